From an optimization exercise on the open Yosys and OpenROAD flow, aimed at small area and a short achievable clock period; shortcuts taken in it are not production practice. Only simulation tests tie the RTL to the original design; equivalence was not proved. Runs are listed by start time; runs that overlapped did not see each other's results, and the first one shown may already differ from the original design. Not every run is shown, and edits may drop behaviour that the tests do not exercise. Power and IR drop assume default switching activity.

### design/flow/design.v
module csa(a,b,cin,s,cout);
   parameter N = 64;
   input [N-1:0] a;
   input [N-1:0] b;
   input [N-1:0] cin;
   output [N-1:0] s;
   output [N-1:0] cout;
   wire [N-1:0]   w_xor_ab = a^b;
   assign s = w_xor_ab ^ cin;
   assign cout = a&b | (cin & w_xor_ab);
endmodule  
module ff(q,d,clk);
   parameter N = 1;
   input logic [N-1:0] d;
   input logic 	       clk;
   output logic [N-1:0] q;
   always_ff@(posedge clk)
     begin
	q <= d;
     end  
endmodule  
module mul(clk,
	   reset,
	   is_signed,
	   is_high,
	   go,
	   src_A,
	   src_B,
	   rob_ptr_in,
	   prf_ptr_in,
	   y,
	   complete,
	   rob_ptr_out,
	   prf_ptr_val_out,
	   prf_ptr_out);
   input logic clk;
   input logic reset;
   input logic is_signed;
   input logic is_high;
   input logic go;
   input logic [31:0] src_A;
   input logic [31:0] src_B;
   input logic [5-1:0] rob_ptr_in;
   input logic [6-1:0] prf_ptr_in;
   output logic [63:0] 			  y;
   output logic 			  complete;
   output logic [5-1:0] 	  rob_ptr_out;
   output logic 			  prf_ptr_val_out;
   output logic [6-1:0] prf_ptr_out;
   logic [3:0] 		      r_is_high;
   logic [3:0] 		      r_complete;
   logic [3:0] 			   r_gpr_val;
   logic [6-1:0] 		   r_gpr_ptr[3:0];
   logic [5-1:0] 		   r_rob_ptr[3:0];
   assign complete = r_complete[3];
   assign rob_ptr_out = r_rob_ptr[3];
   assign prf_ptr_val_out = r_gpr_val[3];
   assign prf_ptr_out = r_gpr_ptr[3];
   logic 			   r_signed;
   wire [63:0] 			   r_mul31;   
   always_comb
     begin
	y = r_is_high[3] ? {32'd0, r_mul31[63:32]} : r_mul31;
     end  
   wire [63:0] w_pp_us[31:0];
   wire [63:0] w_pp[31:0];
   logic [31:0][63:0] r_pp0, r_pp1;
   logic [31:0] rA,rB;
   always_ff@(posedge clk)
     begin
	rA <= src_A;
	rB <= src_B;
	r_signed <= is_signed;
     end
   assign w_pp_us[0] = {32'd0, (rA & {32{rB[0]}})};
   assign w_pp_us[31] = {1'b0, (rA & {32{rB[31]}}), 31'd0};
   generate
      for(genvar i = 1; i < 31; i=i+1)
	begin
	   assign w_pp_us[i] = { {(32-i){1'b0}}, (rA & {32{rB[i]}} ), {i{1'b0}} };
	end
      for(genvar i = 1; i < 31; i=i+1)
	begin
	   assign w_pp[i] = {w_pp_us[i][63:(32+i)], (r_signed ? ~w_pp_us[i][31+i] : w_pp_us[i][31+i]), w_pp_us[i][(30+i):0]};
	end
   endgenerate
   assign w_pp[0] = {w_pp_us[0][63:33], (r_signed ? {1'b1, ~w_pp_us[0][31]} : {1'b0, w_pp_us[0][31]} ), w_pp_us[0][30:0]};
   assign w_pp[31] = r_signed ? {1'b1, w_pp_us[31][62], ~w_pp_us[31][61:31], 31'd0} : w_pp_us[31];
   always_ff@(posedge clk)
     begin
	for(integer j = 0; j < 32; j=j+1)
	  begin
	     r_pp0[j] <= w_pp[j];
	     r_pp1[j] <= r_pp0[j];
	  end
     end
   wire [63:0] w_c0, w_s0;
   csa #(.N(64)) c0 (.a(w_pp[0]), .b(w_pp[1]), .cin(w_pp[2]), .s(w_s0), .cout(w_c0));
   wire [63:0] w_c1, w_s1;
   csa #(.N(64)) c1 (.a(w_s0), .b({w_c0[62:0], 1'b0}), .cin(w_pp[3]), .s(w_s1), .cout(w_c1));
   wire [63:0] w_c2, w_s2;
   csa #(.N(64)) c2 (.a(w_s1), .b({w_c1[62:0], 1'b0}), .cin(w_pp[4]), .s(w_s2), .cout(w_c2));
   wire [63:0] w_c3, w_s3;
   csa #(.N(64)) c3 (.a(w_s2), .b({w_c2[62:0], 1'b0}), .cin(w_pp[5]), .s(w_s3), .cout(w_c3));
   wire [63:0] w_c4, w_s4;
   csa #(.N(64)) c4 (.a(w_s3), .b({w_c3[62:0], 1'b0}), .cin(w_pp[6]), .s(w_s4), .cout(w_c4));
   wire [63:0] w_c5, w_s5;
   csa #(.N(64)) c5 (.a(w_s4), .b({w_c4[62:0], 1'b0}), .cin(w_pp[7]), .s(w_s5), .cout(w_c5));
   wire [63:0] w_c6, w_s6;
   csa #(.N(64)) c6 (.a(w_s5), .b({w_c5[62:0], 1'b0}), .cin(w_pp[8]), .s(w_s6), .cout(w_c6));
   wire [63:0] w_c7, w_s7;
   csa #(.N(64)) c7 (.a(w_s6), .b({w_c6[62:0], 1'b0}), .cin(w_pp[9]), .s(w_s7), .cout(w_c7));
   wire [63:0] w_c8, w_s8;
   csa #(.N(64)) c8 (.a(w_s7), .b({w_c7[62:0], 1'b0}), .cin(w_pp[10]), .s(w_s8), .cout(w_c8));
   wire [63:0] w_c9, w_s9;
   csa #(.N(64)) c9 (.a(w_s8), .b({w_c8[62:0], 1'b0}), .cin(w_pp[11]), .s(w_s9), .cout(w_c9));
   wire [63:0] w_c10, w_s10;
   csa #(.N(64)) c10 (.a(w_s9), .b({w_c9[62:0], 1'b0}), .cin(w_pp[12]), .s(w_s10), .cout(w_c10));
   wire [63:0] w_c11, w_s11;
   csa #(.N(64)) c11 (.a(w_s10), .b({w_c10[62:0], 1'b0}), .cin(w_pp[13]), .s(w_s11), .cout(w_c11));
   wire [63:0] r_s11, r_c11;
   ff #(.N(64)) ff_s0 (.clk(clk), .d(w_s11), .q(r_s11));
   ff #(.N(64)) ff_c0 (.clk(clk), .d(w_c11), .q(r_c11));
   wire [63:0] w_c12, w_s12;
   csa #(.N(64)) c12 (.a(r_s11), .b({r_c11[62:0], 1'b0}), .cin(r_pp0[14]), .s(w_s12), .cout(w_c12));
   wire [63:0] w_c13, w_s13;
   csa #(.N(64)) c13 (.a(w_s12), .b({w_c12[62:0], 1'b0}), .cin(r_pp0[15]), .s(w_s13), .cout(w_c13));
   wire [63:0] w_c14, w_s14;
   csa #(.N(64)) c14 (.a(w_s13), .b({w_c13[62:0], 1'b0}), .cin(r_pp0[16]), .s(w_s14), .cout(w_c14));
   wire [63:0] w_c15, w_s15;
   csa #(.N(64)) c15 (.a(w_s14), .b({w_c14[62:0], 1'b0}), .cin(r_pp0[17]), .s(w_s15), .cout(w_c15));
   wire [63:0] w_c16, w_s16;
   csa #(.N(64)) c16 (.a(w_s15), .b({w_c15[62:0], 1'b0}), .cin(r_pp0[18]), .s(w_s16), .cout(w_c16));
   wire [63:0] w_c17, w_s17;
   csa #(.N(64)) c17 (.a(w_s16), .b({w_c16[62:0], 1'b0}), .cin(r_pp0[19]), .s(w_s17), .cout(w_c17));
   wire [63:0] w_c18, w_s18;
   csa #(.N(64)) c18 (.a(w_s17), .b({w_c17[62:0], 1'b0}), .cin(r_pp0[20]), .s(w_s18), .cout(w_c18));
   wire [63:0] w_c19, w_s19;
   csa #(.N(64)) c19 (.a(w_s18), .b({w_c18[62:0], 1'b0}), .cin(r_pp0[21]), .s(w_s19), .cout(w_c19));
   wire [63:0] w_c20, w_s20;
   csa #(.N(64)) c20 (.a(w_s19), .b({w_c19[62:0], 1'b0}), .cin(r_pp0[22]), .s(w_s20), .cout(w_c20));
   wire [63:0] w_c21, w_s21;
   csa #(.N(64)) c21 (.a(w_s20), .b({w_c20[62:0], 1'b0}), .cin(r_pp0[23]), .s(w_s21), .cout(w_c21));
   wire [63:0] w_c22, w_s22;
   csa #(.N(64)) c22 (.a(w_s21), .b({w_c21[62:0], 1'b0}), .cin(r_pp0[24]), .s(w_s22), .cout(w_c22));
   wire [63:0] r_s22, r_c22;
   ff #(.N(64)) ff_s1 (.clk(clk), .d(w_s22), .q(r_s22));
   ff #(.N(64)) ff_c1 (.clk(clk), .d(w_c22), .q(r_c22));
   wire [63:0] w_c23, w_s23;
   csa #(.N(64)) c23 (.a(r_s22), .b({r_c22[62:0], 1'b0}), .cin(r_pp1[25]), .s(w_s23), .cout(w_c23));
   wire [63:0] w_c24, w_s24;
   csa #(.N(64)) c24 (.a(w_s23), .b({w_c23[62:0], 1'b0}), .cin(r_pp1[26]), .s(w_s24), .cout(w_c24));
   wire [63:0] w_c25, w_s25;
   csa #(.N(64)) c25 (.a(w_s24), .b({w_c24[62:0], 1'b0}), .cin(r_pp1[27]), .s(w_s25), .cout(w_c25));
   wire [63:0] w_c26, w_s26;
   csa #(.N(64)) c26 (.a(w_s25), .b({w_c25[62:0], 1'b0}), .cin(r_pp1[28]), .s(w_s26), .cout(w_c26));
   wire [63:0] w_c27, w_s27;
   csa #(.N(64)) c27 (.a(w_s26), .b({w_c26[62:0], 1'b0}), .cin(r_pp1[29]), .s(w_s27), .cout(w_c27));
   wire [63:0] w_c28, w_s28;
   csa #(.N(64)) c28 (.a(w_s27), .b({w_c27[62:0], 1'b0}), .cin(r_pp1[30]), .s(w_s28), .cout(w_c28));
   wire [63:0] w_c29, w_s29;
   csa #(.N(64)) c29 (.a(w_s28), .b({w_c28[62:0], 1'b0}), .cin(r_pp1[31]), .s(w_s29), .cout(w_c29));
   wire [63:0] w_mul31 = w_s29 + {w_c29[62:0], 1'b0};
   ff #(.N(64)) s0 (.clk(clk), .d(w_mul31), .q(r_mul31));
   always_ff@(posedge clk)
     begin
	if(reset)
	  begin
	     for(integer i = 0; i <= 3; i=i+1)
	       begin
		  r_rob_ptr[i] <= 'd0;
		  r_gpr_ptr[i] <= 'd0;
	       end
	     r_complete <= 'd0;
	     r_gpr_val <= 'd0;
	     r_is_high <= 'd0;
	  end
	else
	  begin
	     for(integer i = 0; i <= 3; i=i+1)
	       begin
		  if(i == 0)
		    begin
		       r_complete[0] <= go;
		       r_is_high[0] <= is_high;
		       r_rob_ptr[0] <= rob_ptr_in;
		       r_gpr_val[0] <= go;
		       r_gpr_ptr[0] <= prf_ptr_in;
		    end
		  else
		    begin
		       r_complete[i] <= r_complete[i-1];
		       r_is_high[i] <= r_is_high[i-1];
		       r_rob_ptr[i] <= r_rob_ptr[i-1];
		       r_gpr_val[i] <= r_gpr_val[i-1];
		       r_gpr_ptr[i] <= r_gpr_ptr[i-1];
		    end
	       end
	  end
     end  
endmodule
### design/flow/run.sh
#!/bin/bash
# synth_recipe.tcl (not shown) runs the flow's synth.tcl, then flattens the netlist and writes it again
# the make line also repeats each setting of config.mk as NAME=value (left out here)
make -C /OpenROAD-flow-scripts/flow DESIGN_CONFIG=/design/flow/config.mk WORK_HOME=/design/flow/orfs CLKGATE_MAP_FILE= SYNTH_SCRIPT=/design/flow/synth_recipe.tcl finish
### design/flow/config.mk
export PLATFORM = sky130hd
export DESIGN_NAME = mul
export DESIGN_NICKNAME = mul
export VERILOG_FILES = /design/flow/design.v
export SDC_FILE = /design/flow/constraint.sdc
export NUM_CORES = 4
export LEC_CHECK = 0
export CAP_MARGIN = 20
export CORE_MARGIN = 2
export CORE_UTILIZATION = 40
export SLEW_MARGIN = 20
### design/flow/constraint.sdc
create_clock -name core_clock -period 8.0 [get_ports {clk}]
set_input_delay 1.6000 -clock core_clock [delete_from_list [all_inputs] [get_ports {clk}]]
set_output_delay 1.6000 -clock core_clock [all_outputs]
set_load 0.01 [all_outputs]
==> reports/metrics.yaml, run 1 <==
clock_network:
  hold_buffers: 0
  clk_path_buf_depth: 3
  clock-sinks: 1148
  clk_pin_slew_worst_paths_ns: 0.07
  tritoncts: "built"
  post_cts_buffers: 0
  cts.htree.levels: 3
  clk_latency_ns: 0.72
  cts_resized: 0
  root_buffer: "clkbuf_16"
  cts_buffers: 115
synthesis:
  synth-edff-count: 0
  synth_cells: 4197
  synth_area_leaders: "dfxtp_1 43%, fa_1 35%, and2_1 9.9%, inv_1 2.8%, clkbuf_1 1.5%"
  yosysMostFrequentCell: "dfxtp_1"
  synth_top_family_by_area: "adder cells"
  synth-simple-area-share_pct: 13.0
  synth-compound-area-share_pct: 1.43
  synth_area_mm2: 0.0536
  synthTopCellsByCount: "1148 x dfxtp_1, 930 x fa_1, 849 x and2_1, 397 x inv_1, 210 x clkbuf_1"
  synth-xor-area-share_pct: 1.45
  yosys_register_bits: 1148
  ys.flop_type: "dfxtp_1"
  synth-seq-area-share_pct: 42.9
  async_reset_ff_share_pct: 0
  synth_top_cell_by_area: "dfxtp_1"
  muxShareOfSynthArea_pct: 0.673
  syn_avg_cell_area_um2: 12.8
  synth_top_area_share_pct: 42.9
  synth-adder-area-share_pct: 36.2
  yosysWarnings: 6
  syn_nets: 5269
  synth_cell_types: 55
grt:
  grt_pass1_vias: 30800
  grt_pass1_wl_mm: 174
  grt_max_degree: 65
  gr-usage-all-layers_pct: 16.3
  antenna_found_initial: 10
  grt-ovfl-total: 0
layout:
  drive_gt1_share_pct: 6.88
  area_delta_synth_final_pct: 13.7
  fin_nets: 5379
placement:
  dpl_worst_slack_ns: 1.10
  gp_congestion: 0.816
  portBuffers: 156
  dp_hpwl_mm: 79.1
critical_path:
  worst_path_most_repeated_cell: "fa_1"
  reg2reg_slack_ns: 1.11
  crit_type: "reg2reg"
  reg2reg_depth: 17
  crit_chain: "buf_4 -> nand2_1 -> fa_1 -> fa_1 -> fa_1 -> fa_1 -> fa_1 -> fa_1 -> fa_1 -> fa_1 -> fa_1 -> inv_1 -> fa_1 -> fa_1 -> inv_1 -> fa_1 -> inv_1"
  crit_start: "rA[4]"
  crit_arrival_ns: 7.55
  r2r_start: "rA[4]"
  slowest_stage: "dfxtp_1"
  worstReg2RegEnd: "ff_s0.q[13]"
  slowest_delay_ns: 0.72
  cp-end-kind: "flop"
  cp_data_required_time_ns: 8.66
  crit_end: "ff_s0.q[13]"
  cp_max_fo: 18
  cp-start-kind: "flop"
sta:
  maxSlewHeadroom_pct: 36.8
  setup_viol: 0
  period_share_pct: 86.2
  final.setup.tns_ns: 0
  rsz0062_at_grt: "false"
  fin_crit_ns: 6.89
  timing.fmax_ghz: 0.145
  worst_pin_slew_ns: 0.947
  finalWorstSetupSlack_ns: 1.11
  hold_violations: 0
  skew_ns: 0.0237
  final_max_slew_viol_count: 0
die:
  die_y_um: 370
  die_area_mm2: 0.137
  start_util_pct: 40.2
  core_area_mm2: 0.133
  die_x_um: 370
  rows: 134
  io_pins: 157
detailed_routing:
  wirelength_mm: 107
  drc: 0
  drt_iter0_drc: 1230
  ant_nets: 0
  vias_per_cell: 4.43
  drt_first_pass_iters: 5
  wire_per_inst_um: 17.3
  vias: 27400
status:
  status: "timing/DRC/antenna clean"
worst_hold_path:
  hold_class: "reg2reg"
flow_run:
  maxCapViolCount: 0
[flip-flops by register name (all words and copies together), names as in the netlist]
name        cells
ff_s1.q        54
r_is_high       4
ff_c1.q        32
r_gpr_ptr      24
rA             32
r_rob_ptr      20
s0.q           64
r_pp1         227
r_signed        1
ff_s0.q        44
rB             32
r_pp0         578
r_complete      4
ff_c0.q        32
[stage by stage]
| step | std cells | hold WS [ns] | area (um^2) | util (%) |
|---|---|---|---|---|
| floorplan | 4197 | 0.310 | 53600 | - |
| global placement | 5958 | 0.310 | 57000 | 42.7 |
| detailed placement | 5958 | 0.312 | 57000 | 42.7 |
| CTS | 6173 | 0.314 | 60900 | 45.7 |
| global route | 6174 | 0.323 | 60900 | 45.7 |
| finish | 6174 | 0.308 | 60900 | 45.7 |
[layout by cell type, fill, tap and decap left out, types with 23 or more instances in the layout]
master and n:
inv_1 397, mux2_2 32, nand2_1 204, xnor2_1 70
ha_1 62, o21ai_0 23, clkbuf_16 116, and2_1 849
clkbuf_8 23, fa_1 930, clkdlybuf4s50_1 155, dfxtp_1 1141
buf_4 62, nor2b_1 85, clkbuf_1 26, a21oi_1 35
nor2_1 25
[routing by layer]
| metal | GRT usage [%] | up-vias | share of wire [%] |
|---|---|---|---|
| met4 | 4.89 | 2 | 2.9 |
| met5 | 0 | - | 0.013 |
| met3 | 2.79 | 165 | 3.7 |
| met1 | 21.5 | 14100 | 45 |
| li1 | - | 12700 | - |
| met2 | 27.6 | 441 | 49 |
[layout make-up]
type / count / area, um^2
fillers: 12100 / 72300
inverters: 397 / 1490
diodes: 1 / 2.50
clock buffers: 165 / 3320
flip-flops and latches: 1148 / 23000
multi-input cells: 2427 / 28200
repair buffers: 218 / 2020
clock inverters: 50 / 662
well taps: 1768 / 2210
[how the worst min path moves through the flow]
stage	slack, ns	from	cells past startpoint	end
5_1_grt	0.32	r_pp0[1851]	0	r_pp1[1851]
3_3_place_gp	0.31	r_pp0[1843]	0	r_pp1[1843]
2_1_floorplan	0.31	ff_s0.q[10]	0	ff_s1.q[10]
3_5_place_dp	0.31	ff_s0.q[4]	0	ff_s1.q[4]
6_report	0.31	r_pp0[1637]	0	r_pp1[1637]
4_1_cts	0.31	r_pp0[1637]	0	r_pp1[1637]
[kinds of logic (layout without fill, tap and decap cells)]
group,after synthesis,count (layout)
flops,1148,1148
compound gates,111,111
fa+ha+maj,992,992
other cells,0,1
xor+xnor,89,89
simple gates,1203,1203
mux,32,32
buf+inv,622,830
[critical path: cells and delay by family, from the launching register on]
kind | cells | cell delay, ns
and+or+nand+nor | 1 | 0.11
buffers and inverters | 4 | 0.59
adders and majority gates | 12 | 5.42
DFF | 1 | 0.72
Power of run 1 is not shown: default switching activity piles up to over one toggle a cycle in this logic, so the estimate is an artifact.
## Run 2: large edit since run 1, in outline
design/flow/design.v: 201 -> 3839 lines; modules unchanged: 1
  mul: edited, 180 -> 3828 lines, shown in part
  removed: ff
==> module mul, changes in run 2, first 51 of 3964 lines <==
@@ -21,160 +21,3808 @@
    input logic [31:0] src_B;
    input logic [5-1:0] rob_ptr_in;
    input logic [6-1:0] prf_ptr_in;
-   output logic [63:0] 			  y;
-   output logic 			  complete;
-   output logic [5-1:0] 	  rob_ptr_out;
-   output logic 			  prf_ptr_val_out;
+   output logic [63:0] y;
+   output logic complete;
+   output logic [5-1:0] rob_ptr_out;
+   output logic prf_ptr_val_out;
    output logic [6-1:0] prf_ptr_out;
-   logic [3:0] 		      r_is_high;
-   logic [3:0] 		      r_complete;
-   logic [3:0] 			   r_gpr_val;
-   logic [6-1:0] 		   r_gpr_ptr[3:0];
-   logic [5-1:0] 		   r_rob_ptr[3:0];
-   assign complete = r_complete[3];
-   assign rob_ptr_out = r_rob_ptr[3];
-   assign prf_ptr_val_out = r_gpr_val[3];
-   assign prf_ptr_out = r_gpr_ptr[3];
-   logic 			   r_signed;
-   wire [63:0] 			   r_mul31;   
-   always_comb
-     begin
-	y = r_is_high[3] ? {32'd0, r_mul31[63:32]} : r_mul31;
-     end  
-   wire [63:0] w_pp_us[31:0];
-   wire [63:0] w_pp[31:0];
-   logic [31:0][63:0] r_pp0, r_pp1;
-   logic [31:0] rA,rB;
-   always_ff@(posedge clk)
-     begin
-	rA <= src_A;
-	rB <= src_B;
-	r_signed <= is_signed;
-     end
-   assign w_pp_us[0] = {32'd0, (rA & {32{rB[0]}})};
-   assign w_pp_us[31] = {1'b0, (rA & {32{rB[31]}}), 31'd0};
-   generate
-      for(genvar i = 1; i < 31; i=i+1)
-	begin
-	   assign w_pp_us[i] = { {(32-i){1'b0}}, (rA & {32{rB[i]}} ), {i{1'b0}} };
-	end
-      for(genvar i = 1; i < 31; i=i+1)
-	begin
-	   assign w_pp[i] = {w_pp_us[i][63:(32+i)], (r_signed ? ~w_pp_us[i][31+i] : w_pp_us[i][31+i]), w_pp_us[i][(30+i):0]};
-	end
-   endgenerate
-   assign w_pp[0] = {w_pp_us[0][63:33], (r_signed ? {1'b1, ~w_pp_us[0][31]} : {1'b0, w_pp_us[0][31]} ), w_pp_us[0][30:0]};
--- a/design/flow/config.mk
+++ b/design/flow/config.mk
@@ -5,7 +5,9 @@
 export SDC_FILE = /design/flow/constraint.sdc
 export NUM_CORES = 4
 export LEC_CHECK = 0
+export ABC_CLOCK_PERIOD_IN_PS = 2500
 export CAP_MARGIN = 20
 export CORE_MARGIN = 2
 export CORE_UTILIZATION = 40
+export SETUP_SLACK_MARGIN = 5
 export SLEW_MARGIN = 20
==> run 2 against run 1 <==
Still clean on timing, DRC and antenna; flip-flop and latch count decreased by 634; non-clock buffer count increased by 110; design area decreased by 26%; via count increased by 1.9%; clock skew increased by 0.029 ns; first-iteration DRC count increased by 130%; global-route usage increased by 9.4 points; critical path depth decreased by 8; cell count decreased by 19%; core utilization increased by 3.6 points; largest cell class unchanged.
==> reports/metrics.yaml, run 2 <==
clock_network:
  clk_path_buf_depth: 3  # unchanged
  clock-sinks: 514  # -55%
  cts_buffers: 60  # -48%
  clk_pin_slew_worst_paths_ns: 0.06  # about the same
  root_buffer: "clkbuf_16"
  tritoncts: "built"
  cts.htree.levels: 2  # -1
  clk_latency_ns: 0.69  # -0.03 ns
  hold_buffers: 0  # unchanged
detailed_routing:
  wire_per_inst_um: 24.8  # +44%
  met2_length_mm: 55.4  # +6.9%
  drt_first_pass_iters: 7  # +2
  vias: 27900  # +1.9%
  wl_met3_mm: 13.7  # +250%
  met1_length_mm: 48.4  # +1.2%
  vias_per_cell: 5.59  # +26%
  drc: 0  # unchanged
  ant_nets: 0  # unchanged
  wirelength_mm: 124  # +16%
  top_layer: "met5"
  drt_iter0_drc: 2776  # +130%
layout:
  largest_register_ff_count: 64  # -89%
  ff_latch_area_mm2: 0.0106  # -54%
  largestRegisters: "r3_y: 64 flops, r0_A: 32 flops, r1_A: 32 flops"
  fillers: 8234  # -32%
  drive_gt1_share_pct: 20.1  # +13 points
  area_delta_synth_final_pct: 22.2
  diodes: 0  # -1
  regMostFlops: "r3_y"
  multi_input_area_mm2: 0.0254  # -10%
  final_cell_mix: "483 x inv_1, 438 x a22oi_1, 410 x dfxtp_1, 390 x fa_1, 315 x xor2_1"
  fin_nets: 4404  # -18%
  final_common_cell: "inv_1"
sta:
  period_share_pct: 39.5  # -47 points
  rsz0062_at_grt: "true"
  fin_crit_ns: 3.16  # -3.74 ns
  final.setup.tns_ns: 0  # unchanged
  setup_viol: 0  # unchanged
  hold_violations: 0  # unchanged
  timing.fmax_ghz: 0.317  # +120%
  maxSlewHeadroom_pct: 47.7  # +11 points
  final_max_slew_viol_count: 0  # unchanged
  worst_pin_slew_ns: 0.784  # -0.163 ns
  skew_ns: 0.0525  # +0.0287 ns
die:
  die_x_um: 308  # -17%
  rows: 111  # -17%
  io_pins: 157  # unchanged
  die_area_mm2: 0.0949  # -31%
  start_util_pct: 40.3  # +0.14 points
  core_area_mm2: 0.0917  # -31%
  die_y_um: 308  # -17%
critical_path:
  crit_chain: "buf_4 -> a22oi_1 -> xor2_1 -> fa_1 -> inv_1 -> fa_2 -> fa_2 -> fa_1 -> fa_2"
  critPathBufInv: 2  # -2
  r2r_start: "r1_x2_12"
  cp-start-kind: "flop"
  cp_data_required_time_ns: 8.55  # -0.11 ns
  crit_type: "reg2reg"
  crit_arrival_ns: 3.71  # -3.84 ns
  slowest_stage: "fa_1"
  cp_max_fo: 6  # -12
  worst_path_most_repeated_cell: "fa_2"
  worst_path_dominant_cell_family: "adder cells"
  worstReg2RegEnd: "r2_40_1"
  reg2reg_depth: 9  # -8
  cp-end-kind: "flop"
  slowest_delay_ns: 0.53  # -0.19 ns
  reg2reg_slack_ns: 4.84  # +3.74 ns
worst_hold_path:
  hold_start: "r0_x1_14"
  hold_class: "reg2reg"
  min_path_cells: 0  # unchanged
  hold_end: "r1_x1_14"
synthesis:
  yosysMostFrequentCell: "dfxtp_1"
  yosys_register_bits: 514  # -55%
  synth-seq-area-share_pct: 27.8  # -15 points
  synth-edff-count: 0  # unchanged
  async_reset_ff_share_pct: 0  # unchanged
  yosysWarnings: 1  # -5
  synth_cells: 3686  # -12%
  synth_top_area_share_pct: 27.8  # -15 points
  synth_area_leaders: "dfxtp_1 28%, fa_1 26%, a22oi_1 10%, xor2_1 7.9%, xnor2_1 7.4%"
  synthTopCellsByCount: "514 x dfxtp_1, 513 x a22oi_1, 509 x inv_1, 472 x fa_1, 333 x xor2_1"
  synth_top_cell_by_area: "dfxtp_1"
  syn_avg_cell_area_um2: 10.0  # -21%
  syn_nets: 4344  # -18%
  synth_cell_types: 66  # +20%
  ys.flop_type: "dfxtp_1"
  synth_area_mm2: 0.0370  # -31%
grt:
  grt_pass1_vias: 29200  # -5.2%
  antenna_found_initial: 2  # -8
  gr-usage-all-layers_pct: 25.7  # +9.4 points
  grt_pass1_wl_mm: 184  # +5.8%
  grt_max_degree: 65  # unchanged
  grt-ovfl-total: 0  # unchanged
status:
  status: "timing/DRC/antenna clean"
flow_run:
  maxCapViolCount: 0  # unchanged
placement:
  gp_congestion: 0.929  # +14%
  portBuffers: 156  # unchanged
  dp_hpwl_mm: 75.8  # -4.2%
run 2: cell types whose count changed in the layout (fill, tap and decap cells not counted), sizes merged, moves of 60 or more:
cell           before  now
buf                63  166
dfxtp            1148  514
dlygate4sd2         0   74
xnor2              70  314
nand2             204  144
xor2               19  333
fa                930  472
a22oi               2  513
inv               403  521
clkdlybuf4s50     155   79
nor2b              85   13
clkbuf            165   81
and2              850   13
nor2               25   85
run 2: area by class of cell:
class                      count  share of cell area (%)
multi-input combinational   2329                    56.2
sequential                   514                    23.4
timing repair buffer         328                    8.07
inverter                     513                    4.31
clock buffer                  77                    3.75
tap                         1186                    3.28
clock inverter                35                   0.975
run 2: kinds of logic (layout without fill, tap and decap cells):
kind of cell	Yosys count	in the layout	share of synthesized area, %
AOI/OAI and AO/OA	759	759	14.7
xor gates and xnor gates	647	647	15.3
adders and majority gates	578	578	29.1
buffers and inverters	843	953	8.64
DFF	514	514	27.8
muxes	11	11	0.311
and+or+nand+nor	334	334	4.09
run 2: timing repair:
action,in CTS,in global routing
endpoints found under the setup margin,280,107
resized for setup,461,256
pin swaps,127,155
setup buffers,86,29
cloned,9,4
run 2: how the worst max path moves through the flow:
stage,from,slack [ns],cells past startpoint,end
detailed placement,r1_ng_10,4.07,7,r2_30_1
global placement,r1_ng_10,4.17,7,r2_30_1
floorplan,r1_ng_16,4.94,8,r2_35_1
global route,r2_35_0,4.76,13,r3_y[30]
finish,r1_x2_12,4.84,9,r2_40_1
CTS,r2_10_2,4.83,11,r3_y[60]
run 2: metrics by stage:
| stage | area, um^2 | setup WS (ns) | util, % | hold slack [ns] | cells |
|---|---|---|---|---|---|
| 6_report | 45200 | 4.84 | 49.3 | 0.297 | 4982 |
| 4_1_cts | 43800 | 4.83 | 47.7 | 0.281 | 4949 |
| 5_1_grt | 45200 | 4.76 | 49.3 | 0.299 | 4982 |
| 3_5_place_dp | 39200 | 4.07 | 42.7 | 0.312 | 4742 |
| 2_1_floorplan | 37200 | 4.94 | - | 0.310 | 3686 |
| 3_3_place_gp | 39200 | 4.17 | 42.7 | 0.310 | 4742 |
run 2: metal layers:
metal	track usage [%]	vias to the layer above
met5	0.0517	-
met4	11.1	2
met3	6.91	378
met2	40.4	1712
met1	33.3	13800
li1	-	12000
Power of run 2 is not shown: the default activity estimate is doubtful for this run.
## Run 3: large edit since run 2, in outline
design/flow/design.v: 3839 -> 3663 lines; modules unchanged: 1
  fa: new, 9 lines
  mul: edited, 3828 -> 3643 lines, shown in part
==> module fa as of run 3 <==
module fa(a,b,c,s,co);
   input a;
   input b;
   input c;
   output s;
   output co;
   assign s = a ^ b ^ c;
   assign co = (a & b) | (a & c) | (b & c);
endmodule  
==> module mul as of run 3, first 75 of 3643 lines <==
module mul(clk,
	   reset,
	   is_signed,
	   is_high,
	   go,
	   src_A,
	   src_B,
	   rob_ptr_in,
	   prf_ptr_in,
	   y,
	   complete,
	   rob_ptr_out,
	   prf_ptr_val_out,
	   prf_ptr_out);
   input logic clk;
   input logic reset;
   input logic is_signed;
   input logic is_high;
   input logic go;
   input logic [31:0] src_A;
   input logic [31:0] src_B;
   input logic [5-1:0] rob_ptr_in;
   input logic [6-1:0] prf_ptr_in;
   output logic [63:0] y;
   output logic complete;
   output logic [5-1:0] rob_ptr_out;
   output logic prf_ptr_val_out;
   output logic [6-1:0] prf_ptr_out;
   logic [3:0] r_v;
   logic [5-1:0] r_rob0, r_rob1, r_rob2, r_rob3;
   logic [6-1:0] r_prf0, r_prf1, r_prf2, r_prf3;
   logic r0_hi, r1_hi, r2_hi;
   logic [31:0] r0_A, r1_A;
   logic r0_sA, r1_sA;
   logic [63:0] r3_y;
   always_ff @(posedge clk) begin
      if (reset) r_v <= 4'd0;
      else r_v <= {r_v[2:0], go};
      r_rob0 <= rob_ptr_in; r_rob1 <= r_rob0; r_rob2 <= r_rob1; r_rob3 <= r_rob2;
      r_prf0 <= prf_ptr_in; r_prf1 <= r_prf0; r_prf2 <= r_prf1; r_prf3 <= r_prf2;
      r0_hi <= is_high; r1_hi <= r0_hi; r2_hi <= r1_hi;
   end
   assign complete = r_v[3];
   assign prf_ptr_val_out = r_v[3];
   assign rob_ptr_out = r_rob3;
   assign prf_ptr_out = r_prf3;
   assign y = r3_y;
   logic r0_x1_0;
   logic r0_x2_0;
   logic r0_ng_0;
   logic r0_x1_1;
   logic r0_x2_1;
   logic r0_ng_1;
   logic r0_x1_2;
   logic r0_x2_2;
   logic r0_ng_2;
   logic r0_x1_3;
   logic r0_x2_3;
   logic r0_ng_3;
   logic r0_x1_4;
   logic r0_x2_4;
   logic r0_ng_4;
   logic r0_x1_5;
   logic r0_x2_5;
   logic r0_ng_5;
   logic r0_x1_6;
   logic r0_x2_6;
   logic r0_ng_6;
   logic r0_x1_7;
   logic r0_x2_7;
   logic r0_ng_7;
   logic r0_x1_8;
   logic r0_x2_8;
   logic r0_ng_8;
   logic r0_x1_9;
--- a/design/flow/config.mk
+++ b/design/flow/config.mk
@@ -11,3 +11,4 @@
 export CORE_UTILIZATION = 40
 export SETUP_SLACK_MARGIN = 5
 export SLEW_MARGIN = 20
+export SYNTH_HIERARCHICAL = 1
==> run 3 against run 2 <==
Flip-flop and latch count grew 15; synthesized area shrank 3.7%; first-iteration DRC count grew 6.9%; critical path depth shrank 8; global-route usage grew 1.6 points.
==> reports/metrics.yaml, run 3 <==
worst_hold_path:
  hold_class: "reg2reg"
  hold_start: "r_prf2[5]"
  hold_end: "r_prf3[5]"
  min_path_cells: 0  # unchanged
clock_network:
  cts_buffers: 59  # -1.7%
  cts.htree.levels: 2  # unchanged
  root_buffer: "clkbuf_16"
  clock-sinks: 529  # +2.9%
  clk_latency_ns: 0.66  # -0.03 ns
  tritoncts: "built"
  clk_pin_slew_worst_paths_ns: 0.06  # about the same
  clk_path_buf_depth: 3  # unchanged
synthesis:
  synth_top_area_share_pct: 29.7  # +1.9 points
  ys.flop_type: "dfxtp_1"
  syn_avg_cell_area_um2: 11.0  # +9.8%
  synth-xor-area-share_pct: 15.8  # +0.49 points
  synth_cells: 3233  # -12%
  muxShareOfSynthArea_pct: 0.151  # -0.16 points
  yosys_register_bits: 529  # +2.9%
  synth-simple-area-share_pct: 4.48  # +0.38 points
  synth_area_leaders: "dfxtp_1 30%, fa_1 27%, xnor2_1 14%, a22oi_1 11%, clkbuf_1 3.2%"
  async_reset_ff_share_pct: 0  # unchanged
  synth_top_cell_by_area: "dfxtp_1"
  yosysWarnings: 7  # +6
  synthTopCellsByCount: "566 x xnor2_1, 529 x dfxtp_1, 512 x a22oi_1, 487 x fa_1, 307 x clkbuf_1"
  synth_cell_types: 67  # +1.5%
  synth-adder-area-share_pct: 30.3  # +1.1 points
  synth_top_family_by_area: "adder cells"
  synth-edff-count: 0  # unchanged
  synth_area_mm2: 0.0356  # -3.7%
  synth-seq-area-share_pct: 29.7  # +1.9 points
  syn_nets: 3882  # -11%
  synth-compound-area-share_pct: 15.3  # +0.60 points
  yosysMostFrequentCell: "xnor2_1"
layout:
  fillers: 8254  # +0.24%
  ff_latch_area_mm2: 0.0108  # +2.1%
  fin_util_pct: 45.2  # -4.1 points
  area_delta_synth_final_pct: 12.2
  final_cell_mix: "564 x xnor2_1, 512 x a22oi_1, 487 x fa_1, 469 x dfxtp_1, 100 x nand2_1"
  largest_register_ff_count: 64  # unchanged
  final_common_cell: "xnor2_1"
  drive_gt1_share_pct: 7.51  # -13 points
  layoutNonFillerInstCount: 4350  # -13%
  largestRegisters: "r3_y: 64 flops, r0_A: 32 flops"
  fin_nets: 3784  # -14%
  multi_input_area_mm2: 0.0236  # -7.3%
  regMostFlops: "r3_y"
detailed_routing:
  drc: 0  # unchanged
  vias_per_cell: 5.99  # +7.2%
  wire_per_inst_um: 28.6  # +15%
  ant_nets: 0  # unchanged
  vias: 26100  # -6.4%
  wirelength_mm: 124  # +0.34%
  drt_first_pass_iters: 6  # -1
  drt_iter0_drc: 2967  # +6.9%
grt:
  grt-busiest-layer: "met2"
  grt-ovfl-total: 0  # unchanged
  grt_max_degree: 79  # +22%
  use_met3_pct: 8.76  # +1.9 points
  grt_pass1_vias: 27500  # -5.7%
  grt_use_met2_pct: 41.5  # +1.1 points
  antenna_found_initial: 8  # +6
  grt_pass1_wl_mm: 184  # -0.11%
  gr-usage-all-layers_pct: 27.3  # +1.6 points
  use_met1_pct: 35.0  # +1.7 points
status:
  status: "timing/DRC/antenna clean"
sta:
  final.setup.tns_ns: 0  # unchanged
  timing.fmax_ghz: 0.337  # +6.4%
  setup_viol: 0  # unchanged
  hold_violations: 0  # unchanged
  rsz0062_at_grt: "true"
  skew_ns: 0.0243  # -0.0282 ns
  period_share_pct: 37.1  # -2.4 points
  maxSlewHeadroom_pct: 36.6  # -11 points
  worst_pin_slew_ns: 0.952  # +0.168 ns
  fin_crit_ns: 2.97  # -0.189 ns
  final_max_slew_viol_count: 0  # unchanged
critical_path:
  reg2reg_depth: 5  # -4
  worstReg2RegEnd: "r1_26_3"
  crit_arrival_ns: 1.37  # -2.34 ns
  crit_type: "reg2out"
  worst_path_dominant_cell_family: "flip-flops"
  cp_max_fo: 1  # -5
  cp-end-kind: "output pin"
  cp_data_required_time_ns: 6.40  # -2.15 ns
  reg2reg_slack_ns: 5.05  # +0.21 ns
  cp-start-kind: "flop"
  critPathBufInv: 1  # -1
  slowest_delay_ns: 0.41  # -0.12 ns
  crit_chain: "clkdlybuf4s15_1"
  slowest_stage: "dfxtp_1"
  r2r_start: "r0_ng_2"
die:
  die_y_um: 302  # -1.8%
  core_area_mm2: 0.0884  # -3.6%
  die_area_mm2: 0.0914  # -3.6%
  start_util_pct: 40.3  # about the same
  die_x_um: 302  # -1.8%
  io_pins: 157  # unchanged
  rows: 109  # -1.8%
placement:
  portBuffers: 156  # unchanged
  dp_hpwl_mm: 75.8  # about the same
  dpl.cell_count: 4238  # -11%
  gp_congestion: 0.939  # +1.2%
power_and_ir_drop:
  vdd_drop_max_mv: 0.455
  p_leak_nw: 14.9
  p_per_area_mw_per_mm2: 463
flow_run:
  maxCapViolCount: 0  # unchanged
run 3: worst max path at each step:
stage | from | end | slack [ns] | depth (start not counted)
final | r3_y[10] | y[10] | 5.03 | 1
after global routing | r2_0_0 | r3_y[60] | 4.93 | 10
after CTS | r3_y[10] | y[10] | 4.95 | 1
after detailed placement | r0_x2_1 | r1_24_3 | 4.82 | 5
after global placement | r0_x2_1 | r1_24_3 | 4.84 | 5
after floorplan | r0_ng_3 | r1_25_3 | 5.15 | 6
run 3: cell type report:
type,instances,share of cell area [%]
antenna,3,0.0188
clock buffer,64,3.82
clock inverter,44,1.65
inverter,51,0.479
multi-input combinational,2296,58.9
sequential,529,27.0
tap,1165,3.65
timing repair buffer,198,4.50
run 3: per-stage QoR:
step	instance area [um^2]	power [mW]	setup WS [ns]	hold slack [ns]
finish	40000	18.5	5.03	0.326
global placement	37700	15.3	4.84	0.310
global route	40000	19.9	4.93	0.332
CTS	39900	18.3	4.95	0.326
floorplan	35600	10.4	5.15	0.310
detailed placement	37700	15.4	4.82	0.312
run 3: worst reg2reg max path, delay by kind of cell, from the launching register on:
kind / cells / cell delay [ns]
xor+xnor: 1 / 0.26
fa+ha+maj: 3 / 1.58
buf+inv: 1 / 0.68
flops: 1 / 0.31
run 3: repair_timing:
item,CTS,global route
setup buffers,1,0
hold buffers,0,0
endpoints found under the setup margin,193,30
pin swaps,1,1
resized for setup,121,17
run 3: report_power, final:
| group | switching [mW] | total [mW] | leakage (nW) | internal, mW |
|---|---|---|---|---|
| sequential | 0.873 | 4.81 | 4.48 | 3.94 |
| clock | 1.22 | 3.01 | 1.03 | 1.79 |
| combinational | 6.37 | 10.7 | 9.39 | 4.32 |
| total | 8.46 | 18.5 | 14.9 | 10.1 |
run 3: cells by family (layout without fill, tap and decap cells):
logic type,Yosys count,count (layout)
AOI/OAI and AO/OA,755,755
xor gates and xnor gates,643,643
adders and majority gates,569,569
buffers and inverters,408,357
DFF,529,529
muxes,5,5
other,0,3
and+or+nand+nor,324,324
run 3: metal layers:
layer | up-vias | wire, um
li1 | 10800 | -
met1 | 12900 | 47800
met2 | 1917 | 53600
met3 | 456 | 15800
met4 | 4 | 7040
met5 | - | 26
run 3: modules after synthesis (local to each module, per instance):
module,flip-flops and latches,area (um^2),cells inside
fa,0,20.0,1
mul,529,25900,2746
==> inputs of run 4 (changes only) <==
==> design/flow/flow/run.sh (new file) <==
#!/bin/bash
# The standard layout (standard.sh: unchanged synthesis, floorplan, power grid, tap
# cells, placement, CTS and routing), with the port buffers that placement inserts on every
# input and output made plain buf_2 cells instead of the default delay-buffer cell.
set -euo pipefail
bash standard.sh "BUFFER_PORTS_ARGS=-buffer_cell sky130_fd_sc_hd__buf_2" finish > standard.log 2>&1
==> design/flow/standard.sh (new file) <==
#!/bin/bash
# synth_recipe.tcl (not shown) runs the flow's synth.tcl, then flattens the netlist and writes it again
# the make line also repeats each setting of config.mk as NAME=value (left out here)
make -C /OpenROAD-flow-scripts/flow DESIGN_CONFIG=/design/flow/config.mk WORK_HOME=/design/flow/orfs CLKGATE_MAP_FILE= SYNTH_SCRIPT=/design/flow/synth_recipe.tcl "${@:-finish}"
==> design/flow/config.mk (replaced) <==
export PLATFORM = sky130hd
export DESIGN_NAME = mul
export DESIGN_NICKNAME = mul
export VERILOG_FILES = /design/flow/design.v
export SDC_FILE = /design/flow/constraint.sdc
export NUM_CORES = 4
export LEC_CHECK = 0
export CAP_MARGIN = 20
export CORE_MARGIN = 2
export CORE_UTILIZATION = 55
export SETUP_SLACK_MARGIN = 5
export SLEW_MARGIN = 20
export SYNTH_HIERARCHICAL = 1
removed: design/flow/run.sh
==> run 4 against run 3 <==
Non-clock buffer count shrank 7; critical path depth grew 8; total power shrank 3.3%; first-iteration DRC count grew 12%; global-route usage grew 8.7 points; hold slack lost 0.0021 ns; combinational power is essentially flat; clock power shrank 12%; via count grew 1.5%; clock skew grew 0.0049 ns; die area shrank 27%.
==> reports/metrics.yaml, run 4 <==
clock_network:
  clock-sinks: 529  # unchanged
  cts_buffers: 56  # -5.1%
  cts.htree.levels: 2  # unchanged
  clk_latency_ns: 0.64  # -0.02 ns
  clk_pin_slew_worst_paths_ns: 0.06  # about the same
  root_buffer: "clkbuf_16"
  tritoncts: "built"
  clk_path_buf_depth: 3  # unchanged
sta:
  skew_ns: 0.0292  # +0.00490 ns
  maxSlewHeadroom_pct: 36.6  # about the same
  fin_crit_ns: 2.95  # -0.0227 ns
  hold_violations: 0  # unchanged
  rsz0062_at_grt: "true"
  final.setup.tns_ns: 0  # unchanged
  timing.fmax_ghz: 0.340  # +0.77%
  period_share_pct: 36.8  # -0.28 points
  setup_viol: 0  # unchanged
  final_max_slew_viol_count: 0  # unchanged
  worst_pin_slew_ns: 0.951  # -0.000273 ns
synthesis:
  synth_top_cell_by_area: "dfxtp_1"
  synth_area_mm2: 0.0356  # unchanged
  yosys_register_bits: 529  # unchanged
  yosysWarnings: 7  # unchanged
  syn_avg_cell_area_um2: 11.0  # unchanged
  synth_cell_types: 67  # unchanged
  synth_area_leaders: "dfxtp_1 30%, fa_1 27%, xnor2_1 14%, a22oi_1 11%, clkbuf_1 3.2%"
  async_reset_ff_share_pct: 0  # unchanged
  synth_cells: 3233  # unchanged
  synth-seq-area-share_pct: 29.7  # unchanged
  synth-edff-count: 0  # unchanged
  synthTopCellsByCount: "566 x xnor2_1, 529 x dfxtp_1, 512 x a22oi_1, 487 x fa_1, 307 x clkbuf_1"
  ys.flop_type: "dfxtp_1"
  yosysMostFrequentCell: "xnor2_1"
  syn_nets: 3882  # unchanged
  synth_top_area_share_pct: 29.7  # unchanged
power_and_ir_drop:
  p_per_area_mw_per_mm2: 464  # +0.18%
  p_leak_nw: 14.6  # -1.7%
  vdd_drop_max_mv: 0.351  # -23%
grt:
  grt_pass1_wl_mm: 178  # -2.9%
  grt-ovfl-total: 0  # unchanged
  gr-usage-all-layers_pct: 36.0  # +8.7 points
  grt_max_degree: 41  # -48%
  antenna_found_initial: 9  # +1
  grt_pass1_vias: 28200  # +2.6%
critical_path:
  reg2reg_slack_ns: 5.05  # about the same
  reg2reg_depth: 9  # +4
  cp_max_fo: 7  # +6
  r2r_start: "r2_42_0"
  crit_end: "r3_y[25]"
  worstReg2RegEnd: "r3_y[25]"
  crit_start: "r2_42_0"
  crit_arrival_ns: 3.48  # +2.11 ns
  crit_type: "reg2reg"
  cp_data_required_time_ns: 8.53  # +2.13 ns
  cp-start-kind: "flop"
  cp-end-kind: "flop"
detailed_routing:
  vias: 26500  # +1.5%
  wirelength_mm: 120  # -3.3%
  drt_first_pass_iters: 7  # +1
  drt_iter0_drc: 3325  # +12%
  drc: 0  # unchanged
  vias_per_cell: 6.58  # +9.8%
  ant_nets: 0  # unchanged
  wire_per_inst_um: 29.8  # +4.5%
layout:
  largest_register_ff_count: 64  # unchanged
  finalInstanceArea_mm2: 0.0386  # -3.5%
  final_common_cell: "xnor2_1"
  largestRegisters: "r3_y: 64 flops, r0_A: 32 flops"
  area_delta_synth_final_pct: 8.29
  fin_nets: 3774  # -0.26%
  drive_gt1_share_pct: 12.1  # +4.6 points
  regMostFlops: "r3_y"
  final_cell_mix: "565 x xnor2_1, 512 x a22oi_1, 487 x fa_1, 458 x dfxtp_1, 156 x buf_2"
  fin_util_pct: 60.0  # +15 points
die:
  io_pins: 157  # unchanged
  start_util_pct: 55.5  # +15 points
  core_area_mm2: 0.0642  # -27%
  die_x_um: 258  # -15%
  die_area_mm2: 0.0668  # -27%
  die_y_um: 258  # -15%
  rows: 93  # -15%
placement:
  placed_area_mm2: 0.0365  # -3.2%
  portBuffers: 156  # unchanged
  dp_hpwl_mm: 73.6  # -2.8%
  gp_congestion: 0.962  # +2.4%
status:
  status: "timing/DRC/antenna clean"
flow_run:
  maxCapViolCount: 0  # unchanged
worst_hold_path:
  hold_class: "reg2reg"
[run 4: cell counts after synthesis]
Identical to the previous run, type by type.
[run 4: timing repair]
| action | CTS | global route |
|---|---|---|
| hold buffers | 0 | 0 |
| hold endpoints to repair | 0 | 0 |
| setup buffers | 1 | 0 |
| setup endpoints to repair | 118 | 65 |
| resized for setup | 51 | 20 |
| pin swaps | 1 | 2 |
| gates cloned | 0 | 0 |
[run 4: kinds of logic (layout without fill, tap and decap cells)]
kind of cell	after synthesis	in the layout	synth area share (%)
adders and majority gates	569	569	30.3
other	0	1	0
DFF	529	529	29.7
buffers and inverters	408	342	4.31
muxes	5	5	0.151
xor gates and xnor gates	643	643	15.8
and+or+nand+nor	324	324	4.48
AOI/OAI and AO/OA	755	755	15.3
[run 4: layer usage]
metal	GRT usage [%]	vias to the layer above	wire length, um
li1	-	10700	-
met1	46.4	13300	44900
met2	55.8	1962	53700
met3	11.2	487	15500
met4	16.3	4	6060
met5	0	-	23
[run 4: through the flow]
step	power, mW	setup slack, ns	cells	hold slack, ns
after global routing	19.1	4.92	4022	0.331
after CTS	17.7	5.00	4022	0.326
after global placement	14.8	4.86	3921	0.309
after detailed placement	15.0	4.81	3921	0.312
final	17.9	5.05	4023	0.324
after floorplan	10.4	5.15	3233	0.310
[run 4: worst min path at each step]
| stage | depth (start not counted) | startpoint | slack (ns) | end |
|---|---|---|---|---|
| 6_report | 0 | r_prf2[3] | 0.32 | r_prf3[3] |
| 5_1_grt | 0 | r1_63_0 | 0.33 | r2_63_0 |
| 4_1_cts | 0 | r_prf1[2] | 0.33 | r_prf2[2] |
| 3_5_place_dp | 0 | r_prf1[0] | 0.31 | r_prf2[0] |
| 3_3_place_gp | 0 | r_rob1[0] | 0.31 | r_rob2[0] |
| 2_1_floorplan | 0 | r0_hi | 0.31 | r1_hi |
[run 4: worst max-delay path: stages, from the launching register on]
cell      delay [ns]
dfxtp_1         0.30
ha_1            0.40
a21o_1          0.22
a21o_1          0.18
a31oi_1         0.16
o21ai_0         0.17
a221oi_1        0.58
a21oi_1         0.23
or3_1           0.40
a31oi_1         0.21
[run 4: report_power, final]
| group | leakage [nW] | switching, mW | internal, mW |
|---|---|---|---|
| logic | 9.24 | 6.22 | 4.25 |
| clock network | 0.927 | 1.10 | 1.54 |
| registers | 4.48 | 0.861 | 3.94 |
[run 4: layout make-up]
class                           instances  area (um^2)
Fill cell                            5368        25700
Multi-Input combinational cell       2296        23600
Sequential cell                       529        10800
Clock buffer                           78         1580
Tap cell                              855         1070
Timing Repair Buffer                  191         1050
Clock inverter                         22          283
Inverter                               51          191
Antenna cell                            1         2.50
[run 4: modules after synthesis (local to each module, per instance)]
module / flip-flops and latches / cells inside / copies in the design / area (um^2)
mul: 529 / 2746 / 1 / 25900
fa: 0 / 1 / 487 / 20.0
--- run 5: outline of the changes from run 4 ---
design/flow/design.v: 3663 -> 2855 lines; modules unchanged: 2
  mul: edited, 3643 -> 2835 lines, shown in part
==> module mul, changes in run 5, first 91 of 4782 lines <==
@@ -45,57 +45,62 @@
    assign rob_ptr_out = r_rob3;
    assign prf_ptr_out = r_prf3;
    assign y = r3_y;
-   logic r0_x1_0;
-   logic r0_x2_0;
+   logic [34:1] r0_T;
+   logic r0_s1_0;
+   logic r0_s2_0;
+   logic r0_s3_0;
+   logic r0_s4_0;
    logic r0_ng_0;
-   logic r0_x1_1;
-   logic r0_x2_1;
+   logic r0_s1_1;
+   logic r0_s2_1;
+   logic r0_s3_1;
+   logic r0_s4_1;
    logic r0_ng_1;
-   logic r0_x1_2;
-   logic r0_x2_2;
+   logic r0_s1_2;
+   logic r0_s2_2;
+   logic r0_s3_2;
+   logic r0_s4_2;
    logic r0_ng_2;
-   logic r0_x1_3;
-   logic r0_x2_3;
+   logic r0_s1_3;
+   logic r0_s2_3;
+   logic r0_s3_3;
+   logic r0_s4_3;
    logic r0_ng_3;
-   logic r0_x1_4;
-   logic r0_x2_4;
+   logic r0_s1_4;
+   logic r0_s2_4;
+   logic r0_s3_4;
+   logic r0_s4_4;
    logic r0_ng_4;
-   logic r0_x1_5;
-   logic r0_x2_5;
+   logic r0_s1_5;
+   logic r0_s2_5;
+   logic r0_s3_5;
+   logic r0_s4_5;
    logic r0_ng_5;
-   logic r0_x1_6;
-   logic r0_x2_6;
+   logic r0_s1_6;
+   logic r0_s2_6;
+   logic r0_s3_6;
+   logic r0_s4_6;
    logic r0_ng_6;
-   logic r0_x1_7;
-   logic r0_x2_7;
+   logic r0_s1_7;
+   logic r0_s2_7;
+   logic r0_s3_7;
+   logic r0_s4_7;
    logic r0_ng_7;
-   logic r0_x1_8;
-   logic r0_x2_8;
+   logic r0_s1_8;
+   logic r0_s2_8;
+   logic r0_s3_8;
+   logic r0_s4_8;
    logic r0_ng_8;
-   logic r0_x1_9;
-   logic r0_x2_9;
+   logic r0_s1_9;
+   logic r0_s2_9;
+   logic r0_s3_9;
+   logic r0_s4_9;
    logic r0_ng_9;
-   logic r0_x1_10;
-   logic r0_x2_10;
+   logic r0_s1_10;
+   logic r0_s2_10;
+   logic r0_s3_10;
+   logic r0_s4_10;
    logic r0_ng_10;
-   logic r0_x1_11;
-   logic r0_x2_11;
-   logic r0_ng_11;
-   logic r0_x1_12;
-   logic r0_x2_12;
-   logic r0_ng_12;
-   logic r0_x1_13;
-   logic r0_x2_13;
-   logic r0_ng_13;
==> run 5 against run 4 <==
Fmax fell by 8.6%; clock power rose by 5%; routed wire length rose by 2.6%; total power fell by 11%; synthesized area fell by 4.0%; clock-buffer cell count fell by 1.
==> reports/metrics.yaml, run 5 <==
status:
  status: "timing/DRC/antenna clean"
detailed_routing:
  drc: 0  # unchanged
  drt_first_pass_iters: 9  # +2
  vias: 28600  # +8.1%
  wire_per_inst_um: 29.9  # +0.30%
  drt_iter0_drc: 3619  # +8.8%
  vias_per_cell: 6.95  # +5.6%
  wirelength_mm: 123  # +2.6%
  ant_nets: 0  # unchanged
layout:
  largest_register_ff_count: 64  # unchanged
  drive_gt1_share_pct: 14.6  # +2.4 points
  area_delta_synth_final_pct: 11.4
  fin_nets: 3721  # -1.4%
  fin_util_pct: 61.8  # +1.8 points
  final_cell_mix: "508 x dfxtp_1, 396 x xnor2_1, 344 x a221oi_1, 341 x a22o_1, 299 x fa_1"
  regMostFlops: "r3_y"
  final_common_cell: "dfxtp_1"
  largestRegisters: "r3_y: 64 flops, r0_T: 33 flops, r0_A: 32 flops"
  fillers: 5009  # -6.7%
grt:
  grt_pass1_wl_mm: 183  # +2.8%
  grt_pass1_vias: 29000  # +2.8%
  grt-ovfl-total: 0  # unchanged
  grt-busiest-layer: "met2"
  grt_use_met2_pct: 56.2  # +0.47 points
  grt_max_degree: 48  # +17%
  antenna_found_initial: 1  # -8
  use_met3_pct: 15.0  # +3.8 points
  use_met1_pct: 48.7  # +2.3 points
  gr-usage-all-layers_pct: 38.1  # +2.1 points
die:
  io_pins: 157  # unchanged
  core_area_mm2: 0.0616  # -4.1%
  rows: 91  # -2.2%
  start_util_pct: 55.5  # about the same
  die_y_um: 253  # -2.0%
  die_area_mm2: 0.0642  # -4.0%
  die_x_um: 253  # -2.0%
synthesis:
  yosysWarnings: 7  # unchanged
  synth_area_mm2: 0.0342  # -4.0%
  ys.flop_type: "dfxtp_1"
  synthTopCellsByCount: "541 x dfxtp_1, 398 x xnor2_1, 345 x a221oi_1, 341 x a22o_1, 330 x clkbuf_1"
  async_reset_ff_share_pct: 0  # unchanged
  synth_cells: 3292  # +1.8%
  synth_area_leaders: "dfxtp_1 32%, fa_1 18%, xnor2_1 10%, a221oi_1 8.8%, a22o_1 8.7%"
  synth-seq-area-share_pct: 31.7  # +2.0 points
  syn_avg_cell_area_um2: 10.4  # -5.7%
  yosys_register_bits: 541  # +2.3%
  synth_top_cell_by_area: "dfxtp_1"
  synth_cell_types: 65  # -3.0%
  synth-edff-count: 0  # unchanged
  syn_nets: 3780  # -2.6%
  yosysMostFrequentCell: "dfxtp_1"
  synth_top_area_share_pct: 31.7  # +2.0 points
clock_network:
  root_buffer: "clkbuf_16"
  cts_buffers: 57  # +1.8%
  clock-sinks: 541  # +2.3%
  clk_path_buf_depth: 3  # unchanged
  tritoncts: "built"
  clk_pin_slew_worst_paths_ns: 0.06  # about the same
  clk_latency_ns: 0.66  # +0.02 ns
  cts.htree.levels: 2  # unchanged
sta:
  rsz0062_at_grt: "true"
  hold_violations: 0  # unchanged
  timing.fmax_ghz: 0.310  # -8.6%
  finalWorstSetupSlack_ns: 4.78  # -0.277 ns
  period_share_pct: 40.3  # +3.5 points
  maxSlewHeadroom_pct: 20.1  # -17 points
  holdWs_ns: 0.325  # +0.000781 ns
  fin_crit_ns: 3.22  # +0.277 ns
  final.setup.tns_ns: 0  # unchanged
  setup_viol: 0  # unchanged
  skew_ns: 0.0458  # +0.0166 ns
  worst_pin_slew_ns: 1.20  # +0.246 ns
  final_max_slew_viol_count: 0  # unchanged
power_and_ir_drop:
  p_leak_nw: 14.7  # +0.23%
  p_per_area_mw_per_mm2: 419  # -9.8%
  power_mw: 15.9  # -11%
  vdd_drop_max_mv: 0.227  # -35%
critical_path:
  reg2reg_depth: 6  # -3
  worst_path_dominant_cell_family: "compound AO/OA/AOI/OAI gates"
  cp-end-kind: "flop"
  cp-start-kind: "input port"
  crit_arrival_ns: 3.73  # +0.25 ns
  critPathBufInv: 1  # +1
  worst_path_most_repeated_cell: "a21o_1"
  worstReg2RegEnd: "r1_33_4"
  reg2reg_slack_ns: 4.96  # -0.09 ns
  crit_chain: "buf_4 -> ha_4 -> a21o_1 -> a21o_1 -> a21o_1 -> o2bb2ai_2 -> o2bb2ai_2 -> a311oi_4 -> o21bai_1 -> a21o_1 -> ha_4 -> or2_4"
  cp_max_fo: 3  # -4
  crit_type: "in2reg"
  r2r_start: "r0_A[26]"
  worst-path-stages: 12  # +3
  slowest_delay_ns: 0.24  # -0.34 ns
  cp_data_required_time_ns: 8.51  # -0.02 ns
  slowest_stage: "a311oi_4"
flow_run:
  maxCapViolCount: 0  # unchanged
placement:
  portBuffers: 156  # unchanged
  gp_congestion: 0.948  # -1.5%
  dp_hpwl_mm: 77.0  # +4.5%
  dpl_worst_slack_ns: 4.10  # -0.718 ns
worst_hold_path:
  hold_start: "r_rob1[0]"
  hold_end: "r_rob2[0]"
  min_path_cells: 0  # unchanged
  hold_class: "reg2reg"
[run 5: routing by layer]
layer / share of wire, % / up-vias
met1: 38 / 13800
met3: 14 / 575
li1: - / 11900
met4: 5.6 / 0
met2: 42 / 2306
met5: 0 / -
[run 5: worst max-delay path by stage]
stage / from / endpoint / slack [ns]
after floorplan: src_A[21] / r0_T[33] / 4.45
after global placement: src_A[8] / r0_T[32] / 4.11
after detailed placement: src_A[8] / r0_T[32] / 4.10
after CTS: src_A[24] / r0_T[33] / 4.85
after global routing: src_A[24] / r0_T[33] / 4.69
final: src_A[21] / r0_T[33] / 4.78
[run 5: cell families (layout without fill, tap and decap cells)]
logic type | Yosys count | in the layout | share of synthesized area, %
adder cells (fa/ha/maj) | 408 | 408 | 21.6
buffers and inverters | 452 | 437 | 4.99
AND/OR/NAND/NOR | 410 | 410 | 5.88
AO/OA/AOI/OAI | 1005 | 1005 | 23.6
XOR/XNOR | 468 | 468 | 12.0
other | 0 | 3 | 0
flip-flops | 541 | 541 | 31.7
multiplexers | 8 | 8 | 0.245
[run 5: repair_timing]
item / 4_1_cts / 5_1_grt
resized for setup: 40 / 45
setup buffers: 16 / 14
pin swaps: 23 / 21
endpoints found under the setup margin: 39 / 53
hold buffers: 0 / 0
[run 5: modules after synthesis, one instance, submodules excluded]
module	cells inside	copies in the design	flops+latches	area [um^2]
mul	2994	1	541	28200
fa	1	298	0	20.0
[run 5: metrics by stage]
step	std cells	cell area (um^2)
after floorplan	3292	34400
after global placement	3981	35400
after detailed placement	3981	35400
after CTS	4100	37700
after global routing	4114	38100
final	4117	38100
[run 5: cell type report]
cell class | instances | area (um^2) | area share (%)
multi-input cells | 2299 | 22200 | 58.3
diodes | 3 | 7.51 | 0.0197
flip-flops and latches | 541 | 10900 | 28.6
clock inverters | 26 | 324 | 0.851
inverters | 69 | 259 | 0.680
well taps | 837 | 1050 | 2.75
clock buffers | 77 | 1660 | 4.36
repair buffers | 265 | 1690 | 4.44
[run 5: power breakdown]
group	total (mW)	switching [mW]	internal (mW)
clock network	2.77	1.15	1.63
registers	4.77	0.884	3.88
logic	8.40	4.86	3.54
==> inputs of run 6 (changes only) <==
==> design/flow/design.v: back to that of run 3 <==
==> design/flow/flow/run.sh (replaced) <==
#!/bin/bash
# The standard layout (standard.sh: unchanged synthesis, floorplan, power grid, tap
# cells, placement, CTS and routing) with two changes to how it is made:
#  - the port buffers that placement inserts on every input and output are plain buf_2
#    cells instead of the default delay-buffer cell;
#  - timing repair aims 5.2 ns below the fixed 8 ns clock period (setup margin).
set -euo pipefail
bash standard.sh "BUFFER_PORTS_ARGS=-buffer_cell sky130_fd_sc_hd__buf_2" "SETUP_SLACK_MARGIN=5.2" finish > standard.log 2>&1
--- a/design/flow/config.mk
+++ b/design/flow/config.mk
@@ -8,6 +8,7 @@
 export CAP_MARGIN = 20
 export CORE_MARGIN = 2
 export CORE_UTILIZATION = 55
-export SETUP_SLACK_MARGIN = 5
+export CTS_CLUSTER_DIAMETER = 60
+export CTS_CLUSTER_SIZE = 24
 export SLEW_MARGIN = 20
 export SYNTH_HIERARCHICAL = 1
==> run 6 against run 5 <==
Sequential power is 1% lower; global-route usage is 2.2 points lower; register-to-register slack better by 0.20 ns; die area is 4.1% higher; clock power is 14% lower; sequential share of layout area is 1.9 points lower; synthesized area is 4.2% higher; routed wire length is 10% higher; hold slack worse by 0.0061 ns; flip-flop and latch count is 12 lower; synthesized cell count is 1.8% lower; via count is 3.5% lower; critical endpoint is now r1_31_3; largest power group unchanged.
==> reports/metrics.yaml, run 6 <==
layout:
  regMostFlops: "r3_y"
  fin_util_pct: 63.0  # +1.2 points
  final_common_cell: "xnor2_1"
  largest_register_ff_count: 64  # unchanged
  fin_nets: 3868  # +4.0%
  largestRegisters: "r3_y: 64 flops, r0_A: 32 flops"
  drive_gt1_share_pct: 16.2  # +1.6 points
  final_cell_mix: "559 x xnor2_1, 512 x a22oi_1, 487 x fa_1, 454 x dfxtp_1, 156 x buf_2"
  area_delta_synth_final_pct: 13.6
clock_network:
  root_buffer: "clkbuf_16"
  cts.htree.levels: 2  # unchanged
  clock-sinks: 529  # -2.2%
  cts_buffers: 44  # -23%
  clk_pin_slew_worst_paths_ns: 0.09  # +0.03 ns
  clk_latency_ns: 0.61  # -0.05 ns
  tritoncts: "built"
  clk_path_buf_depth: 3  # unchanged
die:
  core_area_mm2: 0.0642  # +4.3%
  die_y_um: 258  # +2.0%
  rows: 93  # +2.2%
  start_util_pct: 55.5  # about the same
  io_pins: 157  # unchanged
  die_x_um: 258  # +2.0%
  die_area_mm2: 0.0668  # +4.1%
status:
  status: "timing/DRC/antenna clean"
placement:
  portBuffers: 156  # unchanged
  dp_hpwl_mm: 73.2  # -4.9%
  dpl_worst_slack_ns: 4.80  # +0.705 ns
  gp_congestion: 0.980  # +3.3%
synthesis:
  synthTopCellsByCount: "566 x xnor2_1, 529 x dfxtp_1, 512 x a22oi_1, 487 x fa_1, 307 x clkbuf_1"
  synth_top_cell_by_area: "dfxtp_1"
  synth-edff-count: 0  # unchanged
  ys.flop_type: "dfxtp_1"
  synth_area_mm2: 0.0356  # +4.2%
  yosysMostFrequentCell: "xnor2_1"
  async_reset_ff_share_pct: 0  # unchanged
  yosysWarnings: 7  # unchanged
  syn_avg_cell_area_um2: 11.0  # +6.1%
  synth_area_leaders: "dfxtp_1 30%, fa_1 27%, xnor2_1 14%, a22oi_1 11%, clkbuf_1 3.2%"
  syn_nets: 3882  # +2.7%
  synth_top_area_share_pct: 29.7  # -2.0 points
  synth-seq-area-share_pct: 29.7  # -2.0 points
  synth_cell_types: 67  # +3.1%
  synth_cells: 3233  # -1.8%
  yosys_register_bits: 529  # -2.2%
flow_run:
  maxCapViolCount: 0  # unchanged
sta:
  setup_viol: 0  # unchanged
  rsz0062_at_grt: "true"
  final.setup.tns_ns: 0  # unchanged
  fin_crit_ns: 2.84  # -0.381 ns
  finalWorstSetupSlack_ns: 5.16  # +0.381 ns
  holdWs_ns: 0.319  # -0.00606 ns
  final_max_slew_viol_count: 0  # unchanged
  period_share_pct: 35.5  # -4.8 points
  worst_pin_slew_ns: 0.758  # -0.439 ns
  timing.fmax_ghz: 0.352  # +13%
  maxSlewHeadroom_pct: 49.5  # +29 points
  hold_violations: 0  # unchanged
  skew_ns: 0.0207  # -0.0251 ns
power_and_ir_drop:
  vdd_drop_max_mv: 0.321  # +42%
  p_leak_nw: 15.5  # +5.6%
  power_mw: 18.2  # +14%
  p_per_area_mw_per_mm2: 451  # +7.6%
grt:
  grt_max_degree: 69  # +44%
  grt_pass1_vias: 27700  # -4.4%
  gr-usage-all-layers_pct: 35.9  # -2.2 points
  grt_pass1_wl_mm: 178  # -3.2%
  grt-ovfl-total: 0  # unchanged
  antenna_found_initial: 9  # +8
critical_path:
  reg2reg_slack_ns: 5.16  # +0.20 ns
  cp_max_fo: 18  # +15
  cp-start-kind: "flop"
  crit_arrival_ns: 3.32  # -0.41 ns
  cp-end-kind: "flop"
  reg2reg_depth: 6  # unchanged
  cp_data_required_time_ns: 8.47  # -0.04 ns
  crit_type: "reg2reg"
detailed_routing:
  wire_per_inst_um: 33.1  # +10%
  wirelength_mm: 136  # +10%
  ant_nets: 0  # unchanged
  drt_iter0_drc: 3850  # +6.4%
  vias_per_cell: 6.72  # -3.3%
  vias: 27600  # -3.5%
  drc: 0  # unchanged
  drt_first_pass_iters: 7  # -2
worst_hold_path:
  min_path_cells: 0  # unchanged
  hold_class: "reg2reg"
run 6: what timing repair did:
item,CTS,global route
buffers inserted,10,99
pin swaps,8,26
resized for setup,85,87
hold buffers,0,0
endpoints found under the setup margin,186,107
run 6: layer usage:
layer	vias up	share of wire, %	global-route usage [%]
li1	11000	-	-
met1	13600	36	47.2
met2	2400	42	55.1
met3	650	15	10.2
met4	2	6.9	16.7
met5	-	0.0088	0
run 6: kinds of logic after synthesis:
group	count (synthesis)	share of synthesized area, %
AO/OA/AOI/OAI	755	15.3
AND/OR/NAND/NOR	324	4.48
XOR/XNOR	643	15.8
adder cells (fa/ha/maj)	569	30.3
buffers and inverters	408	4.31
flip-flops	529	29.7
multiplexers	5	0.151
run 6: area by class of cell:
cell class              count  area, um^2
clock inverters            29         437
diodes                      1        2.50
inverters                  51         191
repair buffers            297        2870
flip-flops and latches    529       10800
multi-input cells        2296       23900
well taps                 855        1070
fillers                  5179       23800
clock buffers              50        1160
run 6: path summary, 6_finish.rpt:
| path | from | to |
|---|---|---|
| worst min register to register | r1_61_0 | r2_61_0 |
| worst max register to register | r0_A[14] | r1_31_3 |
| worst max-delay path | r0_A[14] | r1_31_3 |
| worst min-delay path | r1_61_0 | r2_61_0 |
run 6: power breakdown:
part | switching, mW | internal (mW)
registers | 0.787 | 3.94
clock network | 1.14 | 1.24
logic | 6.58 | 4.55
run 6: stage by stage:
| stage | instance area (um^2) | instances |
|---|---|---|
| final | 40500 | 4108 |
| after global routing | 40500 | 4108 |
| after CTS | 38500 | 4008 |
| after detailed placement | 36500 | 3919 |
| after global placement | 36500 | 3919 |
| after floorplan | 35600 | 3233 |
run 6: Yosys stat by module, one instance, submodules excluded:
module  flip-flops and latches  times used
mul                        529           1
fa                           0         487
run 6: critical path, cell delays in order, from the launching register on:
cell and delay (ns):
dfxtp_4 0.63, buf_12 0.29, a22oi_1 0.11, xnor2_1 0.19
fa_1 0.55, fa_1 0.45, fa_1 0.49
==> inputs of run 7 (changes only) <==
--- a/design/flow/design.v
+++ b/design/flow/design.v
@@ -1972,35 +1972,29 @@
    wire bhc1628;
    wire bs1629;
    wire bc1630;
+   wire [20:0] lo2;
    logic r2_0_0;
-   logic r2_0_1;
    logic r2_1_0;
    logic r2_2_0;
    logic r2_3_0;
    logic r2_4_0;
    logic r2_5_0;
    logic r2_6_0;
-   logic r2_6_1;
    logic r2_7_0;
    logic r2_8_0;
-   logic r2_8_1;
    logic r2_9_0;
    logic r2_10_0;
-   logic r2_10_1;
    logic r2_11_0;
    logic r2_12_0;
-   logic r2_12_1;
    logic r2_13_0;
    logic r2_14_0;
-   logic r2_14_1;
    logic r2_15_0;
    logic r2_16_0;
-   logic r2_16_1;
    logic r2_17_0;
    logic r2_18_0;
-   logic r2_18_1;
    logic r2_19_0;
    logic r2_20_0;
+   logic r2_20_1;
    logic r2_21_0;
    logic r2_21_1;
    logic r2_22_0;
@@ -3551,35 +3545,29 @@
    assign bhs1627 = r1_60_0 ^ r1_60_1;
    assign bhc1628 = r1_60_0 & r1_60_1;
    fa u_bs1629 (.a(r1_62_0), .b(r1_62_1), .c(r1_62_2), .s(bs1629), .co(bc1630));
-   always_ff @(posedge clk) r2_0_0 <= r1_0_0;
-   always_ff @(posedge clk) r2_0_1 <= r1_0_1;
-   always_ff @(posedge clk) r2_1_0 <= r1_1_0;
-   always_ff @(posedge clk) r2_2_0 <= r1_2_0;
-   always_ff @(posedge clk) r2_3_0 <= r1_3_0;
-   always_ff @(posedge clk) r2_4_0 <= r1_4_0;
-   always_ff @(posedge clk) r2_5_0 <= bs1341;
-   always_ff @(posedge clk) r2_6_0 <= bhs1343;
-   always_ff @(posedge clk) r2_6_1 <= bc1342;
-   always_ff @(posedge clk) r2_7_0 <= bs1345;
-   always_ff @(posedge clk) r2_8_0 <= bhs1347;
-   always_ff @(posedge clk) r2_8_1 <= bc1346;
-   always_ff @(posedge clk) r2_9_0 <= bs1349;
-   always_ff @(posedge clk) r2_10_0 <= bhs1351;
-   always_ff @(posedge clk) r2_10_1 <= bc1350;
-   always_ff @(posedge clk) r2_11_0 <= bs1353;
-   always_ff @(posedge clk) r2_12_0 <= bhs1355;
-   always_ff @(posedge clk) r2_12_1 <= bc1354;
-   always_ff @(posedge clk) r2_13_0 <= bs1359;
-   always_ff @(posedge clk) r2_14_0 <= bhs1363;
-   always_ff @(posedge clk) r2_14_1 <= bc1360;
-   always_ff @(posedge clk) r2_15_0 <= bs1367;
-   always_ff @(posedge clk) r2_16_0 <= bhs1371;
-   always_ff @(posedge clk) r2_16_1 <= bc1368;
-   always_ff @(posedge clk) r2_17_0 <= bs1375;
-   always_ff @(posedge clk) r2_18_0 <= bhs1379;
-   always_ff @(posedge clk) r2_18_1 <= bc1376;
-   always_ff @(posedge clk) r2_19_0 <= bs1385;
+   assign lo2 = {1'b0, bs1385 , bhs1379 , bs1375 , bhs1371 , bs1367 , bhs1363 , bs1359 , bhs1355 , bs1353 , bhs1351 , bs1349 , bhs1347 , bs1345 , bhs1343 , bs1341 , r1_4_0 , r1_3_0 , r1_2_0 , r1_1_0 , r1_0_0} + {1'b0, 1'b0 , bc1376 , 1'b0 , bc1368 , 1'b0 , bc1360 , 1'b0 , bc1354 , 1'b0 , bc1350 , 1'b0 , bc1346 , 1'b0 , bc1342 , 1'b0 , 1'b0 , 1'b0 , 1'b0 , 1'b0 , r1_0_1};
+   always_ff @(posedge clk) r2_0_0 <= lo2[0];
+   always_ff @(posedge clk) r2_1_0 <= lo2[1];
+   always_ff @(posedge clk) r2_2_0 <= lo2[2];
+   always_ff @(posedge clk) r2_3_0 <= lo2[3];
+   always_ff @(posedge clk) r2_4_0 <= lo2[4];
+   always_ff @(posedge clk) r2_5_0 <= lo2[5];
+   always_ff @(posedge clk) r2_6_0 <= lo2[6];
+   always_ff @(posedge clk) r2_7_0 <= lo2[7];
+   always_ff @(posedge clk) r2_8_0 <= lo2[8];
+   always_ff @(posedge clk) r2_9_0 <= lo2[9];
+   always_ff @(posedge clk) r2_10_0 <= lo2[10];
+   always_ff @(posedge clk) r2_11_0 <= lo2[11];
+   always_ff @(posedge clk) r2_12_0 <= lo2[12];
+   always_ff @(posedge clk) r2_13_0 <= lo2[13];
+   always_ff @(posedge clk) r2_14_0 <= lo2[14];
+   always_ff @(posedge clk) r2_15_0 <= lo2[15];
+   always_ff @(posedge clk) r2_16_0 <= lo2[16];
+   always_ff @(posedge clk) r2_17_0 <= lo2[17];
+   always_ff @(posedge clk) r2_18_0 <= lo2[18];
+   always_ff @(posedge clk) r2_19_0 <= lo2[19];
    always_ff @(posedge clk) r2_20_0 <= bs1391;
+   always_ff @(posedge clk) r2_20_1 <= lo2[20];
    always_ff @(posedge clk) r2_21_0 <= bhs1397;
    always_ff @(posedge clk) r2_21_1 <= bc1392;
    always_ff @(posedge clk) r2_22_0 <= bs1403;
@@ -3657,7 +3645,7 @@
    always_ff @(posedge clk) r2_63_0 <= r1_63_0;
    always_ff @(posedge clk) r2_63_1 <= bc1630;
    wire [63:0] f0 = {r2_63_0, r2_62_0, r2_61_0, r2_60_0, r2_59_0, r2_58_0, r2_57_0, r2_56_0, r2_55_0, r2_54_0, r2_53_0, r2_52_0, r2_51_0, r2_50_0, r2_49_0, r2_48_0, r2_47_0, r2_46_0, r2_45_0, r2_44_0, r2_43_0, r2_42_0, r2_41_0, r2_40_0, r2_39_0, r2_38_0, r2_37_0, r2_36_0, r2_35_0, r2_34_0, r2_33_0, r2_32_0, r2_31_0, r2_30_0, r2_29_0, r2_28_0, r2_27_0, r2_26_0, r2_25_0, r2_24_0, r2_23_0, r2_22_0, r2_21_0, r2_20_0, r2_19_0, r2_18_0, r2_17_0, r2_16_0, r2_15_0, r2_14_0, r2_13_0, r2_12_0, r2_11_0, r2_10_0, r2_9_0, r2_8_0, r2_7_0, r2_6_0, r2_5_0, r2_4_0, r2_3_0, r2_2_0, r2_1_0, r2_0_0};
-   wire [63:0] f1 = {r2_63_1, 1'b0, r2_61_1, r2_60_1, r2_59_1, r2_58_1, r2_57_1, r2_56_1, r2_55_1, r2_54_1, r2_53_1, r2_52_1, r2_51_1, r2_50_1, r2_49_1, 1'b0, r2_47_1, 1'b0, r2_45_1, 1'b0, r2_43_1, r2_42_1, r2_41_1, r2_40_1, r2_39_1, r2_38_1, r2_37_1, r2_36_1, r2_35_1, r2_34_1, r2_33_1, 1'b0, r2_31_1, 1'b0, r2_29_1, 1'b0, r2_27_1, 1'b0, r2_25_1, 1'b0, r2_23_1, 1'b0, r2_21_1, 1'b0, 1'b0, r2_18_1, 1'b0, r2_16_1, 1'b0, r2_14_1, 1'b0, r2_12_1, 1'b0, r2_10_1, 1'b0, r2_8_1, 1'b0, r2_6_1, 1'b0, 1'b0, 1'b0, 1'b0, 1'b0, r2_0_1};
+   wire [63:0] f1 = {r2_63_1, 1'b0, r2_61_1, r2_60_1, r2_59_1, r2_58_1, r2_57_1, r2_56_1, r2_55_1, r2_54_1, r2_53_1, r2_52_1, r2_51_1, r2_50_1, r2_49_1, 1'b0, r2_47_1, 1'b0, r2_45_1, 1'b0, r2_43_1, r2_42_1, r2_41_1, r2_40_1, r2_39_1, r2_38_1, r2_37_1, r2_36_1, r2_35_1, r2_34_1, r2_33_1, 1'b0, r2_31_1, 1'b0, r2_29_1, 1'b0, r2_27_1, 1'b0, r2_25_1, 1'b0, r2_23_1, 1'b0, r2_21_1, r2_20_1, 1'b0, 1'b0, 1'b0, 1'b0, 1'b0, 1'b0, 1'b0, 1'b0, 1'b0, 1'b0, 1'b0, 1'b0, 1'b0, 1'b0, 1'b0, 1'b0, 1'b0, 1'b0, 1'b0, 1'b0};
    wire [63:0] prod = f0 + f1;
    always_ff @(posedge clk) r3_y <= r2_hi ? {32'd0, prod[63:32]} : prod;
 endmodule
==> run 7 against run 6 <==
Total power up 2.0%; core utilization decreased by 0.58 points; synthesized area down 1.1%; clock power grew 3%; first-iteration DRC count down 0.29%; synthesized cell count shrank 2.9%; routed wire length fell by 1.4%; combinational power rose by 4%; via count decreased by 3.0%; critical path type unchanged; largest power group unchanged.
==> reports/metrics.yaml, run 7 <==
layout:
  regMostFlops: "r3_y"
  fin_nets: 3742  # -3.3%
  fillers: 5003  # -3.4%
  largestRegisters: "r3_y: 64 flops, r0_A: 32 flops"
  fin_util_pct: 62.4  # -0.58 points
  largest_register_ff_count: 64  # unchanged
  final_cell_mix: "559 x xnor2_1, 513 x a22oi_1, 487 x fa_1, 447 x dfxtp_1, 156 x buf_2"
  drive_gt1_share_pct: 15.2  # -0.99 points
  finalInstanceArea_mm2: 0.0395  # -2.5%
  final_common_cell: "xnor2_1"
  layoutNonFillerInstCount: 3975  # -3.2%
  area_delta_synth_final_pct: 12.0
critical_path:
  reg2reg_depth: 5  # -1
  r2r_start: "r0_x1_11"
  cp-start-kind: "flop"
  cp_data_required_time_ns: 8.50  # +0.03 ns
  worst_path_most_repeated_cell: "fa_1"
  slowest_delay_ns: 0.80  # +0.17 ns
  cp_max_fo: 34  # +16
  crit_arrival_ns: 3.35  # +0.03 ns
  crit_type: "reg2reg"
  worstReg2RegEnd: "r1_55_1"
  crit_chain: "o21ai_0 -> xor2_1 -> fa_1 -> fa_1 -> fa_1"
  reg2reg_slack_ns: 5.15  # about the same
  cp-end-kind: "flop"
  slowest_stage: "dfxtp_4"
die:
  die_y_um: 257  # -0.54%
  die_x_um: 257  # -0.54%
  core_area_mm2: 0.0632  # -1.6%
  io_pins: 157  # unchanged
  die_area_mm2: 0.0661  # -1.1%
  rows: 92  # -1.1%
  start_util_pct: 55.7  # +0.29 points
placement:
  dpl.cell_count: 3814  # -2.7%
  dp_hpwl_mm: 71.2  # -2.7%
  gp_congestion: 0.949  # -3.1%
  placed_area_mm2: 0.0360  # -1.2%
  portBuffers: 156  # unchanged
  dpl_worst_slack_ns: 4.86  # +0.0593 ns
clock_network:
  tritoncts: "built"
  cts.htree.levels: 2  # unchanged
  cts_buffers: 46  # +4.5%
  clock-sinks: 522  # -1.3%
  hold_buffers: 0  # unchanged
  clk_path_buf_depth: 3  # unchanged
  clk_latency_ns: 0.63  # +0.02 ns
  clk_pin_slew_worst_paths_ns: 0.08  # about the same
  root_buffer: "clkbuf_16"
synthesis:
  async_reset_ff_share_pct: 0  # unchanged
  ys.flop_type: "dfxtp_1"
  synth-seq-area-share_pct: 29.7  # -0.069 points
  yosysWarnings: 7  # unchanged
  synthTopCellsByCount: "563 x xnor2_1, 522 x dfxtp_1, 513 x a22oi_1, 488 x fa_1, 295 x clkbuf_1"
  yosysMostFrequentCell: "xnor2_1"
  synth_top_cell_by_area: "dfxtp_1"
  syn_avg_cell_area_um2: 11.2  # +1.9%
  synth_top_area_share_pct: 29.7  # -0.069 points
  synth-edff-count: 0  # unchanged
  synth_area_mm2: 0.0352  # -1.1%
  synth_cells: 3138  # -2.9%
  synth_area_leaders: "dfxtp_1 30%, fa_1 28%, xnor2_1 14%, a22oi_1 11%, clkbuf_1 3.1%"
  synth_cell_types: 68  # +1.5%
  syn_nets: 3788  # -2.4%
  yosys_register_bits: 522  # -1.3%
detailed_routing:
  vias_per_cell: 6.74  # +0.29%
  drt_iter0_drc: 3839  # -0.29%
  vias: 26800  # -3.0%
  ant_nets: 0  # unchanged
  wirelength_mm: 134  # -1.4%
  drc: 0  # unchanged
  wire_per_inst_um: 33.7  # +1.9%
  drt_first_pass_iters: 8  # +1
sta:
  setup_viol: 0  # unchanged
  period_share_pct: 35.6  # +0.050 points
  skew_ns: 0.0274  # +0.00678 ns
  rsz0062_at_grt: "true"
  final.setup.tns_ns: 0  # unchanged
  hold_violations: 0  # unchanged
  maxSlewHeadroom_pct: 48.5  # -0.94 points
  holdWs_ns: 0.331  # +0.0121 ns
  finalWorstSetupSlack_ns: 5.15  # -0.00398 ns
  final_max_slew_viol_count: 0  # unchanged
  timing.fmax_ghz: 0.351  # -0.14%
  fin_crit_ns: 2.85  # +0.00398 ns
  worst_pin_slew_ns: 0.772  # +0.0141 ns
power_and_ir_drop:
  power_mw: 18.6  # +2.0%
  p_int_mw: 9.85  # +1.2%
  p_per_area_mw_per_mm2: 471  # +4.6%
  sw_frac_of_total_pct: 47.0  # +0.40 points
  p_leak_nw: 15.1  # -2.8%
  power_frac_clock_pct: 13.1  # about the same
  p_seq_share_pct: 25.1  # -0.8 points
  p_comb_share_pct: 61.8  # +0.8 points
  switchingPower_mw: 8.75  # +2.8%
  vdd_drop_max_mv: 0.402  # +25%
worst_hold_path:
  hold_start: "r_rob2[2]"
  hold_end: "r_rob3[2]"
  hold_class: "reg2reg"
  min_path_cells: 0  # unchanged
grt:
  antenna_found_initial: 11  # +2
  grt_pass1_vias: 27300  # -1.4%
  grt_max_degree: 54  # -22%
  gr-usage-all-layers_pct: 35.6  # -0.33 points
  grt-ovfl-total: 0  # unchanged
  grt_pass1_wl_mm: 175  # -1.6%
status:
  status: "timing/DRC/antenna clean"
flow_run:
  maxCapViolCount: 0  # unchanged
-- run 7: changes by cell type after synthesis, moves of 9 or more --
cell and change:
clkbuf_1 -12, nor2_1 -44, a21oi_1 -21, mux2_2 +17
o21ai_0 -22, nand2_1 -9, nor3_1 -11, and2_1 +21
-- run 7: logic make-up (layout without fill, tap and decap cells) --
kind of cell,count (synthesis),after routing,share of synthesized area [%]
compound gates,699,699,14.5
xor+xnor,643,643,16.0
fa+ha+maj,570,570,30.6
buf+inv,406,396,4.41
flops,522,522,29.7
mux,24,24,0.753
other cells,0,1,0
simple gates,274,274,4.03
-- run 7: repair_timing --
| item | CTS | global route |
|---|---|---|
| cloned | 0 | 0 |
| pin swaps | 5 | 5 |
| endpoints found under the setup margin | 161 | 73 |
| setup buffers | 8 | 68 |
| gates resized for setup | 71 | 30 |
-- run 7: power groups by stage --
stage / sequential [mW] / clock (mW) / combinational (mW)
after floorplan: 4.41 / 0 / 6.34
after detailed placement: 4.79 / 0 / 10.7
final: 4.66 / 2.44 / 11.5
after CTS: 4.73 / 2.48 / 10.8
after global routing: 4.74 / 2.58 / 12.4
after global placement: 4.77 / 0 / 10.5
-- run 7: routing by layer --
layer	GRT usage, %	vias to the layer above	routed length, um
met3	10.9	662	19900
met5	0.365	-	123
li1	-	10600	-
met4	17.0	12	9230
met2	55.2	2330	57500
met1	45.4	13300	47200
-- run 7: critical path, delay by kind of cell, from the launching register on --
family | cells | cell delay (ns)
AOI/OAI and AO/OA | 1 | 0.23
xor gates and xnor gates | 1 | 0.20
adders and majority gates | 3 | 1.48
DFF | 1 | 0.80
-- run 7: Yosys stat by module, one instance, submodules excluded --
module / flops+latches / copies in the design / cell area (um^2) / cells inside
fa: 0 / 487 / 20.0 / 1
mul: 522 / 1 / 25500 / 2651
-- run 7: worst max-delay path by stage --
| stage | start | end | slack (ns) |
|---|---|---|---|
| floorplan | r0_ng_7 | r1_26_3 | 5.20 |
| global placement | r0_A[24] | r1_26_3 | 4.88 |
| detailed placement | r0_A[18] | r1_25_3 | 4.86 |
| CTS | r0_A[6] | r1_26_3 | 5.16 |
| global route | r1_13_2 | r2_19_0 | 5.15 |
| finish | r0_x1_11 | r1_55_1 | 5.15 |
-- run 7: cell type report --
type	instances	area (um^2)	area share [%]
Inverter	48	180	0.457
Timing Repair Buffer	264	2580	6.53
Clock buffer	49	1190	3.03
Tap cell	846	1060	2.68
Antenna cell	1	2.50	0.00634
Multi-Input combinational cell	2210	23300	59.1
Clock inverter	35	464	1.18
Sequential cell	522	10700	27.1
==> inputs of run 8 (changes only) <==
==> design/flow/flow/run.sh (replaced) <==
#!/bin/bash
# The standard layout (standard.sh: unchanged synthesis, floorplan, power grid, tap
# cells, placement, CTS and routing) with two changes to how it is made:
#  - the port buffers that placement inserts on every input and output are plain buf_2
#    cells instead of the default delay-buffer cell;
#  - timing repair aims 5.0 ns below the fixed 8 ns clock period (setup margin).
set -euo pipefail
bash standard.sh "BUFFER_PORTS_ARGS=-buffer_cell sky130_fd_sc_hd__buf_2" "SETUP_SLACK_MARGIN=5.0" finish > standard.log 2>&1
--- a/design/flow/config.mk
+++ b/design/flow/config.mk
@@ -7,7 +7,7 @@
 export LEC_CHECK = 0
 export CAP_MARGIN = 20
 export CORE_MARGIN = 2
-export CORE_UTILIZATION = 55
+export CORE_UTILIZATION = 68
 export CTS_CLUSTER_DIAMETER = 60
 export CTS_CLUSTER_SIZE = 24
 export SLEW_MARGIN = 20
==> run 8 against run 7 <==
Still clean; global-route usage increased by 6.5 points; critical path depth increased by 1; synthesized area unchanged; cell count decreased by 6.2%; non-clock buffer count decreased by 71; synthesized cell count unchanged; core utilization increased by 11 points; sequential power increased by 1%; register-to-register slack got worse by 0.08 ns.
==> reports/metrics.yaml, run 8 <==
status:
  status: "timing/DRC/antenna clean"
clock_network:
  clk_pin_slew_worst_paths_ns: 0.08  # about the same
  clk_path_buf_depth: 3  # unchanged
  cts_buffers: 43  # -6.5%
  clk_latency_ns: 0.63  # about the same
  root_buffer: "clkbuf_16"
  cts.htree.levels: 2  # unchanged
  tritoncts: "built"
  clock-sinks: 522  # unchanged
power_and_ir_drop:
  p_leak_nw: 14.3  # -5.2%
  vdd_drop_max_mv: 0.413  # +2.8%
  p_per_area_mw_per_mm2: 475  # +0.87%
  power_mw: 17.8  # -4.1%
sta:
  timing.fmax_ghz: 0.341  # -2.8%
  maxSlewHeadroom_pct: 41.3  # -7.2 points
  fin_crit_ns: 2.93  # +0.0828 ns
  finalWorstSetupSlack_ns: 5.07  # -0.0828 ns
  holdWs_ns: 0.329  # -0.00194 ns
  final_max_slew_viol_count: 0  # unchanged
  rsz0062_at_grt: "false"
  setup_viol: 0  # unchanged
  worst_pin_slew_ns: 0.881  # +0.108 ns
  hold_violations: 0  # unchanged
  skew_ns: 0.0295  # +0.00203 ns
  final.setup.tns_ns: 0  # unchanged
  period_share_pct: 36.6  # +1.0 points
layout:
  regMostFlops: "r3_y"
  fillers: 3593  # -28%
  largestRegisters: "r3_y: 64 flops, r0_A: 32 flops"
  final_cell_mix: "563 x xnor2_1, 513 x a22oi_1, 488 x fa_1, 455 x dfxtp_1, 156 x buf_2"
  final_common_cell: "xnor2_1"
  fin_nets: 3668  # -2.0%
  area_delta_synth_final_pct: 6.45
  largest_register_ff_count: 64  # unchanged
  drive_gt1_share_pct: 12.2  # -2.9 points
flow_run:
  maxCapViolCount: 0  # unchanged
die:
  die_area_mm2: 0.0536  # -19%
  start_util_pct: 68.7  # +13 points
  die_y_um: 232  # -9.9%
  die_x_um: 232  # -9.9%
  io_pins: 157  # unchanged
  core_area_mm2: 0.0513  # -19%
  rows: 83  # -9.8%
critical_path:
  reg2reg_depth: 6  # +1
  worst_path_dominant_cell_family: "adder cells"
  reg2reg_slack_ns: 5.07  # -0.08 ns
  crit_start: "r0_x2_5"
  r2r_start: "r0_x2_5"
  cp-start-kind: "flop"
  worst_path_most_repeated_cell: "fa_1"
  slowest_stage: "fa_1"
  cp_max_fo: 33  # -2.9%
  slowest_delay_ns: 0.52  # -0.28 ns
  worstReg2RegEnd: "r1_38_4"
  crit_type: "reg2reg"
  critPathBufInv: 1  # +1
  worst-path-stages: 6  # +1
  cp_data_required_time_ns: 8.49  # about the same
  cp-end-kind: "flop"
  crit_arrival_ns: 3.41  # +0.06 ns
  crit_end: "r1_38_4"
  crit_chain: "buf_4 -> a22oi_1 -> xnor2_1 -> fa_1 -> fa_1 -> fa_1"
detailed_routing:
  drt_iter0_drc: 3910  # +1.8%
  ant_nets: 0  # unchanged
  drt_first_pass_iters: 7  # -1
  vias_per_cell: 7.00  # +3.9%
  wire_per_inst_um: 29.9  # -11%
  wirelength_mm: 112  # -17%
  drc: 0  # unchanged
  vias: 26100  # -2.6%
synthesis:
  synth_cells: 3138  # unchanged
  synth-seq-area-share_pct: 29.7  # unchanged
  yosysWarnings: 7  # unchanged
  yosys_register_bits: 522  # unchanged
  synth_area_leaders: "dfxtp_1 30%, fa_1 28%, xnor2_1 14%, a22oi_1 11%, clkbuf_1 3.1%"
  async_reset_ff_share_pct: 0  # unchanged
  synth-compound-area-share_pct: 14.5  # unchanged
  ys.flop_type: "dfxtp_1"
  yosysMostFrequentCell: "xnor2_1"
  synth_area_mm2: 0.0352  # unchanged
  synth_top_family_by_area: "adder cells"
  synth-edff-count: 0  # unchanged
  synth_top_cell_by_area: "dfxtp_1"
  synth-adder-area-share_pct: 30.6  # unchanged
  synthTopCellsByCount: "563 x xnor2_1, 522 x dfxtp_1, 513 x a22oi_1, 488 x fa_1, 295 x clkbuf_1"
  muxShareOfSynthArea_pct: 0.753  # unchanged
  synth-simple-area-share_pct: 4.03  # unchanged
  syn_avg_cell_area_um2: 11.2  # unchanged
  synth_cell_types: 68  # unchanged
  syn_nets: 3788  # unchanged
  synth_top_area_share_pct: 29.7  # unchanged
  synth-xor-area-share_pct: 16.0  # unchanged
grt:
  gr-usage-all-layers_pct: 42.1  # +6.5 points
  grt_pass1_vias: 28100  # +2.9%
  grt-ovfl-total: 0  # unchanged
  antenna_found_initial: 8  # -3
  grt_pass1_wl_mm: 167  # -4.2%
  grt_max_degree: 53  # -1.9%
placement:
  dp_hpwl_mm: 67.3  # -5.5%
  dpl_worst_slack_ns: 4.87  # +0.0136 ns
  portBuffers: 156  # unchanged
  gp_congestion: 0.979  # +3.2%
worst_hold_path:
  min_path_cells: 0  # unchanged
  hold_class: "reg2reg"
-- run 8: cell counts after synthesis --
Identical to the previous run, type by type.
-- run 8: modules after synthesis, one instance, submodules excluded --
module  cells  copies in the design  cell area (um^2)  flip-flops and latches
mul      2651                     1             25500                     522
fa          1                   487              20.0                       0
-- run 8: cell type report --
cell class / count / area [um^2] / area share (%)
clock buffer: 44 / 1080 / 2.88
clock inverter: 29 / 445 / 1.19
timing repair buffer: 193 / 1060 / 2.82
inverter: 48 / 180 / 0.480
tap: 680 / 851 / 2.27
sequential: 522 / 10700 / 28.4
multi-input combinational: 2210 / 23200 / 61.9
antenna: 2 / 5.00 / 0.0133
-- run 8: worst min-delay path by stage --
stage / slack (ns) / from / to
6_report: 0.33 / r1_hi / r2_hi
5_1_grt: 0.33 / r_rob0[2] / r_rob1[2]
4_1_cts: 0.33 / r1_hi / r2_hi
3_5_place_dp: 0.31 / r1_hi / r2_hi
3_3_place_gp: 0.31 / r_rob2[4] / r_rob3[4]
2_1_floorplan: 0.31 / r0_hi / r1_hi
-- run 8: worst register-to-register path, cell delays in order, from the launching register on --
cell and delay, ns:
dfxtp_1 0.31, buf_4 0.49, a22oi_1 0.22, xnor2_1 0.28, fa_1 0.48, fa_1 0.48
fa_1 0.52
-- run 8: metal layers --
layer	vias up	part of all wire, %	global-route usage (%)
met1	12700	34	50.5
met2	2328	43	63.7
met4	6	7.2	24.2
met5	-	0.037	0
met3	715	16	17.9
li1	10400	-	-
-- run 8: cells by family after synthesis --
kind of cell	Yosys count
xor gates and xnor gates	643
muxes	24
DFF	522
AOI/OAI and AO/OA	699
buffers and inverters	406
adders and majority gates	570
and+or+nand+nor	274
-- run 8: metrics by stage --
stage          cell area [um^2]  util [%]  instances
2_1_floorplan             35200         -       3138
3_3_place_gp              35800      69.9       3653
3_5_place_dp              35800      69.9       3653
4_1_cts                   37500      73.0       3726
5_1_grt                   37500      73.1       3726
6_report                  37500      73.1       3728
-- run 8: report_power, final --
| group | internal (mW) | switching [mW] |
|---|---|---|
| clock | 1.14 | 1.18 |
| sequential | 3.90 | 0.819 |
| combinational | 4.49 | 6.31 |
| total | 9.53 | 8.30 |
-- run 8: timing repair --
item / CTS / global route
hold buffers: 0 / 0
buffers inserted: 0 / 0
gates resized for setup: 40 / 8
setup endpoints to repair: 60 / 66
==> inputs of run 9 (changes only) <==
==> design/flow/flow/run.sh (replaced) <==
#!/bin/bash
# The standard layout (standard.sh: unchanged synthesis, floorplan, power grid, tap
# cells, placement, CTS and routing) with two changes to how it is made:
#  - the port buffers that placement inserts on every input and output are plain buf_2
#    cells instead of the default delay-buffer cell;
#  - timing repair aims 5.1 ns below the fixed 8 ns clock period (setup margin).
set -euo pipefail
bash standard.sh "BUFFER_PORTS_ARGS=-buffer_cell sky130_fd_sc_hd__buf_2" "SETUP_SLACK_MARGIN=5.1" finish > standard.log 2>&1
==> run 9 against run 8 <==
Highest routed layer unchanged; flip-flop and latch count unchanged; core utilization up 0.34 points; combinational power about the same; critical path depth down 1; synthesized cell count unchanged; sequential share of layout area down 0.13 points; critical endpoint unchanged; die area unchanged; routed wire length up 1.3%; critical path type unchanged; setup slack better by 0.041 ns; fmax up 1.4%; hold slack about the same; via count up 0.72%.
==> reports/metrics.yaml, run 9 <==
die:
  core_area_mm2: 0.0513  # unchanged
  start_util_pct: 68.7  # unchanged
  die_y_um: 232  # unchanged
  rows: 83  # unchanged
  die_area_mm2: 0.0536  # unchanged
  die_x_um: 232  # unchanged
  io_pins: 157  # unchanged
synthesis:
  yosys_register_bits: 522  # unchanged
  synth-edff-count: 0  # unchanged
  synth_area_mm2: 0.0352  # unchanged
  synth_top_area_share_pct: 29.7  # unchanged
  ys.flop_type: "dfxtp_1"
  synth_cells: 3138  # unchanged
  syn_avg_cell_area_um2: 11.2  # unchanged
  yosysMostFrequentCell: "xnor2_1"
  syn_nets: 3788  # unchanged
  synth_area_leaders: "dfxtp_1 30%, fa_1 28%, xnor2_1 14%, a22oi_1 11%, clkbuf_1 3.1%"
  synth-seq-area-share_pct: 29.7  # unchanged
  synthTopCellsByCount: "563 x xnor2_1, 522 x dfxtp_1, 513 x a22oi_1, 488 x fa_1, 295 x clkbuf_1"
  yosysWarnings: 7  # unchanged
  synth_cell_types: 68  # unchanged
  synth_top_cell_by_area: "dfxtp_1"
  async_reset_ff_share_pct: 0  # unchanged
grt:
  grt_max_degree: 53  # unchanged
  grt_pass1_wl_mm: 168  # +0.26%
  grt_pass1_vias: 28200  # +0.060%
  antenna_found_initial: 10  # +2
  gr-usage-all-layers_pct: 42.2  # +0.11 points
  grt-ovfl-total: 0  # unchanged
critical_path:
  cp-end-kind: "flop"
  worstReg2RegEnd: "r1_38_4"
  cp-start-kind: "flop"
  crit_arrival_ns: 3.38  # -0.03 ns
  worst_path_most_repeated_cell: "fa_1"
  cp_data_required_time_ns: 8.49  # about the same
  crit_chain: "a22oi_1 -> xnor2_1 -> fa_1 -> fa_1 -> fa_1"
  slowest_stage: "dfxtp_4"
  r2r_start: "r0_x1_7"
  crit_type: "reg2reg"
  reg2reg_slack_ns: 5.11  # +0.04 ns
  slowest_delay_ns: 0.78  # +0.26 ns
  cp_max_fo: 34  # +3.0%
  reg2reg_depth: 5  # -1
worst_hold_path:
  min_path_cells: 0  # unchanged
  hold_class: "reg2reg"
  hold_end: "r2_hi"
  hold_start: "r1_hi"
power_and_ir_drop:
  vdd_drop_max_mv: 0.434  # +5.1%
  p_per_area_mw_per_mm2: 475  # -0.17%
  power_mw: 17.9  # +0.30%
  p_leak_nw: 14.4  # +0.50%
layout:
  drive_gt1_share_pct: 12.5  # +0.21 points
  finalInstanceArea_mm2: 0.0377  # +0.47%
  fin_nets: 3673  # +0.14%
  largestRegisters: "r3_y: 64 flops, r0_A: 32 flops"
  regMostFlops: "r3_y"
  final_cell_mix: "562 x xnor2_1, 513 x a22oi_1, 488 x fa_1, 455 x dfxtp_1, 156 x buf_2"
  final_common_cell: "xnor2_1"
  area_delta_synth_final_pct: 6.95
  largest_register_ff_count: 64  # unchanged
clock_network:
  cts_buffers: 43  # unchanged
  cts.htree.levels: 2  # unchanged
  clock-sinks: 522  # unchanged
  clk_path_buf_depth: 3  # unchanged
  hold_buffers: 0  # unchanged
  root_buffer: "clkbuf_16"
  clk_pin_slew_worst_paths_ns: 0.08  # about the same
  clk_latency_ns: 0.63  # about the same
  tritoncts: "built"
detailed_routing:
  drc: 0  # unchanged
  wire_per_inst_um: 30.3  # +1.1%
  vias_per_cell: 7.04  # +0.53%
  vias: 26300  # +0.72%
  drt_iter0_drc: 3695  # -5.5%
  drt_first_pass_iters: 7  # unchanged
  ant_nets: 0  # unchanged
  wirelength_mm: 113  # +1.3%
placement:
  gp_congestion: 0.979  # unchanged
  dp_hpwl_mm: 67.3  # unchanged
  placed_area_mm2: 0.0358  # unchanged
  portBuffers: 156  # unchanged
sta:
  hold_violations: 0  # unchanged
  fin_crit_ns: 2.89  # -0.0409 ns
  timing.fmax_ghz: 0.346  # +1.4%
  final_max_slew_viol_count: 0  # unchanged
  setup_viol: 0  # unchanged
  rsz0062_at_grt: "true"
  skew_ns: 0.0278  # -0.00166 ns
  period_share_pct: 36.1  # -0.51 points
  worst_pin_slew_ns: 0.823  # -0.0578 ns
  maxSlewHeadroom_pct: 45.2  # +3.9 points
  final.setup.tns_ns: 0  # unchanged
flow_run:
  maxCapViolCount: 0  # unchanged
status:
  status: "timing/DRC/antenna clean"
run 9: through the flow:
step | hold slack, ns | std cells | utilization [%] | worst slack, ns
after CTS | 0.330 | 3726 | 73.1 | 5.13
after floorplan | 0.310 | 3138 | - | 5.15
after detailed placement | 0.312 | 3653 | 69.9 | 4.87
after global placement | 0.310 | 3653 | 69.9 | 4.94
final | 0.329 | 3735 | 73.4 | 5.11
after global routing | 0.332 | 3731 | 73.4 | 5.03
run 9: logic make-up (layout without fill, tap and decap cells):
logic type	Yosys count	count (layout)	synth area share, %
adder cells (fa/ha/maj)	570	570	30.6
other	0	4	0
flip-flops	522	522	29.7
AO/OA/AOI/OAI	699	699	14.5
buffers and inverters	406	319	4.41
multiplexers	24	24	0.753
XOR/XNOR	643	643	16.0
AND/OR/NAND/NOR	274	274	4.03
run 9: Yosys stat by module, one instance, submodules excluded:
module | copies in the design | flip-flops and latches | area (um^2) | cells
mul | 1 | 522 | 25500 | 2651
fa | 487 | 0 | 20.0 | 1
run 9: worst max-delay path: cells and delay by family (launching register included):
family	cells	cell delay, ns
compound gates	1	0.20
xor+xnor	1	0.26
flops	1	0.78
fa+ha+maj	3	1.48
run 9: area by class of cell:
cell class	instances	area [um^2]
timing repair buffer	198	1210
antenna	4	10.0
fill	3563	13600
clock inverter	29	445
inverter	48	180
sequential	522	10700
multi-input combinational	2210	23200
tap	680	851
clock buffer	44	1080
run 9: power by group:
group / internal [mW] / switching [mW]
sequential: 3.90 / 0.812
combinational: 4.51 / 6.35
clock: 1.14 / 1.17
total: 9.54 / 8.34
run 9: worst max path at each step:
stage / start / end / slack [ns]
6_report: r0_x1_7 / r1_38_4 / 5.11
5_1_grt: r1_13_0 / r2_19_0 / 5.03
4_1_cts: r3_y[48] / y[48] / 5.13
3_5_place_dp: r0_A[16] / r1_25_3 / 4.87
3_3_place_gp: r0_x1_2 / r1_38_4 / 4.94
2_1_floorplan: r0_ng_3 / r1_25_3 / 5.15
run 9: what timing repair did:
item,4_1_cts,5_1_grt
setup buffers,0,5
gates resized for setup,48,16
setup endpoints to repair,124,24
pin swaps,0,1
run 9: layer usage:
| metal | vias to the layer above | routed length (um) | track usage [%] |
|---|---|---|---|
| met3 | 724 | 18000 | 18.4 |
| met5 | - | 41 | 0.735 |
| met4 | 6 | 8380 | 23.6 |
| met2 | 2405 | 48700 | 63.9 |
| li1 | 10400 | - | - |
| met1 | 12800 | 37900 | 50.5 |
--- run 10: outline of the changes from run 9 ---
design/flow/design.v: 3651 -> 3639 lines; modules unchanged: 2
  mul: edited, 3631 -> 3619 lines, shown in part
==> module mul, changes in run 10, first 99 of 1631 lines <==
@@ -94,8 +94,6 @@
    logic r0_x2_15;
    logic r0_ng_15;
    logic r0_x1_16;
-   logic r0_x2_16;
-   logic r0_ng_16;
    wire pp1;
    wire pp2;
    wire pp3;
@@ -1434,8 +1432,6 @@
    wire ac1336;
    wire as1337;
    wire ac1338;
-   wire as1339;
-   wire ac1340;
    logic r1_0_0;
    logic r1_0_1;
    logic r1_1_0;
@@ -1543,7 +1539,6 @@
    logic r1_32_3;
    logic r1_32_4;
    logic r1_32_5;
-   logic r1_32_6;
    logic r1_33_0;
    logic r1_33_1;
    logic r1_33_2;
@@ -1554,12 +1549,13 @@
    logic r1_34_2;
    logic r1_34_3;
    logic r1_34_4;
+   logic r1_34_5;
+   logic r1_34_6;
    logic r1_35_0;
    logic r1_35_1;
    logic r1_35_2;
    logic r1_35_3;
    logic r1_35_4;
-   logic r1_35_5;
    logic r1_36_0;
    logic r1_36_1;
    logic r1_36_2;
@@ -1662,46 +1658,48 @@
    logic r1_62_1;
    logic r1_62_2;
    logic r1_63_0;
-   wire bs1341;
-   wire bc1342;
-   wire bhs1343;
-   wire bhc1344;
-   wire bs1345;
-   wire bc1346;
-   wire bhs1347;
-   wire bhc1348;
-   wire bs1349;
-   wire bc1350;
-   wire bhs1351;
-   wire bhc1352;
-   wire bs1353;
-   wire bc1354;
-   wire bhs1355;
-   wire bhc1356;
+   wire bs1339;
+   wire bc1340;
+   wire bhs1341;
+   wire bhc1342;
+   wire bs1343;
+   wire bc1344;
+   wire bhs1345;
+   wire bhc1346;
+   wire bs1347;
+   wire bc1348;
+   wire bhs1349;
+   wire bhc1350;
+   wire bs1351;
+   wire bc1352;
+   wire bhs1353;
+   wire bhc1354;
+   wire bs1355;
+   wire bc1356;
    wire bs1357;
    wire bc1358;
    wire bs1359;
    wire bc1360;
-   wire bs1361;
-   wire bc1362;
-   wire bhs1363;
-   wire bhc1364;
+   wire bhs1361;
+   wire bhc1362;
+   wire bs1363;
+   wire bc1364;
    wire bs1365;
    wire bc1366;
    wire bs1367;
    wire bc1368;
-   wire bs1369;
-   wire bc1370;
-   wire bhs1371;
-   wire bhc1372;
==> design/flow/flow/run.sh (replaced) <==
#!/bin/bash
# The standard layout (standard.sh: unchanged synthesis, floorplan, power grid, tap
# cells, placement, CTS and routing) with two changes to how it is made:
#  - the port buffers that placement inserts on every input and output are plain buf_2
#    cells instead of the default delay-buffer cell;
#  - timing repair aims 5.0 ns below the fixed 8 ns clock period (setup margin).
set -euo pipefail
bash standard.sh "BUFFER_PORTS_ARGS=-buffer_cell sky130_fd_sc_hd__buf_2" "SETUP_SLACK_MARGIN=5.0" finish > standard.log 2>&1
==> run 10 against run 9 <==
Critical path depth did not move; highest routed layer unchanged; hold slack about the same; die area is 1.0% lower.
==> reports/metrics.yaml, run 10 <==
critical_path:
  cp_max_fo: 34  # unchanged
  slowest_delay_ns: 0.79  # about the same
  worst_path_most_repeated_cell: "fa_1"
  reg2reg_slack_ns: 5.08  # -0.03 ns
  slowest_stage: "dfxtp_4"
  cp-start-kind: "flop"
  cp-end-kind: "flop"
  crit_type: "reg2reg"
  r2r_start: "r0_x1_6"
  worst_path_dominant_cell_family: "adder cells"
  critPathBufInv: 0  # unchanged
  cp_data_required_time_ns: 8.49  # about the same
  reg2reg_depth: 5  # unchanged
  worstReg2RegEnd: "r1_41_3"
  crit_arrival_ns: 3.40  # +0.02 ns
  crit_chain: "a22oi_1 -> xnor2_1 -> fa_1 -> fa_1 -> fa_1"
sta:
  timing.fmax_ghz: 0.343  # -0.97%
  maxSlewHeadroom_pct: 41.0  # -4.2 points
  final.setup.tns_ns: 0  # unchanged
  worst_pin_slew_ns: 0.885  # +0.0623 ns
  fin_crit_ns: 2.92  # +0.0282 ns
  skew_ns: 0.0264  # -0.00138 ns
  rsz0062_at_grt: "true"
  hold_violations: 0  # unchanged
  period_share_pct: 36.4  # +0.35 points
  final_max_slew_viol_count: 0  # unchanged
  setup_viol: 0  # unchanged
die:
  rows: 82  # -1.2%
  start_util_pct: 69.2  # +0.53 points
  die_area_mm2: 0.0531  # -1.0%
  core_area_mm2: 0.0504  # -1.8%
  die_y_um: 230  # -0.51%
  die_x_um: 230  # -0.51%
  io_pins: 157  # unchanged
status:
  status: "timing/DRC/antenna clean"
layout:
  final_cell_mix: "529 x xnor2_1, 513 x a22oi_1, 488 x fa_1, 451 x dfxtp_1, 156 x buf_2"
  fin_nets: 3628  # -1.2%
  area_delta_synth_final_pct: 6.31
  finalInstanceArea_mm2: 0.0371  # -1.6%
  drive_gt1_share_pct: 12.5  # about the same
  final_common_cell: "xnor2_1"
  multi_input_area_mm2: 0.0230  # -1.0%
  fillers: 3531  # -0.90%
  largest_register_ff_count: 64  # unchanged
  layoutNonFillerInstCount: 3686  # -1.3%
  ff_latch_area_mm2: 0.0106  # -0.28%
  largestRegisters: "r3_y: 64 flops, r0_A: 32 flops"
  regMostFlops: "r3_y"
synthesis:
  synth_area_leaders: "dfxtp_1 30%, fa_1 28%, xnor2_1 13%, a22oi_1 11%, clkbuf_1 3.4%"
  synthTopCellsByCount: "530 x xnor2_1, 520 x dfxtp_1, 513 x a22oi_1, 488 x fa_1, 312 x clkbuf_1"
  synth_area_mm2: 0.0349  # -1.0%
  synth_top_area_share_pct: 29.9  # +0.20 points
  ys.flop_type: "dfxtp_1"
  synth_top_cell_by_area: "dfxtp_1"
  syn_avg_cell_area_um2: 11.3  # +0.27%
  syn_nets: 3745  # -1.1%
  synth_cell_types: 69  # +1.5%
  synth-edff-count: 0  # unchanged
  synth-seq-area-share_pct: 29.9  # +0.20 points
  synth_cells: 3097  # -1.3%
  async_reset_ff_share_pct: 0  # unchanged
  yosys_register_bits: 520  # -0.38%
  yosysWarnings: 7  # unchanged
  yosysMostFrequentCell: "xnor2_1"
detailed_routing:
  drt_iter0_drc: 3982  # +7.8%
  met1_length_mm: 37.6  # -1.0%
  wirelength_mm: 109  # -3.5%
  wl_met3_mm: 16.8  # -6.5%
  drt_first_pass_iters: 10  # +3
  top_layer: "met5"
  vias_per_cell: 7.02  # -0.33%
  wire_per_inst_um: 29.6  # -2.2%
  vias: 25900  # -1.6%
  drc: 0  # unchanged
  met2_length_mm: 47.8  # -2.0%
  ant_nets: 0  # unchanged
flow_run:
  maxCapViolCount: 0  # unchanged
grt:
  gr-usage-all-layers_pct: 41.5  # -0.76 points
  antenna_found_initial: 9  # -1
  grt_pass1_wl_mm: 164  # -2.2%
  grt-ovfl-total: 0  # unchanged
  grt_max_degree: 49  # -7.5%
  grt_pass1_vias: 27500  # -2.4%
clock_network:
  cts.htree.levels: 2  # unchanged
  post_cts_buffers: 0  # unchanged
  clock-sinks: 520  # -0.38%
  root_buffer: "clkbuf_16"
  clk_pin_slew_worst_paths_ns: 0.09  # about the same
  tritoncts: "built"
  cts_buffers: 40  # -7.0%
  clk_latency_ns: 0.61  # -0.02 ns
  clk_path_buf_depth: 3  # unchanged
worst_hold_path:
  hold_start: "r_prf2[4]"
  min_path_cells: 0  # unchanged
  hold_end: "r_prf3[4]"
  hold_class: "reg2reg"
placement:
  portBuffers: 156  # unchanged
  dpl.cell_count: 3610  # -1.2%
  placed_area_mm2: 0.0355  # -0.97%
  dp_hpwl_mm: 66.4  # -1.3%
  gp_congestion: 0.951  # -2.9%
-- run 10: changes by cell type in the layout (fill, tap and decap cells not counted), sizes merged, moves of 4 or more --
cell,previous run,this run
a221oi,4,0
xnor2,563,530
and2,27,54
nor2b,13,9
o21a,1,5
buf,198,189
nand2,91,69
nand3,24,11
nor2,30,49
a211oi,4,11
xor2,80,85
-- run 10: worst max path at each step --
stage / startpoint / cells after the start / slack (ns) / end
2_1_floorplan: r0_ng_3 / 6 / 5.15 / r1_25_3
3_3_place_gp: r0_x1_6 / 5 / 4.86 / r1_41_3
3_5_place_dp: r0_x1_5 / 5 / 4.85 / r1_38_4
4_1_cts: r0_x2_4 / 5 / 4.99 / r1_25_3
5_1_grt: r1_6_0 / 10 / 4.98 / r2_19_0
6_report: r0_x1_6 / 5 / 5.08 / r1_41_3
-- run 10: per-module statistics from Yosys, one instance, submodules excluded --
module,cells inside,copies in the design,area [um^2]
fa,1,487,20.0
mul,2610,1,25100
-- run 10: repair_timing --
item / in CTS / in global routing
gates resized for setup: 40 / 21
hold endpoints to repair: 0 / 0
endpoints found under the setup margin: 66 / 92
hold buffers: 0 / 0
-- run 10: metrics by stage --
| step | util, % | setup WS, ns | hold slack (ns) |
|---|---|---|---|
| detailed placement | 70.5 | 4.85 | 0.312 |
| floorplan | - | 5.15 | 0.310 |
| CTS | 73.4 | 4.99 | 0.333 |
| finish | 73.6 | 5.08 | 0.329 |
| global route | 73.5 | 4.98 | 0.330 |
| global placement | 70.5 | 4.86 | 0.310 |
-- run 10: kinds of logic after synthesis --
family	after synthesis	share of synthesized area, %
adders and majority gates	568	30.9
and+or+nand+nor	276	4.16
AOI/OAI and AO/OA	697	14.6
xor gates and xnor gates	615	15.5
muxes	23	0.729
buffers and inverters	398	4.31
DFF	520	29.9
-- run 10: area by class of cell --
cell class	instances	share of cell area [%]
repair buffers	189	2.78
diodes	5	0.0338
inverters	50	0.506
well taps	672	2.27
flip-flops and latches	520	28.7
multi-input cells	2179	62.1
clock buffers	44	2.83
clock inverters	27	0.851
-- run 10: worst reg2reg max path, cell delays in order, from the launching register on --
cell and delay [ns]:
dfxtp_4 0.79, a22oi_1 0.25, xnor2_1 0.35, fa_1 0.49
fa_1 0.52, fa_1 0.41
-- run 10: per-layer routing --
layer  vias up  GRT usage [%]
met2      2426           63.3
met5         -         0.0919
met1     12600           51.9
met4         4           21.5
li1      10200              -
met3       643           15.2
Power of run 10 is not shown: the default activity estimate is doubtful for this run.
==> inputs of run 11 (changes only) <==
==> design/flow/flow/run.sh (replaced) <==
#!/bin/bash
# The standard layout (standard.sh: unchanged synthesis, floorplan, power grid, tap
# cells, placement, CTS and routing) with two changes to how it is made:
#  - the port buffers that placement inserts on every input and output are plain buf_2
#    cells instead of the default delay-buffer cell;
#  - timing repair aims 5.1 ns below the fixed 8 ns clock period (setup margin).
set -euo pipefail
bash standard.sh "BUFFER_PORTS_ARGS=-buffer_cell sky130_fd_sc_hd__buf_2" "SETUP_SLACK_MARGIN=5.1" finish > standard.log 2>&1
==> run 11 against run 10 <==
Global-route usage grew 0.094 points; critical endpoint is now r1_38_4; design area grew 0.37%; die area did not move; non-clock buffer count is 3 higher; synthesized cell count unchanged; highest routed layer unchanged; still clean on timing, DRC and antenna; routed wire length rose by 0.86%; via count down 0.56%; setup slack gained 0.031 ns; synthesized area unchanged; register-to-register slack gained 0.03 ns; clock skew increased by 0.0011 ns; cell count about the same.
==> reports/metrics.yaml, run 11 <==
synthesis:
  async_reset_ff_share_pct: 0  # unchanged
  muxShareOfSynthArea_pct: 0.729  # unchanged
  synth_area_mm2: 0.0349  # unchanged
  synth-compound-area-share_pct: 14.6  # unchanged
  synth_top_cell_by_area: "dfxtp_1"
  synth-seq-area-share_pct: 29.9  # unchanged
  synth_top_area_share_pct: 29.9  # unchanged
  yosysWarnings: 7  # unchanged
  synth-edff-count: 0  # unchanged
  syn_nets: 3745  # unchanged
  synth-adder-area-share_pct: 30.9  # unchanged
  synth-simple-area-share_pct: 4.16  # unchanged
  synthTopCellsByCount: "530 x xnor2_1, 520 x dfxtp_1, 513 x a22oi_1, 488 x fa_1, 312 x clkbuf_1"
  synth_area_leaders: "dfxtp_1 30%, fa_1 28%, xnor2_1 13%, a22oi_1 11%, clkbuf_1 3.4%"
  syn_avg_cell_area_um2: 11.3  # unchanged
  synth-xor-area-share_pct: 15.5  # unchanged
  synth_top_family_by_area: "adder cells"
  synth_cells: 3097  # unchanged
  yosysMostFrequentCell: "xnor2_1"
  synth_cell_types: 69  # unchanged
  ys.flop_type: "dfxtp_1"
  yosys_register_bits: 520  # unchanged
sta:
  period_share_pct: 36.1  # -0.39 points
  hold_violations: 0  # unchanged
  maxSlewHeadroom_pct: 43.4  # +2.4 points
  setup_viol: 0  # unchanged
  timing.fmax_ghz: 0.347  # +1.1%
  final.setup.tns_ns: 0  # unchanged
  worst_pin_slew_ns: 0.848  # -0.0367 ns
  final_max_slew_viol_count: 0  # unchanged
  rsz0062_at_grt: "true"
  fin_crit_ns: 2.88  # -0.0311 ns
  skew_ns: 0.0275  # +0.00109 ns
critical_path:
  cp-start-kind: "flop"
  crit_type: "reg2reg"
  worstReg2RegEnd: "r1_38_4"
  reg2reg_depth: 5  # unchanged
  cp_max_fo: 34  # unchanged
  cp-end-kind: "flop"
  cp_data_required_time_ns: 8.49  # about the same
  reg2reg_slack_ns: 5.12  # +0.03 ns
  crit_arrival_ns: 3.37  # -0.03 ns
  r2r_start: "r0_x1_5"
grt:
  grt-ovfl-total: 0  # unchanged
  grt_max_degree: 49  # unchanged
  grt_pass1_wl_mm: 164  # +0.12%
  use_met3_pct: 15.2  # +0.025 points
  grt_use_met2_pct: 63.2  # -0.15 points
  use_met1_pct: 51.8  # -0.10 points
  antenna_found_initial: 7  # -2
  grt_pass1_vias: 27500  # +0.26%
  gr-usage-all-layers_pct: 41.5  # +0.094 points
  grt-busiest-layer: "met2"
layout:
  area_delta_synth_final_pct: 6.70
  drive_gt1_share_pct: 12.6  # +0.15 points
  final_common_cell: "xnor2_1"
  finalInstanceArea_mm2: 0.0372  # +0.37%
  final_cell_mix: "528 x xnor2_1, 513 x a22oi_1, 488 x fa_1, 451 x dfxtp_1, 156 x buf_2"
  fin_nets: 3631  # +0.083%
  largestRegisters: "r3_y: 64 flops, r0_A: 32 flops"
  regMostFlops: "r3_y"
  largest_register_ff_count: 64  # unchanged
detailed_routing:
  vias_per_cell: 6.98  # -0.59%
  drt_first_pass_iters: 13  # +3
  drc: 0  # unchanged
  ant_nets: 0  # unchanged
  vias: 25700  # -0.56%
  wirelength_mm: 110  # +0.86%
  drt_iter0_drc: 4099  # +2.9%
  wire_per_inst_um: 29.9  # +0.83%
worst_hold_path:
  hold_start: "r_prf2[4]"
  hold_class: "reg2reg"
  hold_end: "r_prf3[4]"
  min_path_cells: 0  # unchanged
clock_network:
  clk_pin_slew_worst_paths_ns: 0.09  # about the same
  clk_latency_ns: 0.61  # about the same
  tritoncts: "built"
  cts.htree.levels: 2  # unchanged
  hold_buffers: 0  # unchanged
  cts_buffers: 40  # unchanged
  root_buffer: "clkbuf_16"
  clk_path_buf_depth: 3  # unchanged
  clock-sinks: 520  # unchanged
die:
  core_area_mm2: 0.0504  # unchanged
  die_area_mm2: 0.0531  # unchanged
  die_y_um: 230  # unchanged
  start_util_pct: 69.2  # unchanged
  rows: 82  # unchanged
  io_pins: 157  # unchanged
  die_x_um: 230  # unchanged
status:
  status: "timing/DRC/antenna clean"
placement:
  gp_congestion: 0.951  # unchanged
  placed_area_mm2: 0.0355  # unchanged
  dp_hpwl_mm: 66.4  # unchanged
  portBuffers: 156  # unchanged
flow_run:
  maxCapViolCount: 0  # unchanged
-- run 11: area by class of cell --
class	instances	area, um^2
Antenna cell	3	7.51
Multi-Input combinational cell	2179	23100
Tap cell	672	841
Clock buffer	44	1050
Sequential cell	520	10600
Timing Repair Buffer	192	1110
Fill cell	3517	13200
Inverter	50	188
Clock inverter	27	315
-- run 11: modules after synthesis (local to each module, per instance) --
module  cells inside  times used
fa                 1         487
mul             2610           1
-- run 11: kinds of logic (layout without fill, tap and decap cells) --
family                   count (synthesis)  in the layout
flip-flops                             520            520
AND/OR/NAND/NOR                        276            276
AO/OA/AOI/OAI                          697            697
adder cells (fa/ha/maj)                568            568
multiplexers                            23             23
other                                    0              3
XOR/XNOR                               615            615
buffers and inverters                  398            313
-- run 11: worst max path at each step --
stage | start | cells past startpoint | end | slack [ns]
after floorplan | r0_ng_3 | 6 | r1_25_3 | 5.15
after global placement | r0_x1_6 | 5 | r1_41_3 | 4.86
after detailed placement | r0_x1_5 | 5 | r1_38_4 | 4.85
after CTS | r2_23_1 | 8 | r3_y[21] | 5.11
after global routing | r1_6_0 | 10 | r2_19_0 | 5.08
final | r0_x1_5 | 5 | r1_38_4 | 5.12
-- run 11: metrics by stage --
stage | worst slack, ns | hold slack (ns) | std cells | util [%]
final | 5.12 | 0.331 | 3687 | 73.8
after global routing | 5.08 | 0.330 | 3684 | 73.8
after detailed placement | 4.85 | 0.312 | 3610 | 70.5
after floorplan | 5.15 | 0.310 | 3097 | -
after CTS | 5.11 | 0.333 | 3681 | 73.5
after global placement | 4.86 | 0.310 | 3610 | 70.5
-- run 11: what timing repair did --
| item | CTS | global route |
|---|---|---|
| setup endpoints to repair | 130 | 26 |
| gates resized for setup | 57 | 17 |
| buffers inserted | 0 | 3 |
| hold endpoints to repair | 0 | 0 |
| gates cloned | 0 | 0 |
-- run 11: worst max-delay path, stage by stage, from the launching register on --
cell and delay (ns):
dfxtp_4 0.76, a22oi_1 0.23, xnor2_1 0.21, fa_1 0.55, fa_1 0.49, fa_1 0.48
-- run 11: layer usage --
| metal | wire, um | up-vias |
|---|---|---|
| met5 | 27 | - |
| met1 | 37900 | 12500 |
| met2 | 47900 | 2325 |
| met3 | 16800 | 670 |
| met4 | 7470 | 4 |
| li1 | - | 10200 |
Power of run 11 is not shown: the default activity estimate is doubtful for this run.

## port drivers added, routing unchanged
The results above use ideal ports. As a check the final layouts listed here were re-extracted and re-timed, cells and wires unchanged.
Step 1 assumes that a clkbuf_16 drives the clock port and a buf_2 every other input.
Step 2 moves the port delays by t, midway between the first and last clock arrival at a register: inputs arrive t later, outputs are due t later. That takes back most of the time a late clock gives input paths.
Three values: ideal, step 1, step 2; two values: the first two.
| run | shift t [ns] | slack for setup (ns) | clock arrival spread, ns |
|---|---|---|---|
| run 1 | 0.774 | 1.105 / 1.105 / 1.105 | 0.025 / 0.025 |
| run 2 | 0.726 | 4.843 / 4.843 / 4.843 | 0.053 / 0.052 |
| run 3 | 0.714 | 5.032 / 4.962 / 4.965 | 0.025 / 0.025 |
| run 4 | 0.695 | 5.055 / 5.055 / 5.055 | 0.030 / 0.030 |
| run 5 | 0.700 | 4.778 / 4.811 / 4.111 | 0.048 / 0.047 |
| run 6 | 0.669 | 5.158 / 5.158 / 5.158 | 0.022 / 0.021 |
| run 7 | 0.681 | 5.154 / 5.154 / 5.154 | 0.029 / 0.029 |
| run 8 | 0.680 | 5.071 / 5.071 / 5.071 | 0.034 / 0.034 |
| run 9 | 0.681 | 5.112 / 5.101 / 5.112 | 0.030 / 0.030 |
| run 10 | 0.656 | 5.084 / 5.084 / 5.084 | 0.027 / 0.028 |
| run 11 | 0.655 | 5.115 / 5.115 / 5.115 | 0.028 / 0.028 |
After both steps every run listed still meets setup and hold. For run 5, which loses most, drivers alone change the setup slack by +0.033 ns; drivers and shift together by -0.667 ns.
